This design comes from an exercise in tuning for small area on the open sky130 flow, not from production work.
Function was checked by simulation only, so behaviour that the tests miss may differ from the original.
Order is by start time. A run may have started before the one above it ended, and the first run may already hold edits.
Not every run is shown, and edits may drop behaviour that the tests do not exercise.
Power is estimated from default activity; no workload was simulated. The flow treats the clock pin as an ideal source, which a real chip does not have.

**flow/config.mk**
```make
export PLATFORM = sky130hd
export DESIGN_NAME = top
export DESIGN_NICKNAME = top
export VERILOG_FILES = /design/flow/design.v
export SDC_FILE = /design/flow/constraint.sdc
export NUM_CORES = 4
export LEC_CHECK = 0
export CAP_MARGIN = 20
export CORE_MARGIN = 2
export CORE_UTILIZATION = 40
export PLACE_DENSITY = 0.6
export SLEW_MARGIN = 20
```
**flow/constraint.sdc**
```tcl
create_clock -name core_clock -period 5.0 [get_ports {clk}]
set_input_delay 1.0000 -clock core_clock [delete_from_list [all_inputs] [get_ports {clk}]]
set_output_delay 1.0000 -clock core_clock [all_outputs]
set_load 0.01 [all_outputs]
```
**flow/design.v**
```verilog
module master (
	input wire clk,
	input wire rst_n,
	input wire [4:0] paddr,
	input wire [31:0] pwdata,
	input wire pwrite_in,
	input wire pready,
	output reg psel,
	output reg penable,
	output reg pwrite,
	output reg [4:0] paddr_out,
	output reg [31:0] pwdata_out
);
reg [1:0] state, next_state;
localparam IDLE = 2'b00;
localparam SETUP = 2'b01;
localparam ACCESS = 2'b10;
localparam WAIT = 2'b11;
always @(posedge clk or negedge rst_n) begin
	if(!rst_n) begin
		state <= IDLE;
	end else begin
		state <= next_state;
	end
end
always @(*) begin
	case (state)
		IDLE: begin
			next_state <=  SETUP; 
		end
		SETUP: begin
			next_state <= ACCESS;
		end
		ACCESS: begin
			next_state <= (pready) ? IDLE : WAIT;
		end
		WAIT: begin
			next_state <= (pready) ? IDLE : WAIT;
		end
	endcase
end
always @(posedge clk or negedge rst_n) begin
	if(!rst_n) begin
		psel <= 1'b0;
		penable <= 1'b0;
		pwrite <= 1'b0;
		paddr_out = 5'h00;
		pwdata_out = 32'h00000000;
	end else begin
		case (state) 
			IDLE: begin
				psel <= 1'b0;
				penable <= 1'b0;
				pwrite <= 1'b0;
			end
			SETUP: begin
				psel <= 1'b1;
				pwrite <= pwrite_in;
			end
			ACCESS: begin
				penable <= 1'b1;
				if(!pready) begin
					paddr_out <= paddr;
					pwdata_out <= pwdata;
				end 
			end
			WAIT: begin	
				if(!pready) begin
					paddr_out <= paddr;
					pwdata_out <= pwdata;
				end
			end
		endcase
	end
end	
endmodule
module slave (
	input wire clk,
	input wire rst_n,
	input wire psel,
	input wire penable,
	input wire pwrite,
	input wire [4:0] paddr,
	input wire [31:0] pwdata,
	output reg pready,
	output reg [31:0] data
);
reg [1:0] state, next_state;
reg [31:0] memory[31:0];
integer i;
reg [2:0] slave_time;
localparam IDLE = 2'b00;
localparam SETUP = 2'b01;
localparam ACCESS = 2'b10;
always @(posedge clk or negedge rst_n) begin
	if(!rst_n) begin
		state <= IDLE;
	end else begin
		state <= next_state;
	end
end
always @(*) begin
	case (state) 
		IDLE: next_state <= (psel) ? SETUP : IDLE; 
		SETUP: next_state <= (psel && penable) ? ACCESS : SETUP;
		ACCESS: next_state <= IDLE;
		default: next_state <= IDLE;
	endcase
end
always @(posedge clk or negedge rst_n) begin
	if(!rst_n) begin
		pready <= 1'b0;
		data <= 32'h00000000;
		for(i = 0; i < 32; i = i + 1) begin
			memory[i] <= 32'h00000000;
		end
		slave_time <= 3'b000;
	end else begin
		if(state == ACCESS) begin
			if(slave_time == 3'b100) begin
				if(pwrite) begin
					memory[paddr] <= pwdata;
					pready <= 1'b1;
					data <= 32'h00000000;
				end else begin
					data <= memory[paddr];
					pready <= 1'b1;
				end
				slave_time <= 3'b000;
			end else begin
				slave_time <= slave_time + 1'b1;
			end
		end else begin
			pready <= 1'b0;
		end
	end
end
endmodule
module top(
	input wire clk,
	input wire rst_n,
	input wire [4:0] paddr,
	input wire [31:0] pwdata,
	input wire pwrite_in,
	output reg [31:0] data,
	output reg pready
);
wire psel, penable, pwrite, pready_internal;
wire [4:0] paddr_internal;
wire [31:0] pwdata_internal, data_out;
master ic1 (
	.clk(clk),
	.rst_n(rst_n),
	.paddr(paddr),
	.pwdata(pwdata),
	.pwrite_in(pwrite_in),
	.pready(pready_internal),
	.psel(psel),
	.penable(penable),
	.pwrite(pwrite),
	.paddr_out(paddr_internal),
	.pwdata_out(pwdata_internal)
);
slave ic2 (
	.clk(clk),
	.rst_n(rst_n),
	.psel(psel),
	.penable(penable),
	.pwrite(pwrite),
	.paddr(paddr_internal),
	.pwdata(pwdata_internal),
	.pready(pready_internal),
	.data(data_out)
);
always @(*) begin
	pready <= pready_internal;
	data <= data_out;
end
endmodule
```
**flow/run.sh**
```bash
#!/bin/bash
# synth_recipe.tcl (not shown) runs the flow's synth.tcl, then flattens the netlist and writes it again
# the make line also repeats each setting of config.mk as NAME=value (left out here)
make -C /OpenROAD-flow-scripts/flow DESIGN_CONFIG=/design/flow/config.mk WORK_HOME=/design/flow/orfs CLKGATE_MAP_FILE= SYNTH_SCRIPT=/design/flow/synth_recipe.tcl finish
```
==> results of run 1 <==
[state kept, by name, indices dropped and copies added (netlist names), 2 cells and up]
signal / count
ic1.paddr_out: 5
ic1.pwdata_out: 32
ic1.state: 2
ic2.data: 32
ic2.memory: 1024
ic2.slave_time: 3
ic2.state: 2
[layout make-up]
class	count	area, um2
multi-input combinational	2059	19780
inverter	4	15.01
antenna	1	2.502
tap	1612	2017
clock inverter	31	340.3
sequential	1104	27660
clock buffer	175	3528
fill	10750	65300
timing repair buffer	164	1652
[how the worst max path moves through the flow]
stage,startpoint,end
final,ic1.paddr_out[1],ic2.data[0]
after detailed placement,ic1.paddr_out[1],ic2.data[0]
after CTS,ic1.paddr_out[1],ic2.data[0]
after floorplan,ic1.paddr_out[2],ic2.data[10]
after global placement,ic1.paddr_out[2],ic2.data[0]
after global routing,ic1.paddr_out[1],ic2.data[0]
[worst max-delay path: cells and delay by family, from the launching register on]
kind / cells / cell delay, ns
flip-flops: 1 / 0.72
buffers and inverters: 2 / 0.97
AO/OA/AOI/OAI: 2 / 0.34
AND/OR/NAND/NOR: 2 / 1.21
[through the flow]
stage	utilization [%]	instances	setup slack [ns]
5_1_grt	45.72	5149	1.504
4_1_cts	45.67	5148	1.632
3_3_place_gp	42.41	4939	1.587
2_1_floorplan	-	3494	3.074
3_5_place_dp	42.45	4942	1.633
6_report	45.72	5150	1.583
[metal layers]
layer  vias to the layer above  routed length, um  global-route usage, %
met2                       775              67050                  37.13
met3                       241               7087                  3.477
met4                         0               4327                  7.026
met5                         -                  0                      0
li1                      12930                  -                      -
met1                     16300              64970                  31.94
[synth_stat cells, types with 7 or more instances]
cell type / number
nor4_1: 32
mux2_2: 1073
a32oi_1: 33
o21ai_0: 38
buf_1: 8
nand3_1: 7
a22oi_1: 156
dfrtp_1: 1104
o22ai_1: 93
buf_2: 137
clkbuf_1: 176
nor2_1: 22
o221ai_2: 30
a221oi_1: 34
mux2i_1: 188
a22o_1: 63
a21oi_1: 70
nand2_1: 76
and3_1: 66
mux2_1: 20
[power by group]
| part | switching, uW | internal, uW | total [uW] |
|---|---|---|---|
| Combinational | 440 | 251 | 690 |
| Clock | 3610 | 5140 | 8750 |
| Sequential | 211 | 9090 | 9300 |
[cells by family (layout without fill, tap and decap cells)]
group | Yosys count | in the layout | synth area share (%)
flops | 1104 | 1104 | 56.84
other cells | 0 | 1 | 0
buf+inv | 331 | 374 | 2.979
compound gates | 529 | 529 | 8.181
fa+ha+maj | 2 | 2 | 0.05148
simple gates | 247 | 247 | 2.749
mux | 1281 | 1281 | 29.20
==> out/qor.yml, run 1 <==
outcome:
  status: "finished clean"
floorplanning:
  initial_core_util_pct: 40.40
  row_count: 127
  die_y_um: 352.6
  dieArea_mm2: 0.1243
  core_mm2: 0.1203
  io_pins: 73
  die_w_um: 352.6
grt:
  antenna_found_initial: 1
  grt_max_degree: 158
  grt_pass1_wl_mm: 214.0
  track_usage_pct: 22.99
  grt_pass1_vias: 31240
  grt_overflow: 0
timing:
  setup_violations: 0
  tns_ns: 0
  holdWs_ns: 0.2420
  hold_viol: 0
  finalMaxSlewViolations: 0
  period_share_pct: 68.33
  min_period_ns: 3.417
  max_freq_mhz: 292.7
  worst_pin_slew_ns: 1.162
  slew_headroom_pct: 22.54
  fin_skew_ns: 0.01978
  rsz0062_at_grt: "no"
final_layout:
  drive_above_1_share_pct: 41.50
  final_nets: 3491
  final_common_cell: "dfrtp_1"
  area_growth_pct: 13.15
  fin_area_mm2: 0.05499
  final_cell_mix: "dfrtp_1, mux2_2, mux2i_1"
cts:
  clockBufferDepth: 3
  ctsHoldBuffers: 0
  cts_resized: 0
  clkSlewWorstSetupHoldPaths_ns: 0.06
  post-cts-setup-buffer-count: 0
  cts_root_buffer: "clkbuf_16"
  cts_tree: "yes"
  clkSinkCount: 1104
  numCtsBuffers: 116
  worstSkewPairLatency_ns: 0.71
  htreeDepth: 3
drt:
  drt_iter0_drc: 2322
  antenna_left: 0
  routedWlPerCell_um: 27.85
  first_pass_iters: 5
  wirelength_mm: 143.4
  via_count: 30240
  vias_per_cell: 5.872
  drc: 0
job:
  drv_cap: 0
setup_path:
  crit_path_max_incr_delay_ns: 0.72
  path_class: "reg2reg"
  r2r_start: "ic1.paddr_out[1]"
  r2r_cells: 6
  cp_max_fo: 28
  rrSetupSlack_ns: 1.58
  r2r_end: "ic2.data[0]"
  startpoint_type: "flip-flop"
  cp_slowest_cell: "dfrtp_4"
  crit_arrival_ns: 3.97
  cp.required_ns: 5.55
  cp-end-kind: "flip-flop"
  critical_path.cell_chain: "buf_4, or3b_4, buf_12, o221ai_2, nor4_1, a32oi_1"
logic_synthesis:
  synth_top_area_share_pct: 56.84
  avgSynthCellArea_um2: 13.91
  synth_area_leaders: "dfrtp_1, mux2_2, mux2i_1, a22oi_1, buf_2"
  yosys.cell_types.count: 54
  synth-main-ff-cell: "dfrtp_1"
  async_flop_share_pct: 100.0
  synth_edf_count: 0
  syn-instance-count: 3494
  syn_nets: 3536
  seq_area_frac_synth_pct: 56.84
  ys_ff_latch: 1104
  synth_top_cell_by_area: "dfrtp_1"
  synth_warnings: 4
  syn_area_mm2: 0.04860
placement:
  io_buffers: 72
  dp.final_hpwl_mm: 83.67
  gp_congestion: 0.8180
  placed_area_mm2: 0.05107
pwr:
  finalPower_uw: 18740
  peakVddDrop_mv: 0.2805
  power_density_mw_per_mm2: 340.7
  p_leak_uw: 0.02646
worst_hold_path:
  hold_class: "in2async"
==> run 2, diff against run 1 <==
==> flow/design.v (replaced) <==
module top(
	input wire clk,
	input wire rst_n,
	input wire [4:0] paddr,
	input wire [31:0] pwdata,
	input wire pwrite_in,
	output reg [31:0] data,
	output reg pready
);
reg [4:0] c;
wire dir_cap  = (c == 5'd1)  | (c == 5'd19);
wire addr_cap = (c == 5'd15) | (c == 5'd30);
wire complete = (c == 5'd16) | (c == 5'd31);
wire clear    = (c <= 5'd10);
always @(posedge clk or negedge rst_n)
	if (!rst_n) c <= 5'd0;
	else c <= (c == 5'd31) ? 5'd17 : c + 5'd1;
reg pw;
always @(posedge clk or negedge rst_n)
	if (!rst_n) pw <= 1'b0;
	else if (dir_cap) pw <= pwrite_in;
reg [4:0] rot;
always @(posedge clk or negedge rst_n)
	if (!rst_n) rot <= 5'd0;
	else rot <= rot + 5'd1;
reg [4:0] pa;
reg [31:0] pd;
reg pend;
always @(posedge clk or negedge rst_n)
	if (!rst_n) begin
		pa <= 5'd0;
		pd <= 32'd0;
	end else if (addr_cap) begin
		pa <= paddr;
		pd <= pwdata;
	end
wire [4:0] pos = pa + rot;
wire at0 = (pos == 5'd31);
wire at1 = (pos == 5'd10);
wire at2 = (pos == 5'd21);
wire ins0 = clear | (pend & at0);
wire ins1 = clear | (pend & at1);
wire ins2 = clear | (pend & at2);
always @(posedge clk or negedge rst_n)
	if (!rst_n) pend <= 1'b0;
	else if (addr_cap) pend <= pw;
	else if (at0 | at1 | at2) pend <= 1'b0;
reg [1023:0] ring;
wire [1023:0] shifted = {ring[991:0], ring[1023:992]};
always @(posedge clk) begin
	ring <= shifted;
	if (ins0) ring[0*32 +: 32]  <= pd;
	if (ins1) ring[11*32 +: 32] <= pd;
	if (ins2) ring[22*32 +: 32] <= pd;
end
reg [31:0] rdata;
integer k;
always @(*) begin
	rdata = 32'd0;
	for (k = 0; k < 32; k = k + 1)
		rdata = rdata | (ring[k*32 +: 32] & {32{pos == k}});
end
always @(posedge clk or negedge rst_n)
	if (!rst_n) begin
		data <= 32'd0;
		pready <= 1'b0;
	end else begin
		pready <= complete;
		if (complete) data <= pw ? 32'd0 : rdata;
	end
endmodule
==> run 2 against run 1 <==
Effect of this change:
- still clean on timing, DRC and antenna
- hold slack gained 0.083 ns
- first-iteration DRC count shrank 27%
- global-route usage grew 0.24 points
- highest routed layer unchanged
==> out/qor.yml, run 2 <==
logic_synthesis:
  synth_warnings: 1  # -3
  synth_area_leaders: "dfxtp_1, dfrtp_1, a22o_1, mux2_2, mux2i_1"
  syn_area_mm2: 0.03296  # -32%
  synth_top_cell_by_area: "dfxtp_1"
  synth_commonest_cells: "dfxtp_1, a22o_1, a21oi_1, clkbuf_1, mux2i_1"
  synth.most_common_cell: "dfxtp_1"
  seq_area_frac_synth_pct: 68.43  # +12 points
  avgSynthCellArea_um2: 13.57  # -2.5%
  ys_ff_latch: 1106  # +0.18%
  synth_mux_area_share_pct: 9.902  # -19 points
  yosys.cell_types.count: 73  # +35%
  synth_top_family_by_area: "compound AO/OA/AOI/OAI gates"
  yosys.area_share.simple_pct: 2.954  # +0.20 points
  synth_compound_area_share_pct: 15.48  # +7.3 points
  async_flop_share_pct: 7.414  # -93 points
  synthAdderAreaFrac_pct: 0.4024  # +0.35 points
  synth_edf_count: 0  # unchanged
  synth_top_area_share_pct: 62.20  # +5.4 points
  syn_nets: 2479  # -30%
  synth-main-ff-cell: "dfxtp_1"
  syn-instance-count: 2429  # -30%
  synth_xor_area_share_pct: 0.3151  # +0.32 points
setup_path:
  cp.required_ns: 5.57  # +0.02 ns
  crit_path_max_incr_delay_ns: 0.68  # -0.04 ns
  cp-end-kind: "flip-flop"
  rrSetupSlack_ns: 1.06  # -0.52 ns
  path_class: "reg2reg"
  critPathTopFamily: "compound AO/OA/AOI/OAI gates"
  crit_arrival_ns: 4.51  # +0.54 ns
  critical_path_buf_inv_count: 1  # -1
  cp_slowest_cell: "a2111o_2"
  startpoint_type: "flip-flop"
  cp_max_fo: 15  # -46%
  critical_path.cell_chain: "ha_4, fa_4, xnor2_1, o21ai_0, a2111o_2, nor2_4, buf_4, a22o_1, a221oi_1, a41oi_2"
final_layout:
  filler_cell_count: 7093  # -34%
  final_cell_mix: "dfxtp_1, a22o_1, a21oi_1"
  fin_cells: 3665  # -29%
  area_growth_pct: 17.97
  reg_top3: "ring (1024), data (32), pd (32)"
  drive_above_1_share_pct: 16.35  # -25 points
  final_common_cell: "dfxtp_1"
  top_register: "ring"
  largest_register_ffs: 1024  # unchanged
  final_nets: 2555  # -27%
timing:
  rsz0062_at_grt: "no"
  max_freq_mhz: 253.9  # -13%
  worst_pin_slew_ns: 1.181  # +0.01886 ns
  fin_skew_ns: 0.04154  # +0.02175 ns
  finalMaxSlewViolations: 0  # unchanged
  holdWs_ns: 0.3246  # +0.08255 ns
  hold_viol: 0  # unchanged
  tns_ns: 0  # unchanged
  slew_headroom_pct: 21.25  # -1.3 points
  setup_ws_ns: 1.061  # -0.5225 ns
  min_period_ns: 3.939  # +0.5225 ns
  setup_violations: 0  # unchanged
  period_share_pct: 78.78  # +10 points
pwr:
  p_int_uw: 14250  # -1.5%
  p_leak_uw: 0.01500  # -43%
  combPwrFrac_pct: 4.2  # +0.5 points
  pwr-share-seq_pct: 49.9  # +0.3 points
  clkPwrFrac_pct: 45.9  # -0.8 points
  switchingPower_uw: 4015  # -5.8%
  power_density_mw_per_mm2: 469.9  # +38%
  peakVddDrop_mv: 0.3216  # +15%
  finalPower_uw: 18270  # -2.5%
  swShare_pct: 21.98  # -0.77 points
floorplanning:
  initial_core_util_pct: 40.26  # -0.14 points
  core_mm2: 0.08185  # -32%
  die_w_um: 291.0  # -17%
  dieArea_mm2: 0.08470  # -32%
  row_count: 105  # -17%
  io_pins: 73  # unchanged
  die_y_um: 291.0  # -17%
job:
  drv_cap: 0  # unchanged
grt:
  grt_pass1_vias: 21770  # -30%
  grt_overflow: 0  # unchanged
  antenna_found_initial: 0  # -1
  grt_pass1_wl_mm: 146.5  # -32%
  track_usage_pct: 23.23  # +0.24 points
  grt_max_degree: 84  # -47%
drt:
  antenna_left: 0  # unchanged
  via_count: 21090  # -30%
  routedWlPerCell_um: 27.28  # -2.1%
  drt_iter0_drc: 1705  # -27%
  first_pass_iters: 6  # +1
  drc: 0  # unchanged
  wirelength_mm: 99.97  # -30%
  vias_per_cell: 5.754  # -2.0%
cts:
  clockBufferDepth: 3  # unchanged
  htreeDepth: 3  # unchanged
  worstSkewPairLatency_ns: 0.68  # -0.03 ns
  numCtsBuffers: 103  # -11%
  post-cts-setup-buffer-count: 0  # unchanged
  clkSlewWorstSetupHoldPaths_ns: 0.06  # about the same
  cts_root_buffer: "clkbuf_16"
  cts_tree: "yes"
  clkSinkCount: 1106  # +0.18%
  ctsHoldBuffers: 0  # unchanged
  cts_resized: 0  # unchanged
placement:
  gp_congestion: 0.8665  # +5.9%
  dp.final_hpwl_mm: 55.41  # -34%
  dp_cells: 3470  # -30%
  io_buffers: 72  # unchanged
  dp_slack_ns: 1.111  # -0.5227 ns
outcome:
  status: "finished clean"
worst_hold_path:
  hold_class: "reg2reg"
run 2: cell types whose count changed in the layout (fill, tap and decap cells not counted), moves of 63 or more:
| cell | change |
|---|---|
| dfxtp_1 | +1024 |
| dfrtp_1 | -1003 |
| mux2_2 | -974 |
| a22o_1 | +119 |
| a22oi_1 | -90 |
| mux2i_1 | -87 |
| o22ai_1 | -63 |
run 2: stage by stage:
stage	utilization [%]	cell area [um2]
CTS	47.50	38870
finish	47.50	38880
global route	47.50	38870
detailed placement	42.97	35170
floorplan	-	32960
global placement	42.96	35160
run 2: per-layer routing:
metal / GRT usage (%) / vias up / wire length, um
met3: 4.665 / 243 / 7678
met1: 31.60 / 10700 / 43710
li1: - / 9159 / -
met2: 36.53 / 993 / 45030
met4: 8.745 / 0 / 3545
met5: 0 / - / 0
run 2: final timing paths:
path                                 from  cells past startpoint   endpoint
worst max-delay path               rot[0]                     10   data[12]
worst min-delay path            ring[253]                      0  ring[285]
worst max register to register     rot[0]                     10   data[12]
worst min register to register  ring[253]                      0  ring[285]
max in group asynchronous           rst_n                      2     pd[31]
min in group asynchronous           rst_n                      1      pd[7]
run 2: kinds of logic (layout without fill, tap and decap cells):
| family | Yosys count | count (layout) |
|---|---|---|
| mux | 270 | 270 |
| compound gates | 662 | 662 |
| fa+ha+maj | 10 | 10 |
| xor+xnor | 11 | 11 |
| buf+inv | 199 | 364 |
| flops | 1106 | 1106 |
| simple gates | 171 | 171 |
| other cells | 0 | 1 |
run 2: power groups by stage:
stage	combinational (uW)	sequential (uW)	clock [uW]
2_1_floorplan	380	9260	0
3_3_place_gp	742	9300	0
3_5_place_dp	750	9310	0
4_1_cts	753	9120	8480
5_1_grt	783	9130	8850
6_report	763	9120	8390
run 2: area by class of cell:
cell class / instances / area (um2) / area share (%)
sequential: 1106 / 22550 / 58.01
clock buffer: 162 / 3144 / 8.088
clock inverter: 32 / 558.0 / 1.435
antenna: 1 / 2.502 / 0.006437
tap: 1070 / 1339 / 3.444
multi-input combinational: 1124 / 9824 / 25.27
timing repair buffer: 133 / 1318 / 3.389
inverter: 37 / 138.9 / 0.3572
run 2: worst reg2reg max path, cell delays in order (launching register included):
cell	delay (ns)
dfrtp_1	0.44
ha_4	0.20
fa_4	0.53
xnor2_1	0.44
o21ai_0	0.24
a2111o_2	0.68
nor2_4	0.37
buf_4	0.42
a22o_1	0.23
a221oi_1	0.07
a41oi_2	0.26
==> run 3, diff against run 2 <==
--- a/flow/design.v
+++ b/flow/design.v
@@ -54,10 +54,24 @@
 	if (ins2) ring[22*32 +: 32] <= pd;
 end
-reg [31:0] rdata;
-integer k;
-always @(*) begin
-	rdata = 32'd0;
-	for (k = 0; k < 32; k = k + 1)
-		rdata = rdata | (ring[k*32 +: 32] & {32{pos == k}});
+wire [32:0] sel;
+assign sel[32] = 1'b0;
+genvar k, b, g;
+for (k = 0; k < 32; k = k + 1) begin : dec
+	assign sel[k] = complete & ~pw & (pos == k);
+end
+wire [31:0] rdata;
+for (b = 0; b < 32; b = b + 1) begin : rd
+	wire [10:0] t;
+	wire [32:0] d;
+	for (k = 0; k < 32; k = k + 1) begin : col
+		assign d[k] = ring[k*32 + b];
+	end
+	assign d[32] = 1'b0;
+	for (g = 0; g < 10; g = g + 1) begin : grp
+		aoi222 u (.a0(d[3*g]), .b0(sel[3*g]), .a1(d[3*g+1]), .b1(sel[3*g+1]),
+		          .a2(d[3*g+2]), .b2(sel[3*g+2]), .y(t[g]));
+	end
+	aoi22 u10 (.a0(d[30]), .b0(sel[30]), .a1(d[31]), .b1(sel[31]), .y(t[10]));
+	assign rdata[b] = ~&t;
 end
 always @(posedge clk or negedge rst_n)
@@ -67,5 +81,11 @@
 	end else begin
 		pready <= complete;
-		if (complete) data <= pw ? 32'd0 : rdata;
+		data <= rdata | (data & {32{~complete}});
 	end
 endmodule
+module aoi222(input a0, b0, a1, b1, a2, b2, output y);
+assign y = ~((a0 & b0) | (a1 & b1) | (a2 & b2));
+endmodule
+module aoi22(input a0, b0, a1, b1, output y);
+assign y = ~((a0 & b0) | (a1 & b1));
+endmodule
--- a/flow/config.mk
+++ b/flow/config.mk
@@ -11,2 +11,4 @@
 export PLACE_DENSITY = 0.6
 export SLEW_MARGIN = 20
+export SYNTH_HIERARCHICAL = 1
+export SYNTH_MINIMUM_KEEP_SIZE = 0
==> run 3 against run 2 <==
Effect of this change:
- clock power is 12% lower
- via count is 14% lower
- global-route usage is 1.5 points lower
- count of clock-buffer cells in the layout is 14 lower
- hold slack better by 0.0066 ns
- total power is 8.6% lower
- cell count is 16% lower
- highest routed layer unchanged
- critical endpoint is now data[17]
- largest cell class unchanged
- clock skew is 0.015 ns lower
- synthesized area is 11% lower
- final area is 9.6% lower
==> out/qor.yml, run 3 <==
grt:
  track_usage_pct: 21.77  # -1.5 points
  grt_pass1_wl_mm: 122.3  # -16%
  antenna_found_initial: 0  # unchanged
  grt_max_degree: 36  # -57%
  grt_overflow: 0  # unchanged
  grt_pass1_vias: 18620  # -14%
logic_synthesis:
  synth_mux_area_share_pct: 5.223  # -4.7 points
  synthAdderAreaFrac_pct: 0.4508  # +0.048 points
  synth_commonest_cells: "dfxtp_1, a222oi_1, mux2_2, dfrtp_1, nand4_1"
  synth_area_leaders: "dfxtp_1, a222oi_1, dfrtp_1, mux2_2, a22oi_2"
  ys_ff_latch: 1106  # unchanged
  synth_compound_area_share_pct: 13.99  # -1.5 points
  synth_xor_area_share_pct: 0.2382  # -0.077 points
  synth_edf_count: 0  # unchanged
  async_flop_share_pct: 7.414  # unchanged
  syn-instance-count: 1848  # -24%
  synth-main-ff-cell: "dfxtp_1"
  synth_warnings: 7  # +6
  yosys.cell_types.count: 43  # -41%
  syn_nets: 1898  # -23%
  seq_area_frac_synth_pct: 76.66  # +8.2 points
  synth.most_common_cell: "dfxtp_1"
  synth_top_area_share_pct: 69.68  # +7.5 points
  yosys.area_share.simple_pct: 2.909  # -0.045 points
  synth_top_family_by_area: "compound AO/OA/AOI/OAI gates"
  avgSynthCellArea_um2: 15.92  # +17%
  synth_top_cell_by_area: "dfxtp_1"
  syn_area_mm2: 0.02942  # -11%
setup_path:
  rrSetupSlack_ns: 0.85  # -0.21 ns
  cp-end-kind: "flip-flop"
  critical_path.cell_chain: "ha_1, fa_1, xor2_1, nor3b_1, nand3_1, nor2_4, buf_4, a22oi_2, nand3_1, a2111o_1"
  cp_max_fo: 19  # +4
  critPathMostFrequentCell: "nand3_1"
  critPathTopFamily: "simple AND/OR/NAND/NOR gates"
  cp.required_ns: 5.58  # about the same
  crit_path_max_incr_delay_ns: 0.78  # +0.10 ns
  crit_arrival_ns: 4.73  # +0.22 ns
  startpoint_type: "flip-flop"
  critical_path_buf_inv_count: 1  # unchanged
  path_class: "reg2reg"
  cp_slowest_cell: "nor2_4"
placement:
  io_buffers: 72  # unchanged
  dp_slack_ns: 0.9521  # -0.1585 ns
  gp_congestion: 0.8012  # -7.5%
  placed_area_mm2: 0.03195  # -9.2%
  dp.final_hpwl_mm: 45.94  # -17%
cts:
  htreeDepth: 3  # unchanged
  cts_root_buffer: "clkbuf_16"
  post-cts-setup-buffer-count: 0  # unchanged
  numCtsBuffers: 101  # -1.9%
  cts_tree: "yes"
  clkSlewWorstSetupHoldPaths_ns: 0.06  # about the same
  clockBufferDepth: 3  # unchanged
  worstSkewPairLatency_ns: 0.65  # -0.03 ns
  clkSinkCount: 1106  # unchanged
  ctsHoldBuffers: 0  # unchanged
  cts_resized: 0  # unchanged
pwr:
  power_density_mw_per_mm2: 474.8  # +1.0%
  p_leak_uw: 0.01349  # -10%
  peakVddDrop_mv: 0.2739  # -15%
drt:
  via_count: 18080  # -14%
  drc: 0  # unchanged
  routedWlPerCell_um: 26.90  # -1.4%
  drt_iter0_drc: 2798  # +64%
  wirelength_mm: 82.81  # -17%
  vias_per_cell: 5.872  # +2.0%
  first_pass_iters: 10  # +4
  antenna_left: 0  # unchanged
final_layout:
  final_common_cell: "dfxtp_1"
  area_growth_pct: 19.50
  final_cell_mix: "dfxtp_1, a222oi_1, mux2_2"
  seqCellArea_mm2: 0.02255  # unchanged
  final_nets: 2095  # -18%
  fin_area_mm2: 0.03516  # -9.6%
  top_register: "ring"
  reg_top3: "ring (1024), data (32), pd (32)"
  filler_cell_count: 6224  # -12%
  diodes: 0  # -1
  largest_register_ffs: 1024  # unchanged
  multiInputGateArea_mm2: 0.006980  # -29%
  drive_above_1_share_pct: 18.87  # +2.5 points
timing:
  setup_violations: 0  # unchanged
  max_freq_mhz: 240.8  # -5.1%
  period_share_pct: 83.06  # +4.3 points
  rsz0062_at_grt: "no"
  fin_skew_ns: 0.02605  # -0.01549 ns
  setup_ws_ns: 0.8472  # -0.2137 ns
  hold_viol: 0  # unchanged
  worst_pin_slew_ns: 1.002  # -0.1791 ns
  finalMaxSlewViolations: 0  # unchanged
  min_period_ns: 4.153  # +0.2137 ns
  holdWs_ns: 0.3312  # +0.006592 ns
  tns_ns: 0  # unchanged
  slew_headroom_pct: 33.06  # +12 points
floorplanning:
  row_count: 99  # -5.7%
  die_w_um: 275.2  # -5.4%
  initial_core_util_pct: 40.39  # +0.13 points
  die_y_um: 275.2  # -5.4%
  core_mm2: 0.07283  # -11%
  dieArea_mm2: 0.07574  # -11%
  io_pins: 73  # unchanged
worst_hold_path:
  hold_class: "reg2reg"
job:
  drv_cap: 0  # unchanged
outcome:
  status: "finished clean"
-- run 3: changes by cell type in the layout (fill, tap and decap cells not counted), moves of 34 or more --
cell / delta
a21oi_1: -124
a222oi_1: +319
a22o_1: -182
a22oi_1: -65
mux2_1: -36
mux2i_1: -99
nand2_1: -41
nand3_1: +40
nand4_1: +63
o21ai_0: -34
o2bb2ai_1: -61
-- run 3: logic make-up after synthesis --
| kind of cell | after synthesis |
|---|---|
| adders and majority gates | 10 |
| xor gates and xnor gates | 8 |
| muxes | 136 |
| buffers and inverters | 26 |
| and+or+nand+nor | 161 |
| DFF | 1106 |
| AOI/OAI and AO/OA | 401 |
-- run 3: stage by stage --
step / std cells / utilization (%) / power [uW]
finish: 3079 / 48.27 / 16690
floorplan: 1848 / - / 9329
global route: 3079 / 48.27 / 17210
CTS: 3079 / 48.27 / 16810
global placement: 2901 / 43.87 / 9448
detailed placement: 2901 / 43.87 / 9457
-- run 3: final timing paths --
path                                start        end  depth (start not counted)
max in group asynchronous           rst_n   data[16]                          2
min in group asynchronous           rst_n    data[1]                          1
worst max register to register     rot[0]   data[17]                         10
worst max-delay path               rot[0]   data[17]                         10
worst min register to register  ring[894]  ring[926]                          0
worst min-delay path            ring[894]  ring[926]                          0
-- run 3: where the power goes --
part,internal [uW],leakage (uW),switching [uW],total (uW)
clock network,4220,0.00158,3210,7420
logic,74.3,0.00261,73.4,148
registers,9010,0.00930,115,9120
total,13300,0.0135,3400,16700
-- run 3: routing by layer --
metal	vias up	routed length [um]	track usage [%]
met5	-	0	0
met4	0	2676	8.777
met3	164	5900	3.133
met2	805	39710	36.32
met1	9225	34530	28.47
li1	7887	-	-
-- run 3: worst register-to-register path: stages, from the launching register on --
cell and delay [ns]:
dfrtp_1 0.41, ha_1 0.24, fa_1 0.41, xor2_1 0.38
nor3b_1 0.45, nand3_1 0.40, nor2_4 0.78, buf_4 0.59
a22oi_2 0.17, nand3_1 0.13, a2111o_1 0.11
-- run 3: per-module statistics from Yosys (local to each module, per instance) --
| module | flops+latches | area, um2 | cells | times used |
|---|---|---|---|---|
| aoi22 | 0 | 12.51 | 1 | 32 |
| aoi222 | 0 | 10.01 | 1 | 320 |
| top | 1106 | 25820 | 1496 | 1 |
-- run 3: cell type report --
class / count / share of cell area [%]
timing repair buffer: 114 / 3.402
tap: 959 / 3.413
multi-input combinational: 716 / 19.85
inverter: 6 / 0.06406
sequential: 1106 / 64.14
clock buffer: 148 / 8.349
clock inverter: 30 / 0.7723
==> run 4, diff against run 3 <==
==> flow/design.v (replaced) <==
module top(
	input wire clk,
	input wire rst_n,
	input wire [4:0] paddr,
	input wire [31:0] pwdata,
	input wire pwrite_in,
	output reg [31:0] data,
	output reg pready
);
reg [4:0] c;
wire dir_cap  = (c == 5'd1)  | (c == 5'd19);
wire addr_cap = (c == 5'd15) | (c == 5'd30);
wire complete = (c == 5'd16) | (c == 5'd31);
wire clear    = (c <= 5'd11);
always @(posedge clk or negedge rst_n)
	if (!rst_n) c <= 5'd0;
	else c <= (c == 5'd31) ? 5'd17 : c + 5'd1;
reg pw;
always @(posedge clk)
	if (dir_cap) pw <= pwrite_in;
reg [4:0] rot;
always @(posedge clk)
	rot <= rot + 5'd1;
reg [4:0] pa;
reg [31:0] pd;
reg pend;
always @(posedge clk)
	if (addr_cap) pa <= paddr;
wire pd_keep = ~addr_cap & ~clear;
wire [31:0] pd_next;
genvar k, b, g;
for (b = 0; b < 32; b = b + 1) begin : pdn
	ao22 u (.a0(pwdata[b]), .b0(addr_cap), .a1(pd[b]), .b1(pd_keep), .y(pd_next[b]));
end
always @(posedge clk)
	pd <= pd_next;
wire [4:0] pos = pa + rot;
wire at0 = (pos == 5'd31);
wire at1 = (pos == 5'd10);
wire at2 = (pos == 5'd21);
wire ins0 = clear | (pend & at0);
wire ins1 = clear | (pend & at1);
wire ins2 = clear | (pend & at2);
always @(posedge clk or negedge rst_n)
	if (!rst_n) pend <= 1'b0;
	else if (addr_cap) pend <= pw;
	else if (at0 | at1 | at2) pend <= 1'b0;
reg [1023:0] ring;
wire [1023:0] shifted = {ring[991:0], ring[1023:992]};
wire [1023:0] ring_next;
for (k = 0; k < 32; k = k + 1) begin : pos_k
	if (k == 0 || k == 11 || k == 22) begin : ins
		wire s = (k == 0) ? ins0 : (k == 11) ? ins1 : ins2;
		assign ring_next[k*32 +: 32] = s ? pd : shifted[k*32 +: 32];
	end else begin : pass
		assign ring_next[k*32 +: 32] = shifted[k*32 +: 32];
	end
end
always @(posedge clk)
	ring <= ring_next;
wire hold = ~complete;
wire [32:0] sel;
assign sel[32] = hold;
for (k = 0; k < 32; k = k + 1) begin : dec
	assign sel[k] = complete & ~pw & (pos == k);
end
wire [31:0] dnext;
for (b = 0; b < 32; b = b + 1) begin : rd
	wire [10:0] t;
	for (g = 0; g < 10; g = g + 1) begin : grp
		aoi222 u (.a0(ring[(3*g)*32 + b]), .b0(sel[3*g]),
		          .a1(ring[(3*g+1)*32 + b]), .b1(sel[3*g+1]),
		          .a2(ring[(3*g+2)*32 + b]), .b2(sel[3*g+2]), .y(t[g]));
	end
	aoi222 u10 (.a0(ring[30*32 + b]), .b0(sel[30]), .a1(ring[31*32 + b]), .b1(sel[31]),
	            .a2(data[b]), .b2(sel[32]), .y(t[10]));
	nd11 u11 (.t(t), .y(dnext[b]));
end
always @(posedge clk or negedge rst_n)
	if (!rst_n) begin
		data <= 32'd0;
		pready <= 1'b0;
	end else begin
		pready <= complete;
		data <= dnext;
	end
endmodule
module aoi222(input a0, b0, a1, b1, a2, b2, output y);
assign y = ~((a0 & b0) | (a1 & b1) | (a2 & b2));
endmodule
module nd11(input [10:0] t, output y);
assign y = ~&t;
endmodule
module ao22(input a0, b0, a1, b1, output y);
assign y = (a0 & b0) | (a1 & b1);
endmodule
==> flow/flow/run.sh (new file) <==
#!/bin/bash
set -euo pipefail
export BUFFER_PORTS_ARGS="-buffer_cell sky130_fd_sc_hd__buf_1"
export CTS_ARGS="-sink_clustering_enable -repair_clock_nets -dont_use_dummy_load -sink_clustering_size 30 -sink_clustering_max_diameter 70"
bash standard.sh finish > standard.log 2>&1
==> flow/standard.sh (new file) <==
#!/bin/bash
# synth_recipe.tcl (not shown) runs the flow's synth.tcl, then flattens the netlist and writes it again
# the make line also repeats each setting of config.mk as NAME=value (left out here)
make -C /OpenROAD-flow-scripts/flow DESIGN_CONFIG=/design/flow/config.mk WORK_HOME=/design/flow/orfs CLKGATE_MAP_FILE= SYNTH_SCRIPT=/design/flow/synth_recipe.tcl "${@:-finish}"
--- a/flow/config.mk
+++ b/flow/config.mk
@@ -8,6 +8,6 @@
 export CAP_MARGIN = 20
 export CORE_MARGIN = 2
-export CORE_UTILIZATION = 40
-export PLACE_DENSITY = 0.6
+export CORE_UTILIZATION = 70
+export PLACE_DENSITY = 0.85
 export SLEW_MARGIN = 20
 export SYNTH_HIERARCHICAL = 1
removed: flow/run.sh
==> run 4 against run 3 <==
Effect of this change:
- hold slack got worse by 0.028 ns
- cell count decreased by 18%
- sequential share of layout area up 6.8 points
- final area down 10%
- critical path depth did not move
- global-route usage rose by 16 points
- die area fell by 43%
- non-clock buffer count up 6
==> out/qor.yml, run 4 <==
setup_path:
  r2r_end: "data[23]"
  r2r_start: "pa[1]"
  cp-end-kind: "flip-flop"
  r2r_cells: 10  # unchanged
  crit_arrival_ns: 4.60  # -0.13 ns
  cp_max_fo: 17  # -2
  rrSetupSlack_ns: 0.94  # +0.10 ns
  startpoint_type: "flip-flop"
  cp.required_ns: 5.55  # -0.03 ns
  startpoint: "pa[1]"
  path_class: "reg2reg"
drt:
  via_count: 19200  # +6.2%
  vias_per_cell: 7.613  # +30%
  drc: 0  # unchanged
  wirelength_mm: 83.11  # +0.36%
  antenna_left: 0  # unchanged
  first_pass_iters: 12  # +2
  routedWlPerCell_um: 32.95  # +23%
  drt_iter0_drc: 4331  # +55%
grt:
  grt_overflow: 0  # unchanged
  grt_pass1_vias: 19170  # +2.9%
  track_usage_pct: 37.47  # +16 points
  grt_pass1_wl_mm: 120.8  # -1.3%
  grt_max_degree: 40  # +11%
  antenna_found_initial: 1  # +1
placement:
  dp_slack_ns: 1.084  # +0.1315 ns
  dp.final_hpwl_mm: 46.48  # +1.2%
  gp_congestion: 0.8610  # +7.5%
  dp_cells: 2478  # -15%
  io_buffers: 72  # unchanged
floorplanning:
  row_count: 74  # -25%
  initial_core_util_pct: 70.93  # +31 points
  core_mm2: 0.04083  # -44%
  dieArea_mm2: 0.04301  # -43%
  die_w_um: 207.4  # -25%
  io_pins: 73  # unchanged
  die_y_um: 207.4  # -25%
logic_synthesis:
  synth_top_cell_by_area: "dfxtp_1"
  synth.most_common_cell: "dfxtp_1"
  avgSynthCellArea_um2: 15.73  # -1.2%
  synth_commonest_cells: "dfxtp_1, a222oi_1, mux2_2, nand4_1, nand3_1"
  synth_warnings: 7  # unchanged
  async_flop_share_pct: 3.526  # -3.9 points
  seq_area_frac_synth_pct: 77.34  # +0.68 points
  syn_area_mm2: 0.02896  # -1.6%
  synth_top_area_share_pct: 73.34  # +3.7 points
  synth_area_leaders: "dfxtp_1, a222oi_1, mux2_2, dfrtp_1, nand4_1"
  ys_ff_latch: 1106  # unchanged
  syn-instance-count: 1841  # -0.38%
  synth_edf_count: 6  # +6
  synth-main-ff-cell: "dfxtp_1"
  syn_nets: 1891  # -0.37%
  yosys.cell_types.count: 48  # +12%
timing:
  period_share_pct: 81.10  # -2.0 points
  slew_headroom_pct: 25.98  # -7.1 points
  rsz0062_at_grt: "no"
  worst_pin_slew_ns: 1.102  # +0.1007 ns
  min_period_ns: 4.055  # -0.09774 ns
  hold_viol: 0  # unchanged
  finalMaxSlewViolations: 0  # unchanged
  tns_ns: 0  # unchanged
  setup_ws_ns: 0.9449  # +0.09774 ns
  setup_violations: 0  # unchanged
  fin_skew_ns: 0.03890  # +0.01285 ns
  max_freq_mhz: 246.6  # +2.4%
final_layout:
  final_common_cell: "dfxtp_1"
  finish.utilization_pct: 77.29  # +29 points
  seqCellArea_mm2: 0.02240  # -0.69%
  largest_register_ffs: 1024  # unchanged
  reg_top3: "ring (1024), data (32), pd (32)"
  final_cell_mix: "dfxtp_1, a222oi_1, mux2_2"
  area_growth_pct: 8.973
  drive_above_1_share_pct: 11.36  # -7.5 points
  fin_cells: 2522  # -18%
  filler_cell_count: 2226  # -64%
  multiInputGateArea_mm2: 0.006673  # -4.4%
  final_nets: 2041  # -2.6%
  top_register: "ring"
worst_hold_path:
  whs_endpoint: "ring[256]"
  whs_path_depth: 0  # unchanged
  hold_class: "reg2reg"
  hold_start: "ring[224]"
cts:
  cts_tree: "yes"
  clockBufferDepth: 3  # unchanged
  htreeDepth: 2  # -1
  ctsHoldBuffers: 0  # unchanged
  clkSinkCount: 1106  # unchanged
  cts_root_buffer: "clkbuf_16"
  cts_resized: 0  # unchanged
  clkSlewWorstSetupHoldPaths_ns: 0.12  # +0.06 ns
  post-cts-setup-buffer-count: 0  # unchanged
  numCtsBuffers: 43  # -57%
  worstSkewPairLatency_ns: 0.62  # -0.03 ns
outcome:
  status: "finished clean"
job:
  drv_cap: 0  # unchanged
==> run 4: changes by cell type after synthesis, sizes merged, moves of 6 or more <==
cell / previous run / this run
a22o: 0 / 32
or3: 0 / 32
dfrtp: 82 / 39
a22oi: 33 / 1
dfxtp: 1024 / 1061
a2111o: 32 / 0
a222oi: 320 / 352
mux2: 134 / 97
edfxtp: 0 / 6
==> run 4: through the flow <==
stage / hold WS (ns) / cell area [um2]
CTS: 0.3152 / 31560
detailed placement: 0.3364 / 30480
global route: 0.3130 / 31560
global placement: 0.3327 / 30480
finish: 0.3030 / 31560
floorplan: 0.3305 / 28960
==> run 4: cell families (layout without fill, tap and decap cells) <==
group | Yosys count | count (layout) | share of synthesized area (%)
other | 0 | 1 | 0
multiplexers | 99 | 99 | 3.841
AO/OA/AOI/OAI | 401 | 401 | 13.73
AND/OR/NAND/NOR | 193 | 193 | 3.703
adder cells (fa/ha/maj) | 10 | 10 | 0.4580
flip-flops | 1106 | 1106 | 77.34
XOR/XNOR | 10 | 10 | 0.4061
buffers and inverters | 22 | 170 | 0.5228
==> run 4: Yosys stat by module (local to each module, per instance) <==
module	times used	flip-flops and latches	cells inside
ao22	32	0	1
nd11	32	0	4
top	1	1106	1329
aoi222	352	0	1
==> run 4: how the worst max path moves through the flow <==
stage                           to  cells after the start
after floorplan            data[0]                      9
after global placement     data[6]                     10
after detailed placement  data[18]                     10
after CTS                 data[23]                     10
after global routing      data[23]                     10
final                     data[23]                     10
==> run 4: final cells by class <==
cell class,count,share of cell area (%)
Multi-Input combinational cell,713,21.14
Timing Repair Buffer,120,2.280
Antenna cell,1,0.007929
Tap cell,532,2.109
Sequential cell,1106,70.97
Clock buffer,43,3.410
Inverter,7,0.08326
==> run 4: routing by layer <==
metal  wire [um]  global-route usage [%]  vias to the layer above  part of all wire, %
met1       29960                   49.51                     9486                   36
met4        3877                   18.23                        0                  4.7
met2       37780                   57.94                     1668                   45
li1            -                       -                     7731                    -
met3       11490                   9.834                      316                   14
met5           0                       0                        -                    0
==> run 4: critical path, stage by stage (launching register included) <==
cell	delay, ns
edfxtp_1	0.43
ha_1	0.30
a21o_1	0.12
a21oi_2	0.07
xnor2_1	0.86
nand2_1	0.51
nor2_4	0.90
buf_4	0.35
a222oi_1	0.14
nand4_1	0.19
or3_1	0.13
Power of run 4 is not shown: the default activity estimate is doubtful for this run.
==> run 5, diff against run 4 <==
--- a/flow/config.mk
+++ b/flow/config.mk
@@ -8,6 +8,6 @@
 export CAP_MARGIN = 20
 export CORE_MARGIN = 2
-export CORE_UTILIZATION = 70
-export PLACE_DENSITY = 0.85
+export CORE_UTILIZATION = 55
+export PLACE_DENSITY = 0.7
 export SLEW_MARGIN = 20
 export SYNTH_HIERARCHICAL = 1
==> run 5 against run 4 <==
Effect of this change:
- global-route usage is 8.5 points lower
- synthesized area did not move
- via count down 5.3%
- synthesized cell count did not move
- utilization fell by 16 points
- count of clock-buffer cells in the layout up 3
- critical path type unchanged
- die area up 27%
- first-iteration DRC count decreased by 3.5%
- hold slack lost 0.011 ns
- register-to-register slack improved by 0.17 ns
==> out/qor.yml, run 5 <==
cts:
  post-cts-setup-buffer-count: 0  # unchanged
  numCtsBuffers: 46  # +7.0%
  clkSlewWorstSetupHoldPaths_ns: 0.10  # -0.02 ns
  clockBufferDepth: 3  # unchanged
  cts_root_buffer: "clkbuf_16"
  cts_resized: 0  # unchanged
  htreeDepth: 2  # unchanged
  clkSinkCount: 1106  # unchanged
  worstSkewPairLatency_ns: 0.63  # about the same
  cts_tree: "yes"
  ctsHoldBuffers: 0  # unchanged
setup_path:
  crit_path_max_incr_delay_ns: 0.95  # +0.05 ns
  cp-end-kind: "flip-flop"
  r2r_cells: 11  # +1
  r2r_start: "pa[0]"
  path_class: "reg2reg"
  cp_slowest_cell: "nor2_4"
  r2r_end: "data[19]"
  cp.required_ns: 5.57  # +0.02 ns
  startpoint: "pa[0]"
  rrSetupSlack_ns: 1.12  # +0.17 ns
  critical_path.cell_chain: "ha_1, fa_1, nand3_1, nand2_1, xnor2_2, nand4_1, nor2_4, buf_4, a222oi_1, nand4_1, or3_1"
  crit_arrival_ns: 4.45  # -0.15 ns
  critPathMostFrequentCell: "nand4_1"
  startpoint_type: "flip-flop"
  cp_max_fo: 23  # +6
  endpoint: "data[19]"
drt:
  drt_iter0_drc: 4181  # -3.5%
  drc: 0  # unchanged
  first_pass_iters: 10  # -2
  routedWlPerCell_um: 30.06  # -8.8%
  vias_per_cell: 6.771  # -11%
  via_count: 18190  # -5.3%
  antenna_left: 0  # unchanged
  wirelength_mm: 80.74  # -2.9%
final_layout:
  final_common_cell: "dfxtp_1"
  drive_above_1_share_pct: 11.81  # +0.45 points
  filler_cell_count: 3915  # +76%
  largest_register_ffs: 1024  # unchanged
  top_register: "ring"
  area_growth_pct: 10.47
  final_nets: 2050  # +0.44%
  final_cell_mix: "dfxtp_1, a222oi_1, mux2_2"
  reg_top3: "ring (1024), data (32), pd (32)"
  diodes: 0  # -1
placement:
  dp_slack_ns: 0.9240  # -0.1596 ns
  dp.final_hpwl_mm: 46.13  # -0.76%
  io_buffers: 72  # unchanged
  gp_congestion: 0.8272  # -3.9%
logic_synthesis:
  synth-main-ff-cell: "dfxtp_1"
  seq_area_frac_synth_pct: 77.34  # unchanged
  yosys.cell_types.count: 48  # unchanged
  ys_ff_latch: 1106  # unchanged
  synth_top_cell_by_area: "dfxtp_1"
  synth.most_common_cell: "dfxtp_1"
  syn_nets: 1891  # unchanged
  synth_edf_count: 6  # unchanged
  synth_warnings: 7  # unchanged
  synth_top_area_share_pct: 73.34  # unchanged
  async_flop_share_pct: 3.526  # unchanged
  avgSynthCellArea_um2: 15.73  # unchanged
  syn_area_mm2: 0.02896  # unchanged
  synth_commonest_cells: "dfxtp_1, a222oi_1, mux2_2, nand4_1, nand3_1"
  synth_area_leaders: "dfxtp_1, a222oi_1, mux2_2, dfrtp_1, nand4_1"
  syn-instance-count: 1841  # unchanged
floorplanning:
  row_count: 84  # +14%
  die_y_um: 233.5  # +13%
  initial_core_util_pct: 55.33  # -16 points
  io_pins: 73  # unchanged
  core_mm2: 0.05234  # +28%
  dieArea_mm2: 0.05451  # +27%
  die_w_um: 233.5  # +13%
timing:
  period_share_pct: 77.60  # -3.5 points
  hold_viol: 0  # unchanged
  tns_ns: 0  # unchanged
  setup_ws_ns: 1.120  # +0.1749 ns
  setup_violations: 0  # unchanged
  finalMaxSlewViolations: 0  # unchanged
  worst_pin_slew_ns: 1.058  # -0.04456 ns
  fin_skew_ns: 0.05711  # +0.01822 ns
  max_freq_mhz: 257.7  # +4.5%
  min_period_ns: 3.880  # -0.1749 ns
  slew_headroom_pct: 29.31  # +3.3 points
  rsz0062_at_grt: "no"
grt:
  grt_pass1_vias: 17770  # -7.3%
  antenna_found_initial: 0  # -1
  grt_max_degree: 40  # unchanged
  track_usage_pct: 29.01  # -8.5 points
  grt_pass1_wl_mm: 115.5  # -4.4%
  grt_overflow: 0  # unchanged
outcome:
  status: "finished clean"
worst_hold_path:
  hold_class: "reg2reg"
job:
  drv_cap: 0  # unchanged
## run 5: changes by cell type in the layout (fill, tap and decap cells not counted)
cell / delta
buf_12: +9
buf_4: -3
clkbuf_16: +3
diode_2: -1
xnor2_1: -1
xnor2_2: +1
## run 5: layout make-up
type | instances | area [um2] | share of cell area (%)
flip-flops and latches | 1106 | 22400 | 70.01
repair buffers | 126 | 877.1 | 2.742
clock buffers | 46 | 1151 | 3.598
inverters | 7 | 26.28 | 0.08213
multi-input cells | 713 | 6680 | 20.88
well taps | 688 | 860.8 | 2.691
## run 5: per-module statistics from Yosys, one instance, submodules excluded
module  flip-flops and latches  copies in the design  cell area, um2  cells
aoi222                       0                   352           10.01      1
top                       1106                     1           24400   1329
nd11                         0                    32           23.77      4
ao22                         0                    32           8.758      1
## run 5: critical path, delay by kind of cell, from the launching register on
| family | cells | cell delay (ns) |
|---|---|---|
| AND/OR/NAND/NOR | 6 | 1.86 |
| AO/OA/AOI/OAI | 1 | 0.14 |
| flip-flops | 1 | 0.39 |
| buffers and inverters | 1 | 0.34 |
| XOR/XNOR | 1 | 0.49 |
| adder cells (fa/ha/maj) | 2 | 0.65 |
## run 5: stage by stage
stage	utilization, %	area [um2]	hold WS (ns)	instances
6_report	61.12	31990	0.2922	2686
5_1_grt	61.12	31990	0.2848	2686
4_1_cts	61.11	31980	0.2941	2686
3_5_place_dp	58.91	30830	0.3346	2640
3_3_place_gp	58.91	30830	0.3319	2640
2_1_floorplan	-	28960	0.3305	1841
## run 5: kinds of logic after synthesis
group | Yosys count | synth area share, %
and+or+nand+nor | 193 | 3.703
adders and majority gates | 10 | 0.4580
AOI/OAI and AO/OA | 401 | 13.73
DFF | 1106 | 77.34
muxes | 99 | 3.841
buffers and inverters | 22 | 0.5228
xor gates and xnor gates | 10 | 0.4061
## run 5: how the worst min path moves through the flow
| stage | cells past startpoint | end | from | slack, ns |
|---|---|---|---|---|
| final | 0 | ring[147] | ring[115] | 0.29 |
| after CTS | 0 | ring[147] | ring[115] | 0.29 |
| after global placement | 0 | ring[1014] | ring[982] | 0.33 |
| after detailed placement | 0 | ring[828] | ring[796] | 0.33 |
| after global routing | 0 | ring[51] | ring[19] | 0.28 |
| after floorplan | 0 | ring[1000] | ring[968] | 0.33 |
## run 5: layer usage
| layer | vias to the layer above | global-route usage, % | share of wire [%] |
|---|---|---|---|
| li1 | 7743 | - | - |
| met1 | 9221 | 42.68 | 43 |
| met2 | 1059 | 43.11 | 44 |
| met3 | 164 | 6.372 | 11 |
| met4 | 0 | 8.366 | 2.8 |
| met5 | - | 0 | 0 |
Power of run 5 is not shown: the default activity estimate is doubtful for this run.
==> run 6, diff against run 5 <==
==> flow/design.v (replaced) <==
module top(
	input wire clk,
	input wire rst_n,
	input wire [4:0] paddr,
	input wire [31:0] pwdata,
	input wire pwrite_in,
	output reg [31:0] data,
	output reg pready
);
genvar k, b, g;
reg [4:0] c;
wire dir_cap  = (c == 5'd1)  | (c == 5'd19);
wire addr_cap = (c == 5'd15) | (c == 5'd30);
wire complete = (c == 5'd16) | (c == 5'd31);
wire clear    = ~c[4];
always @(posedge clk or negedge rst_n)
	if (!rst_n) c <= 5'd0;
	else c <= (c == 5'd31) ? 5'd17 : c + 5'd1;
reg tg;
always @(posedge clk or negedge rst_n)
	if (!rst_n) tg <= 1'b0;
	else tg <= ~tg;
reg pw, pend;
reg [4:0] pa;
reg [31:0] pd;
always @(posedge clk)
	if (dir_cap) pw <= pwrite_in;
always @(posedge clk)
	if (addr_cap) begin
		pa <= paddr;
		pend <= pw;
	end
wire pd_keep = ~addr_cap & ~clear;
wire [31:0] pd_next;
for (b = 0; b < 32; b = b + 1) begin : pdn
	ao22 u (.a0(pwdata[b]), .b0(addr_cap), .a1(pd[b]), .b1(pd_keep), .y(pd_next[b]));
end
always @(posedge clk)
	pd <= pd_next;
wire in_c = (pa[3:0] == 4'd15);
wire hit = (pa[3:0] == c[3:0]) | ((pa[3:0] == 4'd0) & (c[3:0] == 4'd15));
wire insA = clear | (pend & ~pa[4] & ~in_c & hit);
wire insB = clear | (pend &  pa[4] & ~in_c & hit);
wire insC = clear | (pend & in_c & (tg ^ pa[4]));
reg [479:0] ra, rb;
reg [63:0] rc;
always @(posedge clk) begin
	ra <= {ra[447:32], insA ? pd : ra[31:0], ra[479:448]};
	rb <= {rb[447:32], insB ? pd : rb[31:0], rb[479:448]};
	rc <= {rc[31:0], insC ? pd : rc[63:32]};
end
wire rd_en = complete & ~pw;
wire hold = ~complete;
wire [3:0] hi;
wire [7:0] lo;
for (k = 0; k < 4; k = k + 1) begin : dhi
	assign hi[k] = pa[3:2] == k;
end
for (k = 0; k < 8; k = k + 1) begin : dlo
	assign lo[k] = rd_en & (pa[4] == k / 4) & (pa[1:0] == k % 4);
end
wire [32:0] sel;
wire [1055:0] word;
for (k = 0; k < 15; k = k + 1) begin : dab
	localparam integer I = (15 - k) % 15;
	an2 ua (.a(hi[I / 4]), .b(lo[I % 4]), .y(sel[k]));
	an2 ub (.a(hi[I / 4]), .b(lo[4 + I % 4]), .y(sel[15 + k]));
	assign word[k*32 +: 32] = ra[k*32 +: 32];
	assign word[(15 + k)*32 +: 32] = rb[k*32 +: 32];
end
wire rd_c = rd_en & in_c;
assign sel[30] = rd_c & ~(tg ^ pa[4]);
assign sel[31] = rd_c &  (tg ^ pa[4]);
assign sel[32] = hold;
assign word[30*32 +: 32] = rc[31:0];
assign word[31*32 +: 32] = rc[63:32];
wire [31:0] dnext;
for (b = 0; b < 32; b = b + 1) begin : rd
	wire [10:0] t;
	for (g = 0; g < 10; g = g + 1) begin : grp
		aoi222 u (.a0(word[(3*g)*32 + b]), .b0(sel[3*g]),
		          .a1(word[(3*g+1)*32 + b]), .b1(sel[3*g+1]),
		          .a2(word[(3*g+2)*32 + b]), .b2(sel[3*g+2]), .y(t[g]));
	end
	aoi222 u10 (.a0(word[30*32 + b]), .b0(sel[30]), .a1(word[31*32 + b]), .b1(sel[31]),
	            .a2(data[b]), .b2(sel[32]), .y(t[10]));
	nd11 u11 (.t(t), .y(dnext[b]));
end
always @(posedge clk or negedge rst_n)
	if (!rst_n) begin
		data <= 32'd0;
		pready <= 1'b0;
	end else begin
		pready <= complete;
		data <= dnext;
	end
endmodule
module aoi222(input a0, b0, a1, b1, a2, b2, output y);
assign y = ~((a0 & b0) | (a1 & b1) | (a2 & b2));
endmodule
module nd11(input [10:0] t, output y);
assign y = ~&t;
endmodule
module ao22(input a0, b0, a1, b1, output y);
assign y = (a0 & b0) | (a1 & b1);
endmodule
module an2(input a, b, output y);
assign y = a & b;
endmodule
==> flow/flow/run.sh (replaced) <==
#!/bin/bash
set -euo pipefail
export PRE_FLOORPLAN_TCL="$PWD/flow/downsize.tcl"
export BUFFER_PORTS_ARGS="-buffer_cell sky130_fd_sc_hd__buf_1"
export CTS_ARGS="-sink_clustering_enable -repair_clock_nets -dont_use_dummy_load -sink_clustering_size 30 -sink_clustering_max_diameter 70"
bash standard.sh finish > standard.log 2>&1
==> flow/flow/downsize.tcl (new file) <==
# Before floorplanning: give every combinational cell the smallest-area
# variant of its own function (same cell name with another drive strength).
# Repair during placement and after clock tree synthesis sizes up again where
# slew, capacitance or timing needs it. Flip-flops and tie cells are left.
set n 0
set saved 0.0
foreach inst [get_cells *] {
  set m [get_property $inst ref_name]
  if {![regexp {^(sky130_fd_sc_hd__[a-z0-9]+)_([0-9]+)$} $m -> base drv]} { continue }
  if {[regexp {__(df|ed|sdf|sed|dl|conb|clk)} $base]} { continue }
  set cur [get_lib_cells */$m]
  set best $cur
  set barea [get_property $cur area]
  foreach d {0 1 2} {
    set c [get_lib_cells -quiet */${base}_$d]
    if {$c == ""} { continue }
    if {[get_property $c dont_use]} { continue }
    set a [get_property $c area]
    if {$a < $barea} { set best $c; set barea $a }
  }
  if {$best != $cur} {
    set saved [expr {$saved + [get_property $cur area] - $barea}]
    replace_cell $inst $best
    incr n
  }
}
puts "downsize: replaced $n cells, [format %.1f $saved] um2 less"
--- a/flow/config.mk
+++ b/flow/config.mk
@@ -8,6 +8,6 @@
 export CAP_MARGIN = 20
 export CORE_MARGIN = 2
-export CORE_UTILIZATION = 55
-export PLACE_DENSITY = 0.7
+export CORE_UTILIZATION = 70
+export PLACE_DENSITY = 0.85
 export SLEW_MARGIN = 20
 export SYNTH_HIERARCHICAL = 1
==> run 6 against run 5 <==
Effect of this change:
- final area shrank 3.8%
- cell count shrank 8.5%
- largest cell class unchanged
- worst setup slack lost 0.079 ns
- first-iteration DRC count shrank 5.2%
==> out/qor.yml, run 6 <==
outcome:
  status: "finished clean"
worst_hold_path:
  whs_path_depth: 0  # unchanged
  hold_class: "reg2reg"
  hold_start: "rb[416]"
setup_path:
  cp_max_fo: 32  # +39%
  path_class: "reg2reg"
  critPathTopFamily: "simple AND/OR/NAND/NOR gates"
  r2r_start: "c[0]"
  crit_arrival_ns: 4.46  # about the same
  cp.depth: 9  # -2
  critical_path.cell_chain: "ha_1, and3_1, o21ai_4, or3_1, nor2_1, and2_2, a222oi_1, nand4_1, or3_1"
  startpoint_type: "flip-flop"
  cp-end-kind: "flip-flop"
  cp.required_ns: 5.50  # -0.07 ns
  critPathMostFrequentCell: "or3_1"
  crit_path_max_incr_delay_ns: 0.65  # -0.30 ns
  r2r_cells: 9  # -2
  critical_path_buf_inv_count: 0  # -1
  startpoint: "c[0]"
  cp_slowest_cell: "a222oi_1"
timing:
  setup_violations: 0  # unchanged
  worst_pin_slew_ns: 1.307  # +0.2490 ns
  rsz0062_at_grt: "no"
  finalMaxSlewViolations: 0  # unchanged
  slew_headroom_pct: 12.88  # -16 points
  hold_viol: 0  # unchanged
  min_period_ns: 3.959  # +0.07898 ns
  tns_ns: 0  # unchanged
  fin_skew_ns: 0.04699  # -0.01012 ns
  max_freq_mhz: 252.6  # -2.0%
  period_share_pct: 79.18  # +1.6 points
logic_synthesis:
  synth_warnings: 7  # unchanged
  syn-instance-count: 1815  # -1.4%
  syn_nets: 1859  # -1.7%
grt:
  track_usage_pct: 35.75  # +6.7 points
  grt_overflow: 0  # unchanged
  antenna_found_initial: 1  # +1
  grt_pass1_vias: 18400  # +3.5%
  grt_max_degree: 40  # unchanged
  grt_pass1_wl_mm: 111.6  # -3.4%
placement:
  gp_congestion: 0.8546  # +3.3%
  dp.final_hpwl_mm: 39.73  # -14%
  io_buffers: 72  # unchanged
drt:
  routedWlPerCell_um: 31.22  # +3.9%
  wirelength_mm: 76.75  # -4.9%
  first_pass_iters: 11  # +1
  drt_iter0_drc: 3962  # -5.2%
  vias_per_cell: 7.334  # +8.3%
  antenna_left: 0  # unchanged
  via_count: 18030  # -0.89%
  drc: 0  # unchanged
cts:
  cts_root_buffer: "clkbuf_16"
  htreeDepth: 2  # unchanged
  worstSkewPairLatency_ns: 0.61  # -0.02 ns
  clkSinkCount: 1102  # -0.36%
  cts_tree: "yes"
  post-cts-setup-buffer-count: 0  # unchanged
  cts_resized: 0  # unchanged
  ctsHoldBuffers: 0  # unchanged
  clkSlewWorstSetupHoldPaths_ns: 0.11  # about the same
  clockBufferDepth: 3  # unchanged
  numCtsBuffers: 43  # -6.5%
floorplanning:
  die_y_um: 206.1  # -12%
  io_pins: 73  # unchanged
  row_count: 74  # -12%
  core_mm2: 0.04055  # -23%
  die_w_um: 206.1  # -12%
  initial_core_util_pct: 70.50  # +15 points
  dieArea_mm2: 0.04248  # -22%
final_layout:
  seqCellArea_mm2: 0.02233  # -0.31%
  filler_cell_count: 2396  # -39%
  reg_top3: "ra (480), rb (480), rc (64)"
  multiInputGateArea_mm2: 0.006305  # -5.6%
  drive_above_1_share_pct: 6.594  # -5.2 points
  final_nets: 1972  # -3.8%
  final_cell_mix: "dfxtp_1, a222oi_1, buf_1"
  final_common_cell: "dfxtp_1"
  diodes: 0  # unchanged
job:
  drv_cap: 0  # unchanged
[run 6: cell types whose count changed in the layout (fill, tap and decap cells not counted), moves of 6 or more]
cell and change:
mux2_2 -52, nor2_1 +7, buf_4 -29, nand3_1 -6, mux2_1 +51, and2_2 +26, nor2_4 -33, buf_12 -16
[run 6: final cells by class]
| cell class | instances | area share (%) |
|---|---|---|
| clock buffer | 43 | 3.497 |
| inverter | 7 | 0.08540 |
| multi-input combinational | 692 | 20.49 |
| sequential | 1102 | 72.57 |
| tap | 532 | 2.164 |
| timing repair buffer | 82 | 1.192 |
[run 6: routing by layer]
layer / wire length [um] / track usage, % / up-vias
li1: - / - / 7551
met1: 28520 / 45.49 / 8919
met2: 35960 / 58.44 / 1298
met3: 8767 / 7.884 / 256
met4: 3485 / 16.99 / 2
met5: 13 / 0 / -
[run 6: per-stage QoR]
stage | setup WS, ns | area, um2 | std cells | hold WS [ns] | utilization [%]
2_1_floorplan | 0.4536 | 28590 | 1815 | 0.3305 | -
3_3_place_gp | 1.430 | 29660 | 2414 | 0.3335 | 73.13
3_5_place_dp | 1.245 | 29660 | 2414 | 0.3345 | 73.13
4_1_cts | 1.196 | 30730 | 2457 | 0.3130 | 75.78
5_1_grt | 0.9600 | 30770 | 2458 | 0.3158 | 75.86
6_report | 1.041 | 30770 | 2458 | 0.3069 | 75.86
[run 6: worst register-to-register path: cells and delay by family (launching register included)]
kind	cells	cell delay, ns
flops	1	0.46
fa+ha+maj	1	0.31
simple gates	6	1.80
compound gates	2	1.31
[run 6: worst paths after layout]
path                       endpoint  slack, ns
max                         data[6]       1.04
min                         rb[448]       0.31
max reg2reg                 data[6]       1.04
min reg2reg                 rb[448]       0.31
max in group asynchronous  data[15]       3.88
min in group asynchronous   data[9]       0.56
Power of run 6 is not shown: the default activity estimate is doubtful for this run.
==> run 7, diff against run 6 <==
==> flow/flow/run.sh (replaced) <==
#!/bin/bash
set -euo pipefail
export PRE_FLOORPLAN_TCL="$PWD/flow/downsize.tcl"
export BUFFER_PORTS_ARGS="-buffer_cell sky130_fd_sc_hd__buf_1"
export CTS_ARGS="-sink_clustering_enable -repair_clock_nets -dont_use_dummy_load -sink_clustering_size 12 -sink_clustering_max_diameter 40 -buf_list sky130_fd_sc_hd__buf_4"
bash standard.sh finish > standard.log 2>&1
==> run 7 against run 6 <==
Effect of this change:
- still clean on timing, DRC and antenna
- count of clock-buffer cells in the layout grew 66
- non-clock buffer count fell by 1
- worst setup slack improved by 0.076 ns
- first-iteration DRC count decreased by 7.9%
- hold slack worse by 0.0089 ns
- global-route usage shrank 0.36 points
- utilization decreased by 0.70 points
- die area is the same
- via count grew 2.0%
- final area down 0.92%
- synthesized cell count unchanged
- critical path type unchanged
==> out/qor.yml, run 7 <==
setup_path:
  cp_slowest_cell: "o21ai_4"
  cp.required_ns: 5.66  # +0.16 ns
  rrSetupSlack_ns: 1.12  # +0.08 ns
  path_class: "reg2reg"
  r2r_end: "data[16]"
  crit_arrival_ns: 4.54  # +0.08 ns
  critical_path_buf_inv_count: 0  # unchanged
  cp-end-kind: "flip-flop"
  cp_max_fo: 32  # unchanged
  critPathMostFrequentCell: "or3_1"
  r2r_start: "c[0]"
  crit_path_max_incr_delay_ns: 0.65  # about the same
  r2r_cells: 9  # unchanged
  startpoint_type: "flip-flop"
  critical_path.cell_chain: "ha_1, and3_1, o21ai_4, or3_1, nor3_1, and2_2, a222oi_1, nand4_1, or3_1"
  critPathTopFamily: "simple AND/OR/NAND/NOR gates"
drt:
  wirelength_mm: 75.35  # -1.8%
  routedWlPerCell_um: 29.85  # -4.4%
  drc: 0  # unchanged
  vias_per_cell: 7.286  # -0.65%
  first_pass_iters: 11  # unchanged
  antenna_left: 0  # unchanged
  via_count: 18390  # +2.0%
  drt_iter0_drc: 3650  # -7.9%
grt:
  grt_pass1_wl_mm: 110.5  # -0.92%
  grt_pass1_vias: 18670  # +1.5%
  track_usage_pct: 35.39  # -0.36 points
  antenna_found_initial: 1  # unchanged
  grt_max_degree: 40  # unchanged
  grt_overflow: 0  # unchanged
cts:
  htreeDepth: 3  # +1
  post-cts-setup-buffer-count: 0  # unchanged
  numCtsBuffers: 109  # +150%
  cts_resized: 0  # unchanged
  clockBufferDepth: 3  # unchanged
  cts_tree: "yes"
  clkSinkCount: 1102  # unchanged
  clkSlewWorstSetupHoldPaths_ns: 0.11  # about the same
  cts_root_buffer: "buf_4"
  ctsHoldBuffers: 0  # unchanged
  worstSkewPairLatency_ns: 0.77  # +0.16 ns
outcome:
  status: "finished clean"
logic_synthesis:
  synth_warnings: 7  # unchanged
  syn-instance-count: 1815  # unchanged
  syn_nets: 1859  # unchanged
worst_hold_path:
  hold_start: "ra[94]"
  whs_endpoint: "ra[126]"
  whs_path_depth: 0  # unchanged
  hold_class: "reg2reg"
timing:
  setup_violations: 0  # unchanged
  tns_ns: 0  # unchanged
  max_freq_mhz: 257.5  # +2.0%
  fin_skew_ns: 0.08088  # +0.03389 ns
  min_period_ns: 3.883  # -0.07579 ns
  slew_headroom_pct: 14.76  # +1.9 points
  period_share_pct: 77.67  # -1.5 points
  rsz0062_at_grt: "no"
  hold_viol: 0  # unchanged
  worst_pin_slew_ns: 1.279  # -0.02830 ns
  finalMaxSlewViolations: 0  # unchanged
floorplanning:
  initial_core_util_pct: 70.50  # unchanged
  die_w_um: 206.1  # unchanged
  die_y_um: 206.1  # unchanged
  core_mm2: 0.04055  # unchanged
  io_pins: 73  # unchanged
  row_count: 74  # unchanged
  dieArea_mm2: 0.04248  # unchanged
placement:
  dp.final_hpwl_mm: 39.73  # unchanged
  gp_congestion: 0.8546  # unchanged
  io_buffers: 72  # unchanged
final_layout:
  final_nets: 2037  # +3.3%
  multiInputGateArea_mm2: 0.006304  # about the same
  seqCellArea_mm2: 0.02233  # unchanged
  final_cell_mix: "dfxtp_1, a222oi_1, buf_4"
  drive_above_1_share_pct: 9.643  # +3.0 points
  filler_cell_count: 2457  # +2.5%
  reg_top3: "ra (480), rb (480), rc (64)"
  final_common_cell: "dfxtp_1"
job:
  drv_cap: 0  # unchanged
[run 7: worst max-delay path by stage]
| stage | startpoint | to | slack, ns | cells after the start |
|---|---|---|---|---|
| 2_1_floorplan | c[0] | data[0] | 0.45 | 7 |
| 3_3_place_gp | c[0] | data[16] | 1.43 | 9 |
| 3_5_place_dp | c[0] | data[6] | 1.25 | 9 |
| 4_1_cts | c[0] | data[6] | 1.30 | 9 |
| 5_1_grt | c[0] | data[6] | 0.99 | 10 |
| 6_report | c[0] | data[16] | 1.12 | 9 |
[run 7: layer usage]
metal	global-route usage [%]	routed length, um	up-vias	share of wire [%]
met5	0	0	-	0
met4	18.29	3513	0	4.7
met2	56.83	35440	1381	47
met1	45.45	27800	9066	37
li1	-	-	7682	-
met3	7.632	8601	260	11
[run 7: worst reg2reg max path, cell delays in order, from the launching register on]
cell,delay (ns)
dfrtp_1,0.45
ha_1,0.31
and3_1,0.26
o21ai_4,0.65
or3_1,0.28
nor3_1,0.09
and2_2,0.59
a222oi_1,0.65
nand4_1,0.19
or3_1,0.37
[run 7: per-stage QoR]
stage                     util (%)  instances  setup WS, ns  instance area [um2]  hold slack (ns)
after detailed placement     73.13       2414         1.245                29660           0.3345
after global routing         75.16       2524        0.9925                30480           0.2979
after CTS                    75.15       2523         1.298                30480           0.2850
after floorplan                  -       1815        0.4536                28590           0.3305
after global placement       73.13       2414         1.430                29660           0.3335
final                        75.16       2524         1.117                30480           0.2979
[run 7: cell type report]
class                           instances  area share, %
Antenna cell                            1       0.008210
Timing Repair Buffer                   81          1.112
Multi-Input combinational cell        692          20.68
Inverter                                7        0.08620
Tap cell                              532          2.184
Clock buffer                          109          2.685
Sequential cell                      1102          73.25
Power of run 7 is not shown: the default activity estimate is doubtful for this run.
==> run 8, diff against run 7 <==
--- a/flow/design.v
+++ b/flow/design.v
@@ -45,8 +45,15 @@
 reg [479:0] ra, rb;
 reg [63:0] rc;
+wire [31:0] na, nb, nc;
+wire keepA = ~insA, keepB = ~insB, keepC = ~insC;
+for (b = 0; b < 32; b = b + 1) begin : ins
+	ao22 ua (.a0(pd[b]), .b0(insA), .a1(ra[b]), .b1(keepA), .y(na[b]));
+	ao22 ub (.a0(pd[b]), .b0(insB), .a1(rb[b]), .b1(keepB), .y(nb[b]));
+	ao22 uc (.a0(pd[b]), .b0(insC), .a1(rc[32 + b]), .b1(keepC), .y(nc[b]));
+end
 always @(posedge clk) begin
-	ra <= {ra[447:32], insA ? pd : ra[31:0], ra[479:448]};
-	rb <= {rb[447:32], insB ? pd : rb[31:0], rb[479:448]};
-	rc <= {rc[31:0], insC ? pd : rc[63:32]};
+	ra <= {ra[447:32], na, ra[479:448]};
+	rb <= {rb[447:32], nb, rb[479:448]};
+	rc <= {rc[31:0], nc};
 end
 wire rd_en = complete & ~pw;
==> run 8 against run 7 <==
Effect of this change:
- synthesized cell count fell by 0.17%
- fmax down 3.0%
- sequential share of layout area up 0.38 points
- non-clock buffer count is 7 higher
==> out/qor.yml, run 8 <==
placement:
  gp_congestion: 0.8213  # -3.9%
  dp.final_hpwl_mm: 41.45  # +4.3%
  io_buffers: 72  # unchanged
drt:
  drc: 0  # unchanged
  drt_iter0_drc: 3942  # +8.0%
  routedWlPerCell_um: 31.14  # +4.3%
  vias_per_cell: 7.482  # +2.7%
  first_pass_iters: 13  # +2
  wirelength_mm: 78.66  # +4.4%
  antenna_left: 0  # unchanged
  via_count: 18900  # +2.8%
logic_synthesis:
  async_flop_share_pct: 3.539
  syn_nets: 1856  # -0.16%
  synth_area_leaders: "dfxtp_1, a222oi_1, a22o_1, dfrtp_1, nand4_1"
  synth_commonest_cells: "dfxtp_1, a222oi_1, a22o_1, nand4_1, dfrtp_1"
  ys_ff_latch: 1102
  synth_top_area_share_pct: 74.44
  avgSynthCellArea_um2: 15.65
  yosys.cell_types.count: 36
  yosysChipArea_mm2: 0.02840
  seq_area_frac_synth_pct: 78.61
  synth_top_cell_by_area: "dfxtp_1"
  synth-main-ff-cell: "dfxtp_1"
  syn-instance-count: 1812  # -0.17%
  syn_area_mm2: 0.02835
  synth.most_common_cell: "dfxtp_1"
  synth_warnings: 7  # unchanged
  synth_edf_count: 7
setup_path:
  cp_slowest_cell: "and2_2"
  crit_arrival_ns: 4.70  # +0.16 ns
  cp_max_fo: 32  # unchanged
  critical_path.cell_chain: "inv_1, ha_1, nor3b_1, o211ai_1, nor4b_1, and2_2, a222oi_1, nand4_1, or3_1"
  startpoint_type: "flip-flop"
  crit_path_max_incr_delay_ns: 1.05  # +0.40 ns
  cp.required_ns: 5.69  # +0.03 ns
  cp-end-kind: "flip-flop"
  path_class: "reg2reg"
floorplanning:
  die_y_um: 205.3  # -0.41%
  dieArea_mm2: 0.04213  # -0.82%
  die_w_um: 205.3  # -0.41%
  initial_core_util_pct: 71.20  # +0.70 points
  core_mm2: 0.03982  # -1.8%
  row_count: 73  # -1.4%
  io_pins: 73  # unchanged
job:
  drv_cap: 0  # unchanged
timing:
  setup_violations: 0  # unchanged
  worst_pin_slew_ns: 1.286  # +0.007153 ns
  tns_ns: 0  # unchanged
  slew_headroom_pct: 14.29  # -0.48 points
  min_period_ns: 4.005  # +0.1218 ns
  max_freq_mhz: 249.7  # -3.0%
  fin_skew_ns: 0.09519  # +0.01431 ns
  period_share_pct: 80.10  # +2.4 points
  rsz0062_at_grt: "no"
  finalMaxSlewViolations: 0  # unchanged
  hold_viol: 0  # unchanged
cts:
  cts_tree: "yes"
  clkSlewWorstSetupHoldPaths_ns: 0.10  # about the same
  worstSkewPairLatency_ns: 0.76  # about the same
  ctsHoldBuffers: 0  # unchanged
  cts_resized: 0  # unchanged
  htreeDepth: 3  # unchanged
  numCtsBuffers: 106  # -2.8%
  post-cts-setup-buffer-count: 0  # unchanged
  clkSinkCount: 1102  # unchanged
  clockBufferDepth: 3  # unchanged
  cts_root_buffer: "buf_4"
grt:
  antenna_found_initial: 1  # unchanged
  grt_pass1_vias: 19160  # +2.6%
  grt_overflow: 0  # unchanged
  track_usage_pct: 37.15  # +1.8 points
  grt_max_degree: 39  # -2.5%
  grt_pass1_wl_mm: 115.3  # +4.3%
final_layout:
  final_cell_mix: "dfxtp_1, a222oi_1, a22o_1"
  final_common_cell: "dfxtp_1"
  filler_cell_count: 2457  # unchanged
  drive_above_1_share_pct: 8.050  # -1.6 points
  area_growth_pct: 6.941
  final_nets: 2046  # +0.44%
  reg_top3: "ra (480), rb (480), rc (64)"
outcome:
  status: "finished clean"
worst_hold_path:
  hold_class: "reg2reg"
==> run 8: layout make-up <==
type                    count  area [um2]  share of cell area (%)
clock buffers             106       795.8                   2.624
inverters                  10       37.54                  0.1238
diodes                      1       2.502                0.008253
multi-input cells         694        6092                   20.09
well taps                 525       656.9                   2.166
flip-flops and latches   1102       22330                   73.63
repair buffers             88       411.6                   1.358
==> run 8: per-layer routing <==
| metal | wire, um | track usage [%] | vias up |
|---|---|---|---|
| met4 | 4175 | 20.89 | 0 |
| met2 | 35990 | 58.64 | 1542 |
| met1 | 28980 | 47.41 | 9267 |
| met5 | 0 | 0 | - |
| met3 | 9515 | 8.885 | 316 |
| li1 | - | - | 7774 |
==> run 8: worst max-delay path, delay by kind of cell (launching register included) <==
kind	cells	cell delay, ns
AOI/OAI and AO/OA	2	0.79
adders and majority gates	1	0.15
buffers and inverters	1	0.15
DFF	1	0.44
and+or+nand+nor	5	2.42
==> run 8: Yosys stat by module, one instance, submodules excluded <==
module	flops+latches	cells	times used	area, um2
top	1102	1174	1	22810
nd11	0	4	32	23.77
aoi222	0	1	352	10.01
ao22	0	1	128	8.758
an2	0	1	30	6.256
==> run 8: worst paths after layout <==
path                            startpoint        to  slack [ns]  cells past startpoint
min in group asynchronous            rst_n  data[21]        0.41                      1
worst min-delay path                rb[57]    rb[89]        0.30                      0
worst max register to register        c[0]   data[8]        0.99                      9
worst min register to register      rb[57]    rb[89]        0.30                      0
worst max-delay path                  c[0]   data[8]        0.99                      9
max in group asynchronous            rst_n      c[2]        3.51                      2
==> run 8: cells by family (layout without fill, tap and decap cells) <==
logic type	Yosys count	count (layout)	synth area share, %
and+or+nand+nor	189	189	4.022
xor gates and xnor gates	6	6	0.1850
other	0	1	0
adders and majority gates	4	4	0.1762
DFF	1102	1102	78.61
AOI/OAI and AO/OA	494	494	16.73
buffers and inverters	16	204	0.2379
muxes	1	1	0.03525
==> run 8: per-stage QoR <==
step / hold WS, ns / instance area [um2] / setup slack (ns) / instances / util, %
final: 0.3039 / 30320 / 0.9949 / 2526 / 76.14
after global routing: 0.3109 / 30320 / 0.9342 / 2526 / 76.14
after CTS: 0.3010 / 30290 / 1.184 / 2524 / 76.06
after detailed placement: 0.3345 / 29490 / 1.170 / 2418 / 74.06
after global placement: 0.3324 / 29490 / 1.361 / 2418 / 74.06
after floorplan: 0.3305 / 28350 / 1.537 / 1812 / -
Power of run 8 is not shown: the default activity estimate is doubtful for this run.
==> run 9, diff against run 8 <==
--- a/flow/design.v
+++ b/flow/design.v
@@ -57,31 +57,48 @@
 	rc <= {rc[31:0], nc};
 end
-wire rd_en = complete & ~pw;
-wire hold = ~complete;
+reg rvA, rvB, rvC;
+reg dw;
+reg [3:0] dp;
+wire rd = ~pw;
+always @(posedge clk or negedge rst_n)
+	if (!rst_n) begin
+		rvA <= 1'b0;
+		rvB <= 1'b0;
+		rvC <= 1'b0;
+	end else if (complete) begin
+		rvA <= rd & ~pa[4] & ~in_c;
+		rvB <= rd &  pa[4] & ~in_c;
+		rvC <= rd & in_c;
+	end
+always @(posedge clk)
+	if (complete) begin
+		dw <= pa[4];
+		dp <= (pa[3:0] <= 4'd1) ? 4'd1 - pa[3:0] : 4'd0 - pa[3:0];    
+	end else begin
+		dp <= (dp == 4'd14) ? 4'd0 : dp + 4'd1;
+	end
 wire [3:0] hi;
 wire [7:0] lo;
 for (k = 0; k < 4; k = k + 1) begin : dhi
-	assign hi[k] = pa[3:2] == k;
+	assign hi[k] = dp[3:2] == k;
 end
-for (k = 0; k < 8; k = k + 1) begin : dlo
-	assign lo[k] = rd_en & (pa[4] == k / 4) & (pa[1:0] == k % 4);
+for (k = 0; k < 4; k = k + 1) begin : dlo
+	assign lo[k] = rvA & (dp[1:0] == k);
+	assign lo[4 + k] = rvB & (dp[1:0] == k);
 end
-wire [32:0] sel;
-wire [1055:0] word;
+wire [31:0] sel;
+wire [1023:0] word;
 for (k = 0; k < 15; k = k + 1) begin : dab
-	localparam integer I = (15 - k) % 15;
-	an2 ua (.a(hi[I / 4]), .b(lo[I % 4]), .y(sel[k]));
-	an2 ub (.a(hi[I / 4]), .b(lo[4 + I % 4]), .y(sel[15 + k]));
+	an2 ua (.a(hi[k / 4]), .b(lo[k % 4]), .y(sel[k]));
+	an2 ub (.a(hi[k / 4]), .b(lo[4 + k % 4]), .y(sel[15 + k]));
 	assign word[k*32 +: 32] = ra[k*32 +: 32];
 	assign word[(15 + k)*32 +: 32] = rb[k*32 +: 32];
 end
-wire rd_c = rd_en & in_c;
-assign sel[30] = rd_c & ~(tg ^ pa[4]);
-assign sel[31] = rd_c &  (tg ^ pa[4]);
-assign sel[32] = hold;
+assign sel[30] = rvC & ~(tg ^ dw);
+assign sel[31] = rvC &  (tg ^ dw);
 assign word[30*32 +: 32] = rc[31:0];
 assign word[31*32 +: 32] = rc[63:32];
-wire [31:0] dnext;
-for (b = 0; b < 32; b = b + 1) begin : rd
+wire [31:0] dout;
+for (b = 0; b < 32; b = b + 1) begin : rdb
 	wire [10:0] t;
 	for (g = 0; g < 10; g = g + 1) begin : grp
@@ -90,19 +107,18 @@
 		          .a2(word[(3*g+2)*32 + b]), .b2(sel[3*g+2]), .y(t[g]));
 	end
-	aoi222 u10 (.a0(word[30*32 + b]), .b0(sel[30]), .a1(word[31*32 + b]), .b1(sel[31]),
-	            .a2(data[b]), .b2(sel[32]), .y(t[10]));
-	nd11 u11 (.t(t), .y(dnext[b]));
+	aoi22 u10 (.a0(word[30*32 + b]), .b0(sel[30]), .a1(word[31*32 + b]), .b1(sel[31]),
+	           .y(t[10]));
+	nd11 u11 (.t(t), .y(dout[b]));
 end
-always @(posedge clk or negedge rst_n)
-	if (!rst_n) begin
-		data <= 32'd0;
-		pready <= 1'b0;
-	end else begin
-		pready <= complete;
-		data <= dnext;
-	end
+always @(*) begin
+	data = dout;
+	pready = (c == 5'd17);
+end
 endmodule
 module aoi222(input a0, b0, a1, b1, a2, b2, output y);
 assign y = ~((a0 & b0) | (a1 & b1) | (a2 & b2));
+endmodule
+module aoi22(input a0, b0, a1, b1, output y);
+assign y = ~((a0 & b0) | (a1 & b1));
 endmodule
 module nd11(input [10:0] t, output y);
==> run 9 against run 8 <==
Effect of this change:
- highest routed layer unchanged
- utilization fell by 0.78 points
- still clean
- synthesized cell count up 0.77%
- critical path depth decreased by 3
- largest cell class unchanged
==> out/qor.yml, run 9 <==
timing:
  fin_skew_ns: 0.08613  # -0.009063 ns
  rsz0062_at_grt: "no"
  period_share_pct: 92.49  # +12 points
  finalMaxSlewViolations: 0  # unchanged
  slew_headroom_pct: 17.25  # +3.0 points
  setup_violations: 0  # unchanged
  tns_ns: 0  # unchanged
  worst_pin_slew_ns: 1.241  # -0.04445 ns
  hold_viol: 0  # unchanged
  min_period_ns: 4.625  # +0.6194 ns
  max_freq_mhz: 216.2  # -13%
logic_synthesis:
  synth_top_cell_by_area: "dfxtp_1"
  synth-main-ff-cell: "dfxtp_1"
  ys_ff_latch: 1077  # -2.3%
  syn-instance-count: 1826  # +0.77%
  syn_nets: 1873  # +0.92%
  yosysChipArea_mm2: 0.02816  # -0.86%
  seq_area_frac_synth_pct: 77.02  # -1.6 points
  yosys.cell_types.count: 52  # +44%
  synth_area_leaders: "dfxtp_1, a222oi_1, a22o_1, nand4_1, a22oi_2"
  synth_commonest_cells: "dfxtp_1, a222oi_1, a22o_1, nand4_1"
  synth.most_common_cell: "dfxtp_1"
  synth_warnings: 7  # unchanged
  synth_edf_count: 8  # +1
  async_flop_share_pct: 0.8357  # -2.7 points
  synth_top_area_share_pct: 75.37  # +0.93 points
floorplanning:
  io_pins: 73  # unchanged
  die_y_um: 203.8  # -0.74%
  die_w_um: 203.8  # -0.74%
  initial_core_util_pct: 70.62  # -0.58 points
  core_mm2: 0.03955  # -0.69%
  row_count: 73  # unchanged
  dieArea_mm2: 0.04151  # -1.5%
cts:
  cts_tree: "yes"
  numCtsBuffers: 105  # -0.94%
  clockBufferDepth: 3  # unchanged
  clkSlewWorstSetupHoldPaths_ns: 0.11  # about the same
  clkSinkCount: 1077  # -2.3%
  worstSkewPairLatency_ns: 0.75  # about the same
  ctsHoldBuffers: 0  # unchanged
  cts_resized: 0  # unchanged
  post-cts-setup-buffer-count: 0  # unchanged
  htreeDepth: 3  # unchanged
  cts_root_buffer: "buf_4"
placement:
  io_buffers: 72  # unchanged
  gp_congestion: 0.8448  # +2.9%
  dp.final_hpwl_mm: 40.28  # -2.8%
drt:
  wirelength_mm: 77.41  # -1.6%
  via_count: 18670  # -1.2%
  vias_per_cell: 7.379  # -1.4%
  routedWlPerCell_um: 30.60  # -1.7%
  antenna_left: 0  # unchanged
  first_pass_iters: 15  # +2
  drc: 0  # unchanged
  drt_iter0_drc: 4028  # +2.2%
pwr:
  finalPower_uw: 12430
  power_density_mw_per_mm2: 417.0
  p_leak_uw: 0.01136
  peakVddDrop_mv: 0.2223
grt:
  grt_pass1_vias: 18780  # -2.0%
  antenna_found_initial: 1  # unchanged
  grt_pass1_wl_mm: 113.0  # -2.0%
  grt_max_degree: 34  # -13%
  grt_overflow: 0  # unchanged
  track_usage_pct: 36.70  # -0.45 points
setup_path:
  cp-end-kind: "output pin"
  startpoint_type: "flip-flop"
  cp.required_ns: 4.00  # -1.69 ns
  crit_arrival_ns: 3.62  # -1.08 ns
  path_class: "reg2out"
  cp_max_fo: 32  # unchanged
final_layout:
  final_cell_mix: "dfxtp_1, a222oi_1, a22o_1"
  drive_above_1_share_pct: 7.784  # -0.27 points
  reg_top3: "ra (480), rb (480), rc (64)"
  final_common_cell: "dfxtp_1"
  final_nets: 2053  # +0.34%
job:
  drv_cap: 0  # unchanged
outcome:
  status: "finished clean"
worst_hold_path:
  hold_class: "in2async"
[run 9: cell count changes after synthesis, sizes merged, moves of 5 or more]
| cell | delta |
|---|---|
| dfrtp | -30 |
| nor2 | -6 |
| a222oi | -32 |
| a22oi | +33 |
| a21oi | +5 |
[run 9: routing by layer]
| metal | part of all wire, % | vias to the layer above | GRT usage (%) |
|---|---|---|---|
| met3 | 13 | 264 | 10.12 |
| met2 | 45 | 1478 | 56.91 |
| met5 | 0 | - | 0.7143 |
| met1 | 38 | 9146 | 48.74 |
| met4 | 3.7 | 0 | 15.69 |
| li1 | - | 7780 | - |
[run 9: stage by stage]
step                hold WS, ns  instance area (um2)  setup slack [ns]  util (%)  cells
CTS                      0.1755                29800            0.5233     75.36   2529
global placement         0.3323                29020             1.466     73.37   2424
global route             0.1933                29810            0.2661     75.36   2530
finish                   0.1980                29810            0.3755     75.36   2530
floorplan                0.3305                27930             1.500         -   1826
detailed placement       0.3345                29020             1.342     73.37   2424
[run 9: worst max-delay path: stages, from the launching register on]
cell and delay [ns]:
dfxtp_1 0.41, nor3b_1 0.47, and2_2 1.02, a222oi_1 0.36, nand4_1 0.20, or3_1 0.22
buf_1 0.18
[run 9: power breakdown]
| part | switching (uW) | internal [uW] | leakage, uW |
|---|---|---|---|
| registers | 52.4 | 8640 | 0.00876 |
| logic | 163 | 50.7 | 0.00210 |
| clock network | 2460 | 1060 | 0.000505 |
| total | 2680 | 9750 | 0.0114 |
[run 9: Yosys stat by module, one instance, submodules excluded]
module | copies in the design | cells
top | 1 | 1188
nd11 | 32 | 4
aoi22 | 32 | 1
aoi222 | 320 | 1
ao22 | 128 | 1
an2 | 30 | 1
[run 9: cells by family after synthesis]
kind of cell | after synthesis | synth area share (%)
simple gates | 199 | 4.373
xor+xnor | 8 | 0.2489
buf+inv | 20 | 0.3422
flops | 1077 | 77.02
compound gates | 511 | 17.54
fa+ha+maj | 7 | 0.3111
mux | 4 | 0.1600
[run 9: final cells by class]
cell class / count / area [um2]
Multi-Input combinational cell: 729 / 6286
Sequential cell: 1077 / 21690
Clock buffer: 105 / 788.3
Inverter: 11 / 41.29
Tap cell: 525 / 656.9
Antenna cell: 1 / 2.502
Timing Repair Buffer: 82 / 345.3
Fill cell: 2375 / 9743
[run 9: worst paths after layout]
path,depth (start not counted),from,slack (ns),endpoint
worst max-delay path,6,dp[1],0.38,data[4]
worst min-delay path,1,rst_n,0.20,rvB
worst max register to register,6,c[0],2.05,rb[37]
worst min register to register,0,rb[83],0.29,rb[115]
max in group asynchronous,1,rst_n,4.43,rvA
min in group core_clock,0,rb[83],0.29,rb[115]
==> run 10, diff against run 9 <==
--- a/flow/config.mk
+++ b/flow/config.mk
@@ -8,6 +8,6 @@
 export CAP_MARGIN = 20
 export CORE_MARGIN = 2
-export CORE_UTILIZATION = 70
-export PLACE_DENSITY = 0.85
+export CORE_UTILIZATION = 78
+export PLACE_DENSITY = 0.9
 export SLEW_MARGIN = 20
 export SYNTH_HIERARCHICAL = 1
==> run 10 against run 9 <==
Effect of this change:
- non-clock buffer count is 3 higher
- combinational power is 3% higher
- sequential cell count stayed put
- sequential share of layout area is 0.083 points higher
- first-iteration DRC count is 13% higher
- critical path type unchanged
==> out/qor.yml, run 10 <==
setup_path:
  critical_path.cell_chain: "nor2b_1, and2_2, a222oi_1, nand4_1, or3_1, buf_1"
  critical_path_buf_inv_count: 1  # unchanged
  crit_arrival_ns: 3.66  # +0.04 ns
  cp-end-kind: "output pin"
  path_class: "reg2out"
  cp.required_ns: 4.00  # about the same
  cp_slowest_cell: "and2_2"
  crit_path_max_incr_delay_ns: 1.09  # +0.07 ns
  cp_max_fo: 32  # unchanged
  critPathTopFamily: "simple AND/OR/NAND/NOR gates"
  startpoint_type: "flip-flop"
cts:
  ctsHoldBuffers: 0  # unchanged
  numCtsBuffers: 103  # -1.9%
  cts_root_buffer: "buf_4"
  clkSlewWorstSetupHoldPaths_ns: 0.11  # about the same
  clkSinkCount: 1077  # unchanged
  clockBufferDepth: 3  # unchanged
  post-cts-setup-buffer-count: 0  # unchanged
  cts_tree: "yes"
  htreeDepth: 3  # unchanged
  cts_resized: 0  # unchanged
  worstSkewPairLatency_ns: 0.77  # +0.02 ns
logic_synthesis:
  yosys.cell_types.count: 52  # unchanged
  seq_area_frac_synth_pct: 77.02  # unchanged
  synth.most_common_cell: "dfxtp_1"
  synth_warnings: 7  # unchanged
  synth_top_area_share_pct: 75.37  # unchanged
  synth_commonest_cells: "dfxtp_1, a222oi_1, a22o_1, nand4_1"
  synth_area_leaders: "dfxtp_1, a222oi_1, a22o_1, nand4_1, a22oi_2"
  synth_edf_count: 8  # unchanged
  yosysChipArea_mm2: 0.02816  # unchanged
  synth-main-ff-cell: "dfxtp_1"
  syn_nets: 1873  # unchanged
  synth_top_cell_by_area: "dfxtp_1"
  syn-instance-count: 1826  # unchanged
  async_flop_share_pct: 0.8357  # unchanged
  ys_ff_latch: 1077  # unchanged
drt:
  antenna_left: 0  # unchanged
  via_count: 19390  # +3.9%
  drt_iter0_drc: 4547  # +13%
  wirelength_mm: 80.82  # +4.4%
  routedWlPerCell_um: 32.76  # +7.1%
  dr_wl_met3_mm: 11.52  # +14%
  first_pass_iters: 14  # -1
  routed.top_layer: "met4"
  drt-met1-wl_mm: 28.26  # -3.9%
  drc: 0  # unchanged
  vias_per_cell: 7.860  # +6.5%
  wl_met2_mm: 36.33  # +3.8%
timing:
  worst_pin_slew_ns: 1.338  # +0.09690 ns
  rsz0062_at_grt: "no"
  fin_skew_ns: 0.07636  # -0.009770 ns
  max_freq_mhz: 214.7  # -0.71%
  min_period_ns: 4.658  # +0.03322 ns
  tns_ns: 0  # unchanged
  period_share_pct: 93.15  # +0.66 points
  finalMaxSlewViolations: 0  # unchanged
  setup_ws_ns: 0.3423  # -0.03322 ns
  holdWs_ns: 0.1991  # +0.001065 ns
  hold_viol: 0  # unchanged
  slew_headroom_pct: 10.79  # -6.5 points
  setup_violations: 0  # unchanged
grt:
  grt_max_degree: 39  # +15%
  track_usage_pct: 42.09  # +5.4 points
  grt_pass1_vias: 19950  # +6.3%
  grt_overflow: 0  # unchanged
  antenna_found_initial: 1  # unchanged
  grt_pass1_wl_mm: 118.6  # +5.0%
pwr:
  finalPower_uw: 12440  # about the same
  power_density_mw_per_mm2: 417.9  # +0.21%
  p_leak_uw: 0.01138  # +0.16%
  clkPwrFrac_pct: 28.4  # about the same
  switchingPower_uw: 2708  # +1.1%
  pwr-share-seq_pct: 69.9  # about the same
  combPwrFrac_pct: 1.8  # about the same
  peakVddDrop_mv: 0.2748  # +24%
  swShare_pct: 21.77  # +0.22 points
  p_int_uw: 9732  # -0.19%
final_layout:
  fin_cells: 2467  # -2.5%
  final_cell_mix: "dfxtp_1, a222oi_1, a22o_1"
  drive_above_1_share_pct: 7.830  # +0.046 points
  final_common_cell: "dfxtp_1"
  final_nets: 2054  # +0.049%
  reg_top3: "ra (480), rb (480), rc (64)"
worst_hold_path:
  hold_class: "in2async"
placement:
  dp_slack_ns: 1.281  # -0.06107 ns
  dp.final_hpwl_mm: 42.74  # +6.1%
  dp_cells: 2361  # -2.6%
  gp_congestion: 0.8190  # -3.1%
  io_buffers: 72  # unchanged
floorplanning:
  dieArea_mm2: 0.03734  # -10%
  io_pins: 73  # unchanged
  die_w_um: 193.2  # -5.2%
  row_count: 69  # -5.5%
  die_y_um: 193.2  # -5.2%
  core_mm2: 0.03540  # -11%
  initial_core_util_pct: 78.91  # +8.3 points
job:
  drv_cap: 0  # unchanged
outcome:
  status: "finished clean"
run 10: changes by cell type in the layout (fill, tap and decap cells not counted):
cell / before / now
and2_4: 0 / 5
buf_4: 115 / 114
and2_2: 31 / 26
buf_12: 0 / 1
buf_16: 0 / 1
run 10: per-stage QoR:
step	utilization, %	area (um2)
6_report	84.11	29770
2_1_floorplan	-	27930
3_5_place_dp	81.77	28940
3_3_place_gp	81.77	28940
5_1_grt	84.11	29770
4_1_cts	83.95	29720
run 10: path summary, 6_finish.rpt:
check                            to   start  slack (ns)  cells past startpoint
max                        data[10]   dp[2]        0.34                      6
min                             rvB   rst_n        0.20                      1
min in group core_clock     rb[113]  rb[81]        0.28                      0
min reg2reg                 rb[113]  rb[81]        0.28                      0
max in group asynchronous      c[0]   rst_n        4.43                      1
max reg2reg                  ra[63]    c[0]        2.30                      5
run 10: layout make-up:
class	instances	area (um2)
diodes	1	2.502
clock buffers	103	773.2
fillers	1760	5624
inverters	11	41.29
multi-input cells	729	6292
flip-flops and latches	1077	21690
well taps	461	576.8
repair buffers	85	400.4
run 10: logic make-up after synthesis:
family / synth area share (%)
XOR/XNOR: 0.2489
buffers and inverters: 0.3422
AND/OR/NAND/NOR: 4.373
multiplexers: 0.1600
adder cells (fa/ha/maj): 0.3111
flip-flops: 77.02
AO/OA/AOI/OAI: 17.54
run 10: modules after synthesis (local to each module, per instance):
module	cells inside	cell area (um2)	times used
top	1188	22480	1
nd11	4	23.77	32
aoi22	1	12.51	32
aoi222	1	10.01	320
ao22	1	8.758	128
an2	1	6.256	30
run 10: power by group through the flow:
stage	logic [uW]	clock network, uW	registers (uW)
after global placement	195	0	8880
after global routing	220	3820	8700
final	220	3530	8690
after floorplan	104	0	8860
after detailed placement	203	0	8880
after CTS	203	3500	8690
run 10: metal layers:
layer  up-vias  GRT usage [%]
met5         -              0
met4         0          27.62
met3       399          12.17
met2      1887          63.68
met1      9332          53.29
li1       7772              -

-- afterwards: timing with drivers on the ports --
Ports are ideal in the flow. The routed layouts listed here were re-timed in OpenROAD.
Step 1: set_driving_cell puts a clkbuf_16 on clk and a buf_2 on each other input, an assumption about the parent block.
Step 2 also shifts input and output timing later by t, the mid clock arrival at the registers, as if the neighbouring blocks saw the same clock.
Slacks: ideal ports / drivers / drivers and shift; pairs: ideal ports / drivers.
run	t, ns	slack for setup (ns)	hold slack, ns	clock arrival spread, ns	worst data-port slew with drivers (ns)
run 1	0.773	1.583 / 1.583 / 1.583	0.242 / 0.226 / 0.469	0.024 / 0.024	0.05
run 2	0.718	1.061 / 1.061 / 1.061	0.325 / 0.325 / 0.325	0.043 / 0.043	0.05
run 3	0.704	0.847 / 0.847 / 0.847	0.331 / 0.303 / 0.331	0.032 / 0.033	0.03
run 4	0.659	0.945 / 0.945 / 0.945	0.303 / 0.303 / 0.303	0.041 / 0.040	0.05
run 5	0.659	1.120 / 1.120 / 1.120	0.292 / 0.292 / 0.292	0.060 / 0.061	0.03
run 6	0.643	1.041 / 1.041 / 1.041	0.307 / 0.307 / 0.307	0.047 / 0.047	0.04
run 7	0.782	1.117 / 1.117 / 1.117	0.298 / 0.298 / 0.298	0.084 / 0.085	0.04
run 8	0.771	0.995 / 0.995 / 0.995	0.304 / 0.304 / 0.304	0.106 / 0.106	0.04
run 9	0.765	0.375 / 0.319 / 1.084	0.198 / 0.164 / 0.290	0.088 / 0.088	0.04
run 10	0.770	0.342 / 0.287 / 1.057	0.199 / 0.166 / 0.275	0.107 / 0.107	0.04
After both steps every run listed still meets setup and hold.
